Source: an optimization exercise on an open RTL-to-GDS flow (aim: small area). Production flows keep margins and buffers that such runs may drop.
Only simulation tests tie the RTL to the original design; equivalence was not proved.
Order is by start time. A run may have started before the one above it ended, and the first run may already hold edits.
Not every run is shown, and edits may drop behaviour that the tests do not exercise.
Power is estimated from default activity; no workload was simulated.

===== design/flow/run.sh =====
#!/bin/bash
# synth_recipe.tcl (not shown) runs the flow's synth.tcl, then flattens the netlist and writes it again
# the make line also repeats each setting of config.mk as NAME=value (left out here)
make -C /OpenROAD-flow-scripts/flow DESIGN_CONFIG=/design/flow/config.mk WORK_HOME=/design/flow/orfs CLKGATE_MAP_FILE= SYNTH_SCRIPT=/design/flow/synth_recipe.tcl finish

===== design/flow/constraint.sdc =====
create_clock -name core_clock -period 6.0 [get_ports {clk}]
set_input_delay 1.2000 -clock core_clock [delete_from_list [all_inputs] [get_ports {clk}]]
set_output_delay 1.2000 -clock core_clock [all_outputs]
set_load 0.01 [all_outputs]

===== design/flow/design.v =====
`timescale 1ns / 1ps
module pipe_stage#(
    parameter DATA_WD = 32
)(
    input                   clk,
    input                   rst_n,
    input       [DATA_WD-1:0]   din,
    output reg  [DATA_WD-1:0]   dout,
    input                   pre_valid,
    output                  cur_ready,
    output reg              cur_valid,
    input                   nxt_ready
    );
    assign cur_ready = ~cur_valid | nxt_ready;   
always @(posedge clk) begin
    if(~rst_n)
        dout <= 0;
    else if (pre_valid && cur_ready)     
        dout <= din;
    else
        dout <= dout;
end
always @(posedge clk) begin
    if(~rst_n)
        cur_valid <= 0;
    else if(cur_ready)
        cur_valid <= pre_valid;
    else
        cur_valid <= cur_valid;
end
endmodule
`timescale 1ns / 1ps
module axi_stream_insert_header_pipe #(
    parameter   DATA_WD = 32,
    parameter   DATA_BYTE_WD = DATA_WD/8,
    parameter   BYTE_CNT_WD = $clog2(DATA_BYTE_WD)
)
(
        input                       clk,
        input                       rst_n,
        input                       valid_in,
        input   [DATA_WD-1:0]       data_in,
        input   [DATA_BYTE_WD-1:0]  keep_in,  
        input                       last_in,
        output reg                  ready_in,
        output                      valid_out,
        output  [DATA_WD-1:0]       data_out,
        output  [DATA_BYTE_WD-1:0]  keep_out,                      
        output                      last_out,
        input                       ready_out,
        input                       valid_insert,
        input   [DATA_WD-1:0]       data_insert,
        input   [DATA_BYTE_WD-1:0]  keep_insert,
        input   [BYTE_CNT_WD-1:0]   byte_insert_cnt,
        output reg                  ready_insert
    );
    wire [DATA_WD-1:0] data_s1_s2;
    wire [DATA_BYTE_WD-1:0] keep_s1_s2;
    wire last_s1_s2;
    wire valid_o_s1;
    wire rdy_s1_o;     
    wire [DATA_WD-1:0] data_s2_s3;
    wire [DATA_BYTE_WD-1:0] keep_s2_s3;
    wire last_s2_s3;
    wire valid_o_s2;
    wire rdy_s2_s1;     
    wire [DATA_WD-1:0] data_s3_o;
    wire [DATA_BYTE_WD-1:0] keep_s3_o;
    wire last_s3_o;
    wire valid_o_s3;
    wire rdy_s3_s2;     
    reg rdy_nxt;
pipe_stage #(
    .DATA_WD(DATA_WD + DATA_BYTE_WD + 1)
)data_st1(
    .clk                               (clk                       ),
    .rst_n                             (rst_n                     ),
    .din                               ({data_in, keep_in, last_in}),
    .dout                              ({data_s1_s2,keep_s1_s2,last_s1_s2}   ),
    .pre_valid                         (valid_in                  ),
    .cur_ready                         (rdy_s1_o                  ),
    .cur_valid                         (valid_o_s1                ),
    .nxt_ready                         (rdy_s2_s1                 ) 
);
pipe_stage #(
    .DATA_WD(DATA_WD + DATA_BYTE_WD+1)
)data_st2(
    .clk                               (clk                       ),
    .rst_n                             (rst_n                     ),
    .din                               ({data_s1_s2, keep_s1_s2,last_s1_s2}  ),
    .dout                              ({data_s2_s3, keep_s2_s3,last_s2_s3}  ),
    .pre_valid                         (valid_o_s1                ),
    .cur_ready                         (rdy_s2_s1                 ),
    .cur_valid                         (valid_o_s2                ),
    .nxt_ready                         (rdy_s3_s2                 )
);
pipe_stage #(
    .DATA_WD(DATA_WD + DATA_BYTE_WD+1)
)data_st3(
    .clk                               (clk                       ),
    .rst_n                             (rst_n                     ),
    .din                               ({data_s2_s3, keep_s2_s3,last_s2_s3}  ),
    .dout                              ({data_s3_o, keep_s3_o,last_s3_o}    ),
    .pre_valid                         (valid_o_s2                ),
    .cur_ready                         (rdy_s3_s2                 ),
    .cur_valid                         (valid_o_s3                ),
    .nxt_ready                         (rdy_nxt                 )
);
    wire [DATA_WD-1:0] head_s1_s2;
    wire [DATA_BYTE_WD-1:0] hkeep_s1_s2;
    wire hvalid_o_s1;
    wire hrdy_s1_o;     
    wire [DATA_WD-1:0] head_s2_s3;
    wire [DATA_BYTE_WD-1:0] hkeep_s2_s3;
    wire hvalid_o_s2;
    wire hrdy_s2_s1;     
    reg hrdy_nxt;
    reg [7:0] cnt_insert;
    reg [7:0] cnt_in;
    reg [7:0] cnt_out;
pipe_stage #(
    .DATA_WD(DATA_WD + DATA_BYTE_WD)
)head_st1(
    .clk                               (clk                       ),
    .rst_n                             (rst_n                     ),
    .din                               ({data_insert, keep_insert}),
    .dout                              ({head_s1_s2, hkeep_s1_s2} ),               
    .pre_valid                         (valid_insert              ),
    .cur_ready                         (hrdy_s1_o                 ),
    .cur_valid                         (hvalid_o_s1               ),
    .nxt_ready                         (hrdy_s2_s1                ) 
);
pipe_stage #(
    .DATA_WD(DATA_WD + DATA_BYTE_WD)
) head_st2(
    .clk                               (clk                       ),
    .rst_n                             (rst_n                     ),
    .din                               ({head_s1_s2, hkeep_s1_s2} ),
    .dout                              ({head_s2_s3, hkeep_s2_s3} ),
    .pre_valid                         (hvalid_o_s1               ),
    .cur_ready                         (hrdy_s2_s1                ),
    .cur_valid                         (hvalid_o_s2               ),
    .nxt_ready                         (hrdy_nxt                  )
);
always @(posedge clk) begin
    if(~rst_n)
        cnt_out <= 0;
    else if (valid_out & ready_out)
        cnt_out <= cnt_out + 1;
end
always @(posedge clk ) begin
    if(~rst_n)
        cnt_insert <= 0;
    else if (valid_insert & ready_insert)
        cnt_insert <= cnt_insert + 1;
end
always @(posedge clk ) begin
    if(~rst_n)
        cnt_in <= 0;
    else if (valid_in & ready_in)
        cnt_in <= cnt_in + 1;
end
always @(*) begin
    if (cnt_insert < 2-1)
        hrdy_nxt = 1;
    else if(cnt_out <= byte_insert_cnt)
        hrdy_nxt = ready_out;
    else
        hrdy_nxt = 0;
end
always @(*) begin
    if (cnt_in < 3-1)
        rdy_nxt = 1;
    else if(cnt_out <= byte_insert_cnt)
        rdy_nxt = 0;
    else
        rdy_nxt = ready_out;
end
always @(*) begin
    if(~rst_n) begin
        ready_insert = 0;
    end
    else if (cnt_insert < 2) begin
        ready_insert = 1;
    end
    else if (cnt_out < byte_insert_cnt) begin
        ready_insert = hrdy_s1_o;
    end
    else begin
        ready_insert = 0;
    end
end
always @(*) begin
    if(~rst_n) begin
        ready_in <= 0;
    end
    else if (cnt_in < 3) begin
        ready_in <= 1;
    end
    else if (cnt_out < byte_insert_cnt) begin
        ready_in <= 0;
    end
    else
        ready_in <= rdy_s1_o;
end
assign data_out = (cnt_out <= byte_insert_cnt) ? head_s2_s3 : data_s3_o;
assign keep_out = (cnt_out <= byte_insert_cnt) ? hkeep_s2_s3 : keep_s3_o;
assign last_out = (cnt_out <= byte_insert_cnt) ? 0 : last_s3_o & valid_o_s3;
assign valid_out = (cnt_out <= byte_insert_cnt) ? hvalid_o_s2 : valid_o_s3;
endmodule

===== design/flow/config.mk =====
export PLATFORM = sky130hd
export DESIGN_NAME = axi_stream_insert_header_pipe
export DESIGN_NICKNAME = axi_stream_insert_header_pipe
export VERILOG_FILES = /design/flow/design.v
export SDC_FILE = /design/flow/constraint.sdc
export NUM_CORES = 4
export LEC_CHECK = 0
export CAP_MARGIN = 20
export CORE_MARGIN = 2
export CORE_UTILIZATION = 40
export SLEW_MARGIN = 20

==> results of run 1 <==
==> cell families after synthesis <==
group                    synth area share [%]
buffers and inverters                    3.73
XOR/XNOR                                0.945
AND/OR/NAND/NOR                          20.8
flip-flops                               50.9
multiplexers                             9.78
AO/OA/AOI/OAI                            12.9
adder cells (fa/ha/maj)                 0.900
==> layer usage <==
metal  routed length, um  up-vias  global-route usage [%]
li1                    -     3515                       -
met3                 885       27                    2.61
met4                 352        0                    4.29
met1               10000     3121                    26.8
met5                   0        -                       0
met2                9010      152                    29.8
==> worst max-delay path: stages <==
cell and delay, ns:
clkdlybuf4s50_1 0.45, inv_1 0.05, ha_1 0.31, nand2b_1 0.11, a22o_1 0.28, nand2_2 0.13, buf_4 0.45, mux2_2 0.41
clkdlybuf4s50_1 0.48
==> through the flow <==
step / area, sq um / utilization [%]
3_5_place_dp: 9760 / 47.9
3_3_place_gp: 9710 / 47.7
2_1_floorplan: 8340 / -
6_report: 10500 / 51.8
4_1_cts: 10500 / 51.8
5_1_grt: 10500 / 51.8
==> report_power, final <==
group,switching [mW],internal [mW],total [mW],leakage (nW)
Sequential,0.0261,1.45,1.48,1.73
Clock,0.548,0.882,1.43,0.386
Combinational,0.138,0.117,0.254,1.91
==> area by class of cell <==
| cell class | count | area (sq um) | area share, % |
|---|---|---|---|
| flip-flops and latches | 212 | 4240 | 40.3 |
| well taps | 270 | 338 | 3.20 |
| multi-input cells | 705 | 3830 | 36.3 |
| clock inverters | 7 | 91.3 | 0.866 |
| repair buffers | 128 | 1300 | 12.3 |
| clock buffers | 32 | 689 | 6.54 |
| inverters | 13 | 53.8 | 0.510 |
==> sequential cells by signal, summed over array words and instances (netlist names) <==
register and cells:
head_st1.dout 36, data_st1.cur_valid 1, data_st2.cur_valid 1, head_st2.dout 36, data_st3.cur_valid 1, cnt_insert 8, data_st3.dout 37, cnt_in 8
data_st1.dout 37, cnt_out 8, head_st1.cur_valid 1, head_st2.cur_valid 1, data_st2.dout 37
==> worst max path at each step <==
stage                                   from            to  slack, ns  cells after the start
after floorplan           byte_insert_cnt[1]  data_out[10]       1.93                      7
after global placement    byte_insert_cnt[1]  data_out[24]       0.97                      9
after detailed placement  byte_insert_cnt[1]  data_out[23]       0.87                      9
after CTS                 byte_insert_cnt[1]  data_out[23]       0.85                      9
after global routing      byte_insert_cnt[1]  data_out[23]       0.71                      9
final                     byte_insert_cnt[1]  data_out[23]       0.91                      9
==> cell usage after synthesis, types with 3 or more instances <==
| master | number |
|---|---|
| mux2_2 | 36 |
| clkbuf_1 | 42 |
| ha_1 | 6 |
| or3_1 | 3 |
| mux2i_1 | 41 |
| and2_1 | 4 |
| buf_1 | 8 |
| o21a_1 | 5 |
| nand2_1 | 276 |
| nor4_1 | 5 |
| a21oi_1 | 121 |
| nand2b_1 | 7 |
| o21ai_0 | 40 |
| inv_1 | 11 |
| nand3_1 | 43 |
| a211oi_1 | 3 |
| o21ai_1 | 3 |
| or4_1 | 4 |
| o31ai_1 | 4 |
| o211ai_1 | 3 |
| nor2_1 | 60 |
| dfxtp_1 | 212 |
| and3_1 | 5 |
| buf_2 | 15 |
| nand4_1 | 6 |
| xnor2_1 | 9 |
==> cell usage in the layout, fill, tap and decap left out, types with 11 or more instances in the layout <==
cell and count:
o21ai_0 40, dfxtp_1 212, nand2_1 274, a21oi_1 121, clkdlybuf4s50_1 118, inv_1 11
clkbuf_16 23, mux2_2 36, nand3_1 43, mux2i_1 41, nor2_1 60
==> results.yml, run 1 <==
outcome:
  status: "no timing/DRC/antenna violations"
worst_setup_path:
  r2r_start: "cnt_out[2]"
  crit_path_max_fanout: 35
  r2r_cells: 7
  path_class: "in2out"
  regToRegSetupSlack_ns: 2.80
  worstPathArrival_ns: 3.89
  end_kind: "primary output"
  worstPathRequired_ns: 4.80
  r2r-end: "head_st2.dout[32]"
  startpoint_type: "primary input"
clock_tree:
  hold_buffers: 0
  cts_tree: "done"
  cts_buffers: 22
  htreeDepth: 1
  cts_resized: 0
  clkSinkCount: 212
  cts-root-buf: "clkbuf_16"
  clockBufferDepth: 3
  clk_pin_slew_ns: 0.06
  clkLatencyLatePin_ns: 0.50
  cts_setup_buffers: 0
floorplanning:
  die-area_sq_mm: 0.0220
  die_y_um: 148
  ios: 120
  die_w_um: 148
  placementRows: 52
  initial_utilization_pct: 41.0
  core_area_sq_mm: 0.0204
worst_hold_path:
  hold_class: "reg2reg"
  hold_end: "data_st3.dout[2]"
  min_from: "data_st2.dout[2]"
  hold_depth: 2
timing:
  post-route-period-util_pct: 84.9
  worstMarginPinSlew_ns: 1.02
  slew_viol_final: 0
  hold_violations: 0
  setup_viol: 0
  fin_ws_ns: 0.906
  worst_hold_slack_ns: 0.450
  tns_ns: 0
  fin_skew_ns: 0.0105
  slew_headroom_pct: 31.8
  min_period_ns: 5.09
  rsz0062_at_grt: "no"
  fmax_ghz: 0.196
place:
  place_ws_ns: 0.865
  place_congestion: 0.812
  portBuffers: 119
  placed_cells: 1328
  hpwl_um: 12800
grt:
  grt-ovfl-total: 0
  grt_antenna_before_repair: 0
  grt_pass1_vias: 6418
  grt_pass1_wl_um: 33500
  track_usage_pct: 18.6
  grt_max_degree: 92
synth:
  yosysWarnings: 3
  synth_cells: 995
  synth_top_cell_by_area: "dfxtp_1"
  seq_area_frac_synth_pct: 50.9
  ys_ff_latch: 212
  synth_nets: 1081
  async_flop_share_pct: 0
  ys.flop_type: "dfxtp_1"
  synthesis.area_sq_mm: 0.00834
  synth.avg_cell_area_sq_um: 8.38
  synth_area_leaders: "dfxtp_1 (51%), nand2_1 (12%), a21oi_1 (7.3%)"
  synth_edf_count: 0
  synth_cell_type_count: 46
  synth_top_area_share_pct: 50.9
route:
  ant_nets: 0
  vias_per_cell: 4.99
  drtIter0Drc: 389
  dr.pass1.iters: 5
  vias: 6815
  wl_per_cell_um: 14.8
  drcViolationCount: 0
  routed_wl_um: 20300
finish:
  nets: 1168
  fillers: 1941
  final_cells: 1367
  area_delta_synth_final_pct: 26.4
  drive_gt1_share_pct: 9.12
  antenna_cells: 0
power_and_ir_drop:
  leakage_nw: 4.02
  peakVddDrop_v: 0.000180
  p_per_area_mw_per_mm2: 300
  power_mw: 3.16
flow_run:
  drv_cap: 0
==> run 2: changes to the inputs <==
==> design/flow/design.v (replaced) <==
module pipe_stage #(
    parameter DATA_WD = 32
)(
    input                       clk,
    input                       rst_n,
    input       [DATA_WD-1:0]   din,
    output reg  [DATA_WD-1:0]   dout,
    input                       pre_valid,
    output                      cur_ready,
    output reg                  cur_valid,
    input                       nxt_ready
);
    assign cur_ready = ~cur_valid | nxt_ready;
    always @(posedge clk)
        if (cur_ready)
            dout <= din;
    always @(posedge clk)
        if (~rst_n)
            cur_valid <= 1'b0;
        else if (cur_ready)
            cur_valid <= pre_valid;
endmodule
`timescale 1ns / 1ps
module axi_stream_insert_header_pipe #(
    parameter   DATA_WD = 32,
    parameter   DATA_BYTE_WD = DATA_WD/8,
    parameter   BYTE_CNT_WD = $clog2(DATA_BYTE_WD)
)
(
        input                       clk,
        input                       rst_n,
        input                       valid_in,
        input   [DATA_WD-1:0]       data_in,
        input   [DATA_BYTE_WD-1:0]  keep_in,
        input                       last_in,
        output                      ready_in,
        output                      valid_out,
        output  [DATA_WD-1:0]       data_out,
        output  [DATA_BYTE_WD-1:0]  keep_out,
        output                      last_out,
        input                       ready_out,
        input                       valid_insert,
        input   [DATA_WD-1:0]       data_insert,
        input   [DATA_BYTE_WD-1:0]  keep_insert,
        input   [BYTE_CNT_WD-1:0]   byte_insert_cnt,
        output                      ready_insert
    );
    localparam DW = DATA_WD + DATA_BYTE_WD + 1;
    localparam HW = DATA_WD + DATA_BYTE_WD;
    reg [7:0] cnt_in, cnt_insert, cnt_out;
    wire out_hi  = |cnt_out[7:2];
    wire hdr_sel = ~out_hi & (cnt_out[1:0] <= byte_insert_cnt);
    wire hdr_lt  = ~out_hi & (cnt_out[1:0] <  byte_insert_cnt);
    wire in_hi   = |cnt_in[7:2];
    wire ins_hi  = |cnt_insert[7:2];
    wire in_lt2  = ~in_hi & ~cnt_in[1];
    wire in_lt3  = ~in_hi & ~(cnt_in[1] & cnt_in[0]);
    wire ins_lt1 = ~ins_hi & ~cnt_insert[1] & ~cnt_insert[0];
    wire ins_lt2 = ~ins_hi & ~cnt_insert[1];
    wire [DW-1:0] d1, d2, d3;
    wire v1, v2, v3, r1, r2, r3;
    wire rdy_nxt = in_lt2 | (~hdr_sel & ready_out);
    pipe_stage #(.DATA_WD(DW)) data_st1 (.clk(clk), .rst_n(rst_n),
        .din({data_in, keep_in, last_in}), .dout(d1),
        .pre_valid(valid_in), .cur_ready(r1), .cur_valid(v1), .nxt_ready(r2));
    pipe_stage #(.DATA_WD(DW)) data_st2 (.clk(clk), .rst_n(rst_n),
        .din(d1), .dout(d2),
        .pre_valid(v1), .cur_ready(r2), .cur_valid(v2), .nxt_ready(r3));
    pipe_stage #(.DATA_WD(DW)) data_st3 (.clk(clk), .rst_n(rst_n),
        .din(d2), .dout(d3),
        .pre_valid(v2), .cur_ready(r3), .cur_valid(v3), .nxt_ready(rdy_nxt));
    wire [HW-1:0] h1, h2;
    wire hv1, hv2, hr1, hr2;
    wire hrdy_nxt = ins_lt1 | (hdr_sel & ready_out);
    pipe_stage #(.DATA_WD(HW)) head_st1 (.clk(clk), .rst_n(rst_n),
        .din({data_insert, keep_insert}), .dout(h1),
        .pre_valid(valid_insert), .cur_ready(hr1), .cur_valid(hv1), .nxt_ready(hr2));
    pipe_stage #(.DATA_WD(HW)) head_st2 (.clk(clk), .rst_n(rst_n),
        .din(h1), .dout(h2),
        .pre_valid(hv1), .cur_ready(hr2), .cur_valid(hv2), .nxt_ready(hrdy_nxt));
    assign ready_insert = rst_n & (ins_lt2 | (hdr_lt & hr1));
    assign ready_in     = rst_n & (in_lt3 | (~hdr_lt & r1));
    assign data_out  = hdr_sel ? h2[HW-1:DATA_BYTE_WD] : d3[DW-1:DATA_BYTE_WD+1];
    assign keep_out  = hdr_sel ? h2[DATA_BYTE_WD-1:0]  : d3[DATA_BYTE_WD:1];
    assign last_out  = ~hdr_sel & d3[0] & v3;
    assign valid_out = hdr_sel ? hv2 : v3;
    always @(posedge clk)
        if (~rst_n)                  cnt_out <= 8'd0;
        else if (valid_out & ready_out) cnt_out <= cnt_out + 8'd1;
    always @(posedge clk)
        if (~rst_n)                  cnt_insert <= 8'd0;
        else if (valid_insert & ready_insert) cnt_insert <= cnt_insert + 8'd1;
    always @(posedge clk)
        if (~rst_n)                  cnt_in <= 8'd0;
        else if (valid_in & ready_in) cnt_in <= cnt_in + 8'd1;
endmodule
==> results.yml, run 2 <==
grt:
  grt_pass1_wl_um: 21300
  track_usage_pct: 13.6
  grt_max_degree: 39
  grt-ovfl-total: 0
  grt_antenna_before_repair: 0
  grt_pass1_vias: 4052
floorplanning:
  ios: 120
  die_w_um: 141
  core_area_sq_mm: 0.0186
  die_y_um: 141
  die-area_sq_mm: 0.0200
  initial_utilization_pct: 40.6
  placementRows: 50
clock_tree:
  cts_buffers: 22
  cts_resized: 0
  clockBufferDepth: 3
  cts_setup_buffers: 0
  clkLatencyLatePin_ns: 0.49
  htreeDepth: 1
  cts-root-buf: "clkbuf_16"
  hold_buffers: 0
  cts_tree: "done"
  clkSinkCount: 212
  clk_pin_slew_ns: 0.06
worst_setup_path:
  worstPathArrival_ns: 3.90
  worstPathRequired_ns: 4.80
  crit_path_max_fanout: 37
  startpoint_type: "primary input"
  path_class: "in2out"
  r2r_cells: 5
  end_kind: "primary output"
finish:
  top_regs: "data_st1.dout: 37 flops, data_st2.dout: 37 flops, data_st3.dout: 37 flops"
  area_delta_synth_final_pct: 28.5
  mostFrequentLayoutCells: "edfxtp_1 (183), clkdlybuf4s50_1 (119), mux2_2 (36)"
  drive_gt1_share_pct: 14.4
  antenna_cells: 0
  final_core_util_pct: 52.1
  multi_input_area_sq_mm: 0.00141
  fillers: 1504
  layout_commonest_cell: "edfxtp_1"
  ff_latch_area_sq_mm: 0.00608
  nets: 640
timing:
  tns_ns: 0
  worstMarginPinSlew_ns: 0.989
  rsz0062_at_grt: "no"
  slew_viol_final: 0
  hold_violations: 0
  fin_skew_ns: 0.0157
  setup_viol: 0
  slew_headroom_pct: 34.1
  min_period_ns: 5.10
  post-route-period-util_pct: 85.0
  fmax_ghz: 0.196
  fin_ws_ns: 0.901
route:
  wl_per_cell_um: 16.9
  ant_nets: 0
  vias_per_cell: 4.85
  vias: 3893
  routed_wl_um: 13500
  dr.pass1.iters: 4
  drcViolationCount: 0
  drtIter0Drc: 195
synth:
  async_flop_share_pct: 0
  synth_nets: 499
  synth_cells: 414
  synth_top_cell_by_area: "edfxtp_1"
  synth.avg_cell_area_sq_um: 18.2
  ys.flop_type: "edfxtp_1"
  yosysWarnings: 3
  synthesis.area_sq_mm: 0.00754
  synth_cell_type_count: 46
  synth_area_leaders: "edfxtp_1 (73%), dfxtp_1 (7.7%), mux2_2 (5.4%)"
  ys_ff_latch: 212
  synth_top_area_share_pct: 72.9
  seq_area_frac_synth_pct: 80.6
  synth_edf_count: 183
  yosys.cell_count.top_type: "edfxtp_1"
  synthTopCellsByCount: "edfxtp_1 (183), mux2_2 (36), dfxtp_1 (29)"
power_and_ir_drop:
  pwr-share-seq_pct: 54.6
  power_mw: 3.14
  p_comb_share_pct: 6.6
  peakVddDrop_v: 0.000170
  swShare_pct: 19.5
  p_sw_mw: 0.612
  p_int_mw: 2.53
  p_per_area_mw_per_mm2: 324
  clkPwrFrac_pct: 38.8
  leakage_nw: 3.49
worst_hold_path:
  hold_class: "reg2reg"
  hold_depth: 0
place:
  place_congestion: 0.857
  place_ws_ns: 0.898
  hpwl_um: 8730
  portBuffers: 119
outcome:
  status: "no timing/DRC/antenna violations"
flow_run:
  drv_cap: 0
## run 2: cell types whose count changed in the layout (fill, tap and decap cells not counted), sizes merged, moves of 32 or more
cell and change:
nand3 -38, a21oi -111, edfxtp +183, nor2 -43
dfxtp -183, o21ai -37, mux2i -32, nand2 -250
## run 2: layout make-up
| type | count | area share (%) |
|---|---|---|
| multi-input combinational | 185 | 14.5 |
| tap | 234 | 3.02 |
| clock inverter | 10 | 0.801 |
| inverter | 11 | 0.426 |
| sequential | 212 | 62.7 |
| timing repair buffer | 123 | 12.6 |
| clock buffer | 28 | 5.91 |
## run 2: stage by stage
stage,instance area [sq um],hold WS (ns),instances
floorplan,7540,0.400,414
global placement,9040,0.401,765
detailed placement,9040,0.405,765
CTS,9690,0.415,803
global route,9690,0.417,803
finish,9690,0.412,803
## run 2: path summary, 6_finish.rpt
kind	start	endpoint	slack, ns
setup / recovery	byte_insert_cnt[1]	data_out[31]	0.90
hold / removal	data_st1.dout[14]	data_st2.dout[14]	0.41
setup reg to reg	cnt_out[2]	data_st2.dout[7]	2.92
hold reg to reg	data_st1.dout[14]	data_st2.dout[14]	0.41
## run 2: cell families after synthesis
| group | Yosys count | share of synthesized area (%) |
|---|---|---|
| AOI/OAI and AO/OA | 35 | 3.53 |
| xor gates and xnor gates | 8 | 0.929 |
| adders and majority gates | 5 | 0.830 |
| buffers and inverters | 17 | 0.879 |
| DFF | 212 | 80.6 |
| muxes | 45 | 6.57 |
| and+or+nand+nor | 92 | 6.67 |
## run 2: critical path, stage by stage
cell and delay [ns]:
clkdlybuf4s50_1 0.45, inv_1 0.04, ha_1 0.27, nor2b_1 0.22, o21ai_1 0.22, nand2_2 0.12, buf_4 0.45, mux2_2 0.42
clkdlybuf4s50_1 0.49
## run 2: power by group through the flow
stage	clock [mW]	sequential, mW	combinational [mW]
2_1_floorplan	0	1.73	0.0867
3_3_place_gp	0	1.74	0.207
3_5_place_dp	0	1.75	0.209
4_1_cts	1.26	1.71	0.210
5_1_grt	1.32	1.72	0.225
6_report	1.22	1.71	0.208
## run 2: layer usage
metal  wire (um)  global-route usage [%]
met5           0                       0
met4         259                    4.74
met3         782                    3.14
met2        6650                    22.6
met1        5860                    17.8
==> run 3: changes to the inputs <==
==> design/flow/flow/run.sh (new file) <==
#!/bin/bash
# Standard ORFS layout, except that port buffers use the smallest buffer cell.
set -euo pipefail
export BUFFER_PORTS_ARGS="-buffer_cell sky130_fd_sc_hd__buf_1"
bash standard.sh > standard_flow.log 2>&1
==> design/flow/standard.sh (new file) <==
#!/bin/bash
# synth_recipe.tcl (not shown) runs the flow's synth.tcl, then flattens the netlist and writes it again
# the make line also repeats each setting of config.mk as NAME=value (left out here)
make -C /OpenROAD-flow-scripts/flow DESIGN_CONFIG=/design/flow/config.mk WORK_HOME=/design/flow/orfs CLKGATE_MAP_FILE= SYNTH_SCRIPT=/design/flow/synth_recipe.tcl "${@:-finish}"
removed: design/flow/run.sh
==> results.yml, run 3 <==
outcome:
  status: "no timing/DRC/antenna violations"
timing:
  min_period_ns: 4.78
  worst_hold_slack_ns: 0.405
  slew_viol_final: 0
  post-route-period-util_pct: 79.6
  worstMarginPinSlew_ns: 1.00
  tns_ns: 0
  slew_headroom_pct: 32.9
  setup_viol: 0
  fmax_ghz: 0.209
  rsz0062_at_grt: "no"
  fin_ws_ns: 1.22
  fin_skew_ns: 0.0145
  hold_violations: 0
route:
  vias: 3905
  routed_wl_um: 13800
  drtIter0Drc: 181
  vias_per_cell: 4.83
  ant_nets: 0
  wl_per_cell_um: 17.1
  dr.pass1.iters: 4
  drcViolationCount: 0
worst_setup_path:
  r2r_start: "cnt_out[2]"
  worstPathRequired_ns: 4.80
  r2r_cells: 5
  end_kind: "primary output"
  path_class: "in2out"
  crit_path_end: "data_out[3]"
  r2r-end: "data_st2.dout[0]"
  crit_path_max_fanout: 37
  regToRegSetupSlack_ns: 2.96
  worstPathArrival_ns: 3.58
  startpoint_type: "primary input"
  critPathLaunch: "byte_insert_cnt[1]"
synth:
  synth_cells: 414
  synth_cell_type_count: 46
  synthesis.area_sq_mm: 0.00754
  synth_top_cell_by_area: "edfxtp_1"
  synth_top_area_share_pct: 72.9
  yosysWarnings: 3
  synth_nets: 499
  yosys.cell_count.top_type: "edfxtp_1"
  synth_edf_count: 183
  synth_area_leaders: "edfxtp_1 (73%), dfxtp_1 (7.7%), mux2_2 (5.4%)"
  async_flop_share_pct: 0
  synth.avg_cell_area_sq_um: 18.2
  synthTopCellsByCount: "edfxtp_1 (183), mux2_2 (36), dfxtp_1 (29)"
  seq_area_frac_synth_pct: 80.6
  ys_ff_latch: 212
  ys.flop_type: "edfxtp_1"
clock_tree:
  clk_pin_slew_ns: 0.06
  cts-root-buf: "clkbuf_16"
  hold_buffers: 0
  clockBufferDepth: 3
  htreeDepth: 1
  clkSinkCount: 212
  cts_setup_buffers: 0
  clkLatencyLatePin_ns: 0.51
  cts_tree: "done"
  cts_resized: 0
  cts_buffers: 24
flow_run:
  drv_cap: 0
finish:
  design_area_sq_mm: 0.00917
  mostFrequentLayoutCells: "edfxtp_1 (183), buf_1 (119), mux2_2 (36)"
  layout_commonest_cell: "edfxtp_1"
  final_cells: 809
  area_delta_synth_final_pct: 21.7
  nets: 641
  drive_gt1_share_pct: 16.6
  top_regs: "data_st1.dout: 37 flops, data_st2.dout: 37 flops, data_st3.dout: 37 flops"
place:
  portBuffers: 119
  place_congestion: 0.786
  hpwl_um: 8700
  place_ws_ns: 1.18
  placed_area_sq_mm: 0.00829
  placed_cells: 764
floorplanning:
  die-area_sq_mm: 0.0200
  die_w_um: 141
  initial_utilization_pct: 40.6
  placementRows: 50
  ios: 120
  core_area_sq_mm: 0.0186
  die_y_um: 141
power_and_ir_drop:
  leakage_nw: 3.28
  peakVddDrop_v: 0.000310
  p_per_area_mw_per_mm2: 374
grt:
  grt_max_degree: 39
  grt_pass1_wl_um: 21300
  grt-ovfl-total: 0
  grt_antenna_before_repair: 1
  track_usage_pct: 13.6
  grt_pass1_vias: 4068
worst_hold_path:
  hold_class: "reg2reg"
run 3: metal layers:
metal	up-vias	share of wire [%]	global-route usage, %
li1	1875	-	-
met1	1882	42	17.1
met2	116	49	23.2
met3	32	6.4	3.31
met4	0	2.5	4.53
met5	-	0	0
run 3: critical path: stages:
cell and delay (ns):
buf_1 0.07, inv_1 0.04, ha_1 0.29, nor2b_1 0.16, o21ai_1 0.43, nand2_2 0.69
mux2_2 0.52, buf_1 0.15
run 3: metrics by stage:
stage | util (%) | total power, mW
2_1_floorplan | - | 1.82
3_3_place_gp | 44.6 | 1.88
3_5_place_dp | 44.6 | 1.89
4_1_cts | 49.4 | 3.47
5_1_grt | 49.4 | 3.55
6_report | 49.4 | 3.43
run 3: report_power, final:
part	switching [mW]	internal, mW	leakage (nW)
logic	0.0785	0.0617	0.678
registers	0.0292	1.68	2.17
clock network	0.557	1.02	0.432
total	0.664	2.76	3.28
run 3: cell type report:
class	count	area, sq um
clock buffer	30	678
fill	1558	9410
antenna	1	2.50
clock inverter	14	205
tap	234	293
sequential	212	6080
inverter	11	41.3
multi-input combinational	185	1410
timing repair buffer	122	469
run 3: cell families after synthesis:
| group | synth area share, % |
|---|---|
| AOI/OAI and AO/OA | 3.53 |
| xor gates and xnor gates | 0.929 |
| adders and majority gates | 0.830 |
| buffers and inverters | 0.879 |
| DFF | 80.6 |
| muxes | 6.57 |
| and+or+nand+nor | 6.67 |
run 3: how the worst min path moves through the flow:
stage	to	slack, ns	start	cells after the start
final	head_st2.dout[4]	0.40	head_st1.dout[4]	0
after global routing	data_st2.dout[6]	0.41	data_st1.dout[6]	0
after CTS	head_st2.dout[4]	0.40	head_st1.dout[4]	0
after detailed placement	data_st2.dout[18]	0.40	data_st1.dout[18]	0
after global placement	data_st3.dout[26]	0.40	data_st2.dout[26]	0
after floorplan	data_st2.dout[0]	0.40	data_st1.dout[0]	0
==> run 4: changes to the inputs <==
==> design/flow/flow/run.sh (replaced) <==
#!/bin/bash
# Standard ORFS layout with two changes: port buffers use the smallest buffer
# cell, and clock tree synthesis uses the arguments in flow/cts_args (no dummy
# loads, smaller clock buffers).
set -euo pipefail
export BUFFER_PORTS_ARGS="-buffer_cell sky130_fd_sc_hd__buf_1"
export CTS_ARGS="$(cat flow/cts_args)"
bash standard.sh > standard_flow.log 2>&1
==> design/flow/flow/cts_args (new file) <==
-sink_clustering_enable -repair_clock_nets -dont_use_dummy_load -buf_list sky130_fd_sc_hd__clkbuf_4 -sink_clustering_size 12 -sink_clustering_max_diameter 50
==> results.yml, run 4 <==
route:
  dr.pass1.iters: 4
  drcViolationCount: 0
  routed_wl_um: 13700
  wl_per_cell_um: 17.3
  vias_per_cell: 4.95
  drtIter0Drc: 182
  vias: 3912
  ant_nets: 0
timing:
  post-route-period-util_pct: 79.7
  slew_viol_final: 0
  slew_headroom_pct: 31.4
  min_period_ns: 4.78
  worstMarginPinSlew_ns: 1.03
  fmax_ghz: 0.209
  tns_ns: 0
  rsz0062_at_grt: "no"
  fin_skew_ns: 0.0421
  setup_viol: 0
  fin_ws_ns: 1.22
  hold_violations: 0
outcome:
  status: "no timing/DRC/antenna violations"
synth:
  synth_top_cell_by_area: "edfxtp_1"
  seq_area_frac_synth_pct: 80.6
  synth_edf_count: 183
  yosysWarnings: 3
  synth.avg_cell_area_sq_um: 18.2
  synthesis.area_sq_mm: 0.00754
  synth_nets: 499
  synth_cells: 414
  synthTopCellsByCount: "edfxtp_1 (183), mux2_2 (36), dfxtp_1 (29)"
  yosys.cell_count.top_type: "edfxtp_1"
  ys.flop_type: "edfxtp_1"
  synth_cell_type_count: 46
  synth_area_leaders: "edfxtp_1 (73%), dfxtp_1 (7.7%), mux2_2 (5.4%)"
  ys_ff_latch: 212
  synth_top_area_share_pct: 72.9
  async_flop_share_pct: 0
worst_hold_path:
  hold_class: "reg2reg"
finish:
  multi_input_area_sq_mm: 0.00141
  fillers: 1630
  area_delta_synth_final_pct: 12.4
  top_regs: "data_st1.dout: 37 flops, data_st2.dout: 37 flops, data_st3.dout: 37 flops"
  nets: 641
  final_cells: 790
  layout_commonest_cell: "edfxtp_1"
  drive_gt1_share_pct: 14.4
  mostFrequentLayoutCells: "edfxtp_1 (183), buf_1 (119), mux2_2 (36)"
  ff_latch_area_sq_mm: 0.00608
clock_tree:
  clkSinkCount: 212
  cts_resized: 0
  clkLatencyLatePin_ns: 0.62
  htreeDepth: 1
  clk_pin_slew_ns: 0.11
  clockBufferDepth: 3
  cts-root-buf: "clkbuf_4"
  cts_tree: "done"
  cts_buffers: 24
  cts_setup_buffers: 0
  hold_buffers: 0
floorplanning:
  die_y_um: 141
  die_w_um: 141
  core_area_sq_mm: 0.0186
  initial_utilization_pct: 40.6
  placementRows: 50
  die-area_sq_mm: 0.0200
  ios: 120
worst_setup_path:
  path_class: "in2out"
  worstPathArrival_ns: 3.58
  worstPathRequired_ns: 4.80
  end_kind: "primary output"
  crit_path_max_fanout: 37
  startpoint_type: "primary input"
grt:
  use_met1_pct: 17.2
  grt-ovfl-total: 0
  grt_antenna_before_repair: 2
  track_usage_pct: 13.6
  grt.met3_usage_pct: 3.48
  grt_max_degree: 39
  grt_pass1_wl_um: 21100
  grt_util_met2_pct: 22.5
  grt_pass1_vias: 4068
  grt_busiest_layer: "met2"
place:
  place_ws_ns: 1.18
  portBuffers: 119
  placed_cells: 764
  hpwl_um: 8700
  place_congestion: 0.786
power_and_ir_drop:
  peakVddDrop_v: 0.000148
  leakage_nw: 2.96
  p_per_area_mw_per_mm2: 289
  power_mw: 2.45
flow_run:
  drv_cap: 0
==> run 4: cell count changes in the layout (fill, tap and decap cells not counted), sizes merged <==
cell	previous run	this run
inv	11	10
clkbuf	30	24
diode	1	2
clkinv	8	1
clkinvlp	1	0
bufinv	5	0
==> run 4: worst paths after layout <==
| check | endpoint | startpoint | cells past startpoint | slack (ns) |
|---|---|---|---|---|
| worst max-delay path | data_out[3] | byte_insert_cnt[1] | 8 | 1.22 |
| worst max register to register | data_st2.dout[0] | cnt_out[2] | 5 | 2.90 |
| worst min register to register | data_st3.dout[0] | data_st2.dout[0] | 0 | 0.39 |
| worst min-delay path | data_st3.dout[0] | data_st2.dout[0] | 0 | 0.39 |
==> run 4: report_power, final <==
part           internal, mW  switching (mW)
registers              1.68          0.0291
logic                0.0617          0.0785
clock network         0.184           0.412
==> run 4: layer usage <==
layer	vias up	part of all wire, %
met2	117	48
met3	30	5.7
li1	1866	-
met5	-	0
met4	0	2.9
met1	1899	43
==> run 4: cells by family (layout without fill, tap and decap cells) <==
group	Yosys count	after routing	synth area share (%)
other	0	2	0
buffers and inverters	17	157	0.879
AO/OA/AOI/OAI	35	35	3.53
multiplexers	45	45	6.57
XOR/XNOR	8	8	0.929
flip-flops	212	212	80.6
AND/OR/NAND/NOR	92	92	6.67
adder cells (fa/ha/maj)	5	5	0.830
==> run 4: through the flow <==
stage / area [sq um] / utilization, % / hold slack (ns)
final: 8470 / 45.6 / 0.390
after global routing: 8470 / 45.6 / 0.393
after CTS: 8470 / 45.6 / 0.380
after detailed placement: 8290 / 44.6 / 0.405
after global placement: 8290 / 44.6 / 0.400
after floorplan: 7540 / - / 0.400
==> run 4: final cells by class <==
class,count,area share (%)
multi-input combinational,185,16.6
sequential,212,71.7
inverter,11,0.487
antenna,2,0.0591
tap,234,3.46
clock buffer,24,2.13
timing repair buffer,122,5.54
==> run 4: critical path: stages <==
cell and delay, ns:
buf_1 0.07, inv_1 0.04, ha_1 0.29, nor2b_1 0.16, o21ai_1 0.43, nand2_2 0.70
mux2_2 0.52, buf_1 0.15
==> run 5: changes to the inputs <==
==> design/flow/flow/cts_args (replaced) <==
-sink_clustering_enable -repair_clock_nets -dont_use_dummy_load -buf_list sky130_fd_sc_hd__clkbuf_8 -sink_clustering_size 20 -sink_clustering_max_diameter 60
==> results.yml, run 5 <==
clock_tree:
  hold_buffers: 0
  clkLatencyLatePin_ns: 0.52
  cts-root-buf: "clkbuf_8"
  cts_setup_buffers: 0
  clk_pin_slew_ns: 0.10
  cts_tree: "done"
  clockBufferDepth: 3
  clkSinkCount: 212
  cts_resized: 0
  htreeDepth: 1
  cts_buffers: 17
timing:
  slew_viol_final: 0
  hold_violations: 0
  worstMarginPinSlew_ns: 1.01
  setup_viol: 0
  fmax_ghz: 0.209
  slew_headroom_pct: 32.3
  rsz0062_at_grt: "no"
  fin_ws_ns: 1.21
  fin_skew_ns: 0.0577
  post-route-period-util_pct: 79.8
  min_period_ns: 4.79
  tns_ns: 0
worst_setup_path:
  worstPathArrival_ns: 3.59
  end_kind: "primary output"
  worstPathRequired_ns: 4.80
  path_class: "in2out"
  regToRegSetupSlack_ns: 2.89
  startpoint_type: "primary input"
  crit_path_max_fanout: 37
synth:
  yosys.cell_count.top_type: "edfxtp_1"
  async_flop_share_pct: 0
  seq_area_frac_synth_pct: 80.6
  ys.flop_type: "edfxtp_1"
  ys_ff_latch: 212
  synth_area_leaders: "edfxtp_1 (73%), dfxtp_1 (7.7%), mux2_2 (5.4%)"
  synth.avg_cell_area_sq_um: 18.2
  synth_cells: 414
  synth_top_cell_by_area: "edfxtp_1"
  synthTopCellsByCount: "edfxtp_1 (183), mux2_2 (36), dfxtp_1 (29)"
  synth_edf_count: 183
  yosysWarnings: 3
  synth_nets: 499
  synth_cell_type_count: 46
  synthesis.area_sq_mm: 0.00754
  synth_top_area_share_pct: 72.9
grt:
  grt_pass1_wl_um: 20900
  track_usage_pct: 13.4
  grt-ovfl-total: 0
  grt_pass1_vias: 3972
  grt_max_degree: 39
  grt_antenna_before_repair: 1
power_and_ir_drop:
  leakage_nw: 2.97
  p_int_mw: 2.00
  p_comb_share_pct: 5.6
  clkPwrFrac_pct: 26.6
  p_per_area_mw_per_mm2: 296
  power_mw: 2.52
  peakVddDrop_v: 0.000176
  pwr-share-seq_pct: 67.8
  swShare_pct: 20.8
  p_sw_mw: 0.524
outcome:
  status: "no timing/DRC/antenna violations"
finish:
  final_cells: 782
  fillers: 1612
  mostFrequentLayoutCells: "edfxtp_1 (183), buf_1 (119), mux2_2 (36)"
  nets: 634
  area_delta_synth_final_pct: 13.0
  layout_commonest_cell: "edfxtp_1"
  drive_gt1_share_pct: 13.3
  top_regs: "data_st1.dout: 37 flops, data_st2.dout: 37 flops, data_st3.dout: 37 flops"
  final_core_util_pct: 45.9
floorplanning:
  ios: 120
  initial_utilization_pct: 40.6
  core_area_sq_mm: 0.0186
  die-area_sq_mm: 0.0200
  die_y_um: 141
  die_w_um: 141
  placementRows: 50
place:
  portBuffers: 119
  place_congestion: 0.786
  hpwl_um: 8700
  placed_cells: 764
  place_ws_ns: 1.18
route:
  vias: 3815
  vias_per_cell: 4.88
  dr.pass1.iters: 4
  drtIter0Drc: 216
  routed_wl_um: 13600
  wl_per_cell_um: 17.4
  ant_nets: 0
  drcViolationCount: 0
flow_run:
  drv_cap: 0
worst_hold_path:
  hold_class: "reg2reg"
==> run 5: cell counts after synthesis <==
Identical to the previous run, type by type.
==> run 5: final timing paths <==
check | from | to | cells after the start
setup reg to reg | cnt_out[2] | data_st2.dout[30] | 5
hold / removal | data_st1.dout[0] | data_st2.dout[0] | 0
hold reg to reg | data_st1.dout[0] | data_st2.dout[0] | 0
setup / recovery | byte_insert_cnt[1] | data_out[3] | 8
==> run 5: worst max-delay path: stages <==
cell	delay, ns
buf_1	0.07
inv_1	0.04
ha_1	0.29
nor2b_1	0.16
o21ai_1	0.44
nand2_2	0.70
mux2_2	0.52
buf_1	0.15
==> run 5: cell families (layout without fill, tap and decap cells) <==
kind of cell             count (synthesis)  in the layout  synth area share [%]
flip-flops                             212            212                  80.6
AND/OR/NAND/NOR                         92             92                  6.67
multiplexers                            45             45                  6.57
AO/OA/AOI/OAI                           35             35                  3.53
buffers and inverters                   17            150                 0.879
XOR/XNOR                                 8              8                 0.929
adder cells (fa/ha/maj)                  5              5                 0.830
other                                    0              1                     0
==> run 5: final cells by class <==
type,instances,area (sq um),area share (%)
multi-input cells,185,1410,16.5
repair buffers,122,469,5.50
inverters,11,41.3,0.484
diodes,1,2.50,0.0294
well taps,234,293,3.44
clock buffers,17,234,2.75
flip-flops and latches,212,6080,71.3
==> run 5: per-layer routing <==
metal / track usage, % / up-vias / part of all wire (%)
met5: 0 / - / 0
met4: 4.42 / 0 / 2.7
met3: 2.94 / 25 / 4.9
met2: 22.8 / 106 / 49
met1: 17.2 / 1847 / 43
li1: - / 1837 / -
==> run 5: power by group through the flow <==
stage	Clock (mW)	Sequential [mW]	Combinational (mW)
after global placement	0	1.74	0.138
after CTS	0.712	1.71	0.143
after floorplan	0	1.73	0.0867
after detailed placement	0	1.75	0.142
after global routing	0.756	1.72	0.156
final	0.672	1.71	0.140
==> run 5: per-stage QoR <==
stage	instance area, sq um	hold WS [ns]
floorplan	7540	0.400
global placement	8290	0.400
detailed placement	8290	0.405
CTS	8520	0.378
global route	8520	0.379
finish	8520	0.382
==> run 6: changes to the inputs <==
--- a/design/flow/design.v
+++ b/design/flow/design.v
@@ -86,11 +86,20 @@
     assign valid_out = hdr_sel ? hv2 : v3;
-    always @(posedge clk)
-        if (~rst_n)                  cnt_out <= 8'd0;
-        else if (valid_out & ready_out) cnt_out <= cnt_out + 8'd1;
-    always @(posedge clk)
-        if (~rst_n)                  cnt_insert <= 8'd0;
-        else if (valid_insert & ready_insert) cnt_insert <= cnt_insert + 8'd1;
-    always @(posedge clk)
-        if (~rst_n)                  cnt_in <= 8'd0;
-        else if (valid_in & ready_in) cnt_in <= cnt_in + 8'd1;
+    wire fire_out = valid_out & ready_out;
+    wire fire_ins = valid_insert & ready_insert;
+    wire fire_in  = valid_in & ready_in;
+    wire [8:0] t_out, t_ins, t_in;
+    assign t_out[0] = fire_out;
+    assign t_ins[0] = fire_ins;
+    assign t_in[0]  = fire_in;
+    genvar i;
+    generate for (i = 0; i < 8; i = i + 1) begin : g_cnt
+        assign t_out[i+1] = t_out[i] & cnt_out[i];
+        assign t_ins[i+1] = t_ins[i] & cnt_insert[i];
+        assign t_in[i+1]  = t_in[i]  & cnt_in[i];
+        always @(posedge clk) begin
+            cnt_out[i]    <= rst_n & (cnt_out[i]    ^ t_out[i]);
+            cnt_insert[i] <= rst_n & (cnt_insert[i] ^ t_ins[i]);
+            cnt_in[i]     <= rst_n & (cnt_in[i]     ^ t_in[i]);
+        end
+    end endgenerate
 endmodule
==> design/flow/flow/cts_args (replaced) <==
-sink_clustering_enable -repair_clock_nets -dont_use_dummy_load -buf_list sky130_fd_sc_hd__clkbuf_4 -sink_clustering_size 12 -sink_clustering_max_diameter 50
==> results.yml, run 6 <==
timing:
  fmax_ghz: 0.213
  worst_hold_slack_ns: 0.378
  slew_viol_final: 0
  post-route-period-util_pct: 78.1
  hold_violations: 0
  fin_skew_ns: 0.0563
  slew_headroom_pct: 37.0
  rsz0062_at_grt: "no"
  min_period_ns: 4.69
  worstMarginPinSlew_ns: 0.944
  tns_ns: 0
  setup_viol: 0
clock_tree:
  htreeDepth: 1
  cts_buffers: 24
  clk_pin_slew_ns: 0.11
  clkSinkCount: 212
  clkLatencyLatePin_ns: 0.59
  cts-root-buf: "clkbuf_4"
  cts_setup_buffers: 0
  cts_tree: "done"
  clockBufferDepth: 3
  cts_resized: 0
  hold_buffers: 0
synth:
  synthXorXnorAreaFrac_pct: 0.361
  synth_top_area_share_pct: 75.5
  synth_nets: 459
  synth_top_cell_by_area: "edfxtp_1"
  synth_top_family_by_area: "multiplexers"
  synth_compound_area_share_pct: 1.53
  synthMuxAreaShare_pct: 5.72
  yosysWarnings: 3
  synthesis.area_sq_mm: 0.00728
  synth_edf_count: 183
  ys_ff_latch: 212
  synth.avg_cell_area_sq_um: 20.4
  synthAdderAreaFrac_pct: 3.95
  async_flop_share_pct: 0
  ys.flop_type: "edfxtp_1"
  yosys.cell_count.top_type: "edfxtp_1"
  synth_area_leaders: "edfxtp_1 (75%), dfxtp_1 (8.0%), mux2_2 (5.7%)"
  synth_cell_type_count: 30
  seq_area_frac_synth_pct: 83.5
  synthTopCellsByCount: "edfxtp_1 (183), mux2_2 (37), dfxtp_1 (29)"
  synthSimpleGateAreaFrac_pct: 3.88
  synth_cells: 356
worst_setup_path:
  r2r-end: "cnt_in[6]"
  crit_path_max_fanout: 18
  path_class: "in2out"
  worstPathArrival_ns: 3.49
  regToRegSetupSlack_ns: 2.10
  startpoint_type: "primary input"
  r2r_cells: 14
  end_kind: "primary output"
  worstPathRequired_ns: 4.80
  r2r_start: "cnt_out[1]"
finish:
  mostFrequentLayoutCells: "edfxtp_1 (183), buf_1 (119), mux2_2 (37)"
  layout_commonest_cell: "edfxtp_1"
  fillers: 1586
  drive_gt1_share_pct: 14.8
  final_cells: 724
  area_delta_synth_final_pct: 12.2
  top_regs: "data_st1.dout: 37 flops, data_st2.dout: 37 flops, data_st3.dout: 37 flops"
  nets: 599
floorplanning:
  ios: 120
  die_y_um: 139
  placementRows: 49
  core_area_sq_mm: 0.0179
  initial_utilization_pct: 40.7
  die-area_sq_mm: 0.0193
  die_w_um: 139
power_and_ir_drop:
  swShare_pct: 20.4
  power_mw: 2.39
  p_sw_mw: 0.488
  clkPwrFrac_pct: 24.9
  pwr-share-seq_pct: 70.6
  peakVddDrop_v: 0.000161
  p_int_mw: 1.90
  p_comb_share_pct: 4.5
  p_per_area_mw_per_mm2: 293
  leakage_nw: 3.03
route:
  routed_wl_um: 12000
  ant_nets: 0
  vias_per_cell: 4.63
  drcViolationCount: 0
  drtIter0Drc: 102
  dr.pass1.iters: 4
  vias: 3354
  wl_per_cell_um: 16.6
place:
  placed_cells: 699
  hpwl_um: 7500
  place_congestion: 0.722
  portBuffers: 119
grt:
  grt_util_met2_pct: 21.6
  grt_max_degree: 39
  track_usage_pct: 12.6
  grt_antenna_before_repair: 1
  grt.met3_usage_pct: 3.14
  grt-ovfl-total: 0
  grt_pass1_wl_um: 19000
  grt_pass1_vias: 3569
  grt_busiest_layer: "met2"
  use_met1_pct: 15.9
outcome:
  status: "no timing/DRC/antenna violations"
worst_hold_path:
  hold_class: "reg2reg"
  hold_end: "data_st3.dout[5]"
  min_from: "data_st2.dout[5]"
  hold_depth: 0
flow_run:
  drv_cap: 0
## run 6: cell count changes after synthesis, sizes merged, moves of 9 or more
cell,delta
mux2i,-9
and2,+21
nand2,-19
nor2,-13
ha,+18
## run 6: worst max-delay path: stages
cell and delay [ns]:
buf_1 0.07, inv_1 0.04, ha_1 0.29, nor2b_1 0.14, o21ai_0 0.33, nand2_2 0.40
a2111oi_2 0.65, o21ai_0 0.21, buf_1 0.16
## run 6: kinds of logic after synthesis
family	count (synthesis)
DFF	212
and+or+nand+nor	48
xor gates and xnor gates	3
adders and majority gates	23
buffers and inverters	17
muxes	37
AOI/OAI and AO/OA	16
## run 6: per-stage QoR
step,utilization [%],area (sq um),setup slack [ns]
finish,45.6,8170,1.31
global route,45.6,8170,1.05
CTS,45.6,8170,1.27
detailed placement,44.6,7990,1.06
global placement,44.6,7990,1.21
floorplan,-,7280,1.77
## run 6: metal layers
layer | vias up | routed length, um
met3 | 16 | 654
met2 | 94 | 6000
met5 | - | 0
met1 | 1616 | 5180
met4 | 0 | 189
li1 | 1628 | -
## run 6: worst max-delay path by stage
stage / from / end / slack (ns) / cells after the start
6_report: byte_insert_cnt[1] / ready_in / 1.31 / 9
5_1_grt: byte_insert_cnt[1] / ready_in / 1.05 / 9
4_1_cts: byte_insert_cnt[1] / ready_in / 1.27 / 9
3_5_place_dp: byte_insert_cnt[1] / cnt_in[7] / 1.06 / 17
3_3_place_gp: byte_insert_cnt[1] / cnt_in[6] / 1.21 / 16
2_1_floorplan: byte_insert_cnt[1] / cnt_in[6] / 1.77 / 15
## run 6: final cells by class
cell class / count / area (sq um) / area share (%)
tap: 229 / 287 / 3.51
multi-input combinational: 127 / 1130 / 13.8
inverter: 10 / 37.5 / 0.459
clock buffer: 24 / 180 / 2.21
sequential: 212 / 6080 / 74.4
antenna: 1 / 2.50 / 0.0306
timing repair buffer: 121 / 462 / 5.65
## run 6: power by group through the flow
stage                     sequential, mW  clock [mW]  combinational [mW]
final                               1.69       0.595               0.108
after global routing                1.70       0.691               0.120
after CTS                           1.69       0.638               0.111
after detailed placement            1.72           0               0.110
after global placement              1.72           0               0.108
after floorplan                     1.71           0              0.0623
==> run 7: changes to the inputs <==
==> design/flow/flow/run.sh (replaced) <==
#!/bin/bash
# Standard ORFS layout with three changes:
#  - after the standard synthesis, the combinational logic (everything but the
#    flip-flops, which keep their names and cells) is re-mapped by ABC for area
#    (flow/area.abc);
#  - port buffers use the smallest buffer cell;
#  - clock tree synthesis uses the arguments in flow/cts_args.
set -euo pipefail
export BUFFER_PORTS_ARGS="-buffer_cell sky130_fd_sc_hd__buf_1"
export CTS_ARGS="$(cat flow/cts_args)"
R=orfs/results/${FLOW_PLATFORM}/axi_stream_insert_header_pipe/base
LIB=${FLOW_HOME}/platforms/${FLOW_PLATFORM}/lib/sky130_fd_sc_hd__tt_025C_1v80.lib
YOSYS=${FLOW_HOME}/../tools/install/yosys/bin/yosys

bash standard.sh synth > standard_synth.log 2>&1
cp $R/1_2_yosys.v std_synth.v

DONT_USE=""
for c in $(sed -n '/^export DONT_USE_CELLS/,/^#/p' ${FLOW_HOME}/platforms/${FLOW_PLATFORM}/config.mk | grep -o 'sky130_fd_sc_hd__[a-z0-9_]*'); do
  DONT_USE="$DONT_USE -dont_use $c"
done
FLOPS=$(grep -oE '^ *sky130_fd_sc_hd__[a-z0-9_]+' std_synth.v | sort -u | grep -E '__(e|s|se)?df' | tr '\n' ' ')

cat > resyn.ys <<EOY
read_liberty -ignore_miss_func $LIB
blackbox $FLOPS
read_verilog std_synth.v
hierarchy -top ${FLOW_TOP}
flatten
opt_clean -purge
stat -liberty $LIB
abc -liberty $LIB -script flow/area.abc $DONT_USE
opt_clean -purge
setundef -zero
hilomap -singleton -hicell sky130_fd_sc_hd__conb_1 HI -locell sky130_fd_sc_hd__conb_1 LO
splitnets
opt_clean -purge
insbuf -buf sky130_fd_sc_hd__buf_1 A X
opt_clean -purge
rename -hide w:*.*
stat -liberty $LIB
write_verilog -noattr -noexpr -nohex -nodec resyn.v
EOY
$YOSYS -l resyn.log -q resyn.ys > /dev/null 2>&1

cp resyn.v $R/1_2_yosys.v
rm -f $R/1_synth.odb $R/1_synth.sdc
bash standard.sh > standard_flow.log 2>&1
==> design/flow/flow/area.abc (new file) <==
strash
dch -f
amap
topo
==> results.yml, run 7 <==
power_and_ir_drop:
  swShare_pct: 19.9
  p_per_area_mw_per_mm2: 295
  leakage_nw: 2.69
  pwr-share-seq_pct: 72.0
  p_int_mw: 1.88
  p_sw_mw: 0.466
  clkPwrFrac_pct: 24.6
  peakVddDrop_v: 0.000182
  p_comb_share_pct: 3.5
route:
  vias: 3532
  vias_per_cell: 4.81
  ant_nets: 0
  dr.pass1.iters: 4
  routed_wl_um: 12100
  drcViolationCount: 0
  drtIter0Drc: 186
  wl_per_cell_um: 16.4
worst_setup_path:
  startpoint_type: "primary input"
  worstPathArrival_ns: 3.61
  end_kind: "primary output"
  worstPathRequired_ns: 4.80
  crit_chain: "buf_1, nand2_1, a311oi_4, buf_4, o221ai_4, or2_2, nor2_1, o22a_1, nor2_1, buf_1"
  crit_family: "simple AND/OR/NAND/NOR gates"
  path_class: "in2out"
  critPathMaxStageDelay_ns: 0.65
  crit_path_max_fanout: 39
  crit_slowest_cell: "or2_2"
  cp.buffers_inverters: 3
floorplanning:
  ios: 120
  initial_utilization_pct: 40.5
  placementRows: 48
  die_w_um: 136
  die_y_um: 136
  core_area_sq_mm: 0.0172
  die-area_sq_mm: 0.0185
timing:
  rsz0062_at_grt: "no"
  worst_hold_slack_ns: 0.351
  post-route-period-util_pct: 80.2
  min_period_ns: 4.81
  hold_violations: 0
  slew_headroom_pct: 34.5
  fmax_ghz: 0.208
  setup_viol: 0
  tns_ns: 0
  worstMarginPinSlew_ns: 0.983
  fin_ws_ns: 1.19
  fin_skew_ns: 0.0575
  slew_viol_final: 0
clock_tree:
  clkSinkCount: 212
  clk_pin_slew_ns: 0.12
  cts_tree: "done"
  cts_resized: 0
  cts_buffers: 23
  clockBufferDepth: 3
  hold_buffers: 0
  clkLatencyLatePin_ns: 0.61
  cts-root-buf: "clkbuf_4"
  cts_setup_buffers: 0
  htreeDepth: 1
finish:
  final_cells: 735
  nets: 591
  mostFrequentLayoutCells: "edfxtp_1 (183), buf_1 (119), o22a_1 (37)"
  area_delta_synth_final_pct: 14.4
  fillers: 1544
  drive_gt1_share_pct: 6.88
  final_core_util_pct: 46.3
  top_regs: "data_st1.dout: 37 flops, data_st2.dout: 37 flops, data_st3.dout: 37 flops"
  layout_commonest_cell: "edfxtp_1"
place:
  place_ws_ns: 1.15
  place_congestion: 0.733
  hpwl_um: 7540
  portBuffers: 119
  placed_cells: 711
synth:
  synthesis.area_sq_mm: 0.00696
  yosysWarnings: 3
  synth_cells: 362
  synth.avg_cell_area_sq_um: 19.2
  synth_nets: 442
worst_hold_path:
  hold_class: "reg2reg"
grt:
  grt_antenna_before_repair: 1
  grt-ovfl-total: 0
  grt_max_degree: 40
  track_usage_pct: 13.0
  grt_pass1_wl_um: 18300
  grt_pass1_vias: 3513
outcome:
  status: "no timing/DRC/antenna violations"
flow_run:
  drv_cap: 0
-- run 7: routing by layer --
metal	vias up	wire [um]	track usage, %	part of all wire [%]
met1	1681	4770	16.0	40
met3	17	796	2.39	6.6
li1	1721	-	-	-
met2	113	6260	23.1	52
met5	-	0	0	0
met4	0	233	4.40	1.9
-- run 7: cell type report --
cell class | count | area [sq um] | share of cell area, %
Sequential cell | 212 | 6080 | 76.4
Timing Repair Buffer | 124 | 484 | 6.09
Tap cell | 225 | 282 | 3.54
Multi-Input combinational cell | 133 | 870 | 10.9
Inverter | 17 | 68.8 | 0.865
Antenna cell | 1 | 2.50 | 0.0315
Clock buffer | 23 | 173 | 2.17
-- run 7: worst paths after layout --
kind | start | end | slack (ns) | cells after the start
min reg2reg | data_st2.dout[1] | data_st3.dout[1] | 0.35 | 0
min | data_st2.dout[1] | data_st3.dout[1] | 0.35 | 0
max | byte_insert_cnt[1] | ready_in | 1.19 | 10
max reg2reg | cnt_out[1] | cnt_in[7] | 2.02 | 18
-- run 7: metrics by stage --
| stage | power, mW | area [sq um] |
|---|---|---|
| after floorplan | 1.76 | 7000 |
| after global placement | 1.80 | 7780 |
| after detailed placement | 1.81 | 7780 |
| after CTS | 2.38 | 7950 |
| after global routing | 2.45 | 7960 |
| final | 2.35 | 7960 |
-- run 7: power groups by stage --
stage | logic [mW] | clock network [mW] | registers [mW]
after global placement | 0.0823 | 0 | 1.72
after floorplan | 0.0398 | 0 | 1.72
after global routing | 0.0910 | 0.661 | 1.70
after CTS | 0.0840 | 0.608 | 1.69
final | 0.0819 | 0.576 | 1.69
after detailed placement | 0.0834 | 0 | 1.72
-- run 7: worst reg2reg max path: stages, from the launching register on --
cell and delay (ns):
dfxtp_1 0.33, clkinv_1 0.10, nor2_1 0.26, a311oi_4 0.09, buf_4 0.25, o221ai_4 0.20, or2_2 0.80, nor2_1 0.17
o22a_1 0.26, nor2_1 0.15, nand2_1 0.09, nor2_1 0.16, and2_0 0.23, nand2_1 0.09, nor2_1 0.19, nand2_1 0.11
nor2_1 0.18, nor2_1 0.06, a211oi_1 0.18
==> run 8: changes to the inputs <==
==> design/flow/flow/cts_args (replaced) <==
-sink_clustering_enable -repair_clock_nets -dont_use_dummy_load -buf_list sky130_fd_sc_hd__clkbuf_8 -sink_clustering_size 22 -sink_clustering_max_diameter 40
==> results.yml, run 8 <==
clock_tree:
  clk_pin_slew_ns: 0.08
  clockBufferDepth: 3
  cts-root-buf: "clkbuf_8"
  hold_buffers: 0
  clkSinkCount: 212
  clkLatencyLatePin_ns: 0.54
  htreeDepth: 1
  cts_setup_buffers: 0
  cts_tree: "done"
  cts_resized: 0
  cts_buffers: 25
worst_hold_path:
  hold_end: "data_st2.dout[36]"
  min_from: "data_st1.dout[36]"
  hold_depth: 0
  hold_class: "reg2reg"
timing:
  min_period_ns: 4.81
  worst_hold_slack_ns: 0.391
  tns_ns: 0
  setup_viol: 0
  hold_violations: 0
  rsz0062_at_grt: "no"
  post-route-period-util_pct: 80.2
  slew_headroom_pct: 34.8
  slew_viol_final: 0
  fin_skew_ns: 0.0752
  fin_ws_ns: 1.19
  worstMarginPinSlew_ns: 0.977
  fmax_ghz: 0.208
grt:
  grt_max_degree: 40
  grt-ovfl-total: 0
  track_usage_pct: 13.1
  grt_pass1_wl_um: 18400
  grt_pass1_vias: 3565
  grt_antenna_before_repair: 0
floorplanning:
  die_w_um: 136
  placementRows: 48
  initial_utilization_pct: 40.5
  ios: 120
  die-area_sq_mm: 0.0185
  core_area_sq_mm: 0.0172
  die_y_um: 136
place:
  portBuffers: 119
  place_ws_ns: 1.15
  place_congestion: 0.733
  placed_cells: 711
  hpwl_um: 7540
  placed_area_sq_mm: 0.00778
finish:
  area_delta_synth_final_pct: 16.8
  fillers: 1526
  final_core_util_pct: 47.3
  design_area_sq_mm: 0.00812
  nets: 593
  top_regs: "data_st1.dout: 37 flops, data_st2.dout: 37 flops, data_st3.dout: 37 flops"
  antenna_cells: 0
  drive_gt1_share_pct: 7.24
  final_cells: 736
  layout_commonest_cell: "edfxtp_1"
  mostFrequentLayoutCells: "edfxtp_1 (183), buf_1 (119), o22a_1 (37)"
worst_setup_path:
  r2r_start: "cnt_out[1]"
  crit_path_max_fanout: 39
  cp.buffers_inverters: 3
  crit_chain: "buf_1, nand2_1, a311oi_4, buf_4, o221ai_4, or2_2, nor2_1, o22a_1, nor2_1, buf_1"
  crit_family: "simple AND/OR/NAND/NOR gates"
  critPathMaxStageDelay_ns: 0.65
  startpoint_type: "primary input"
  end_kind: "primary output"
  r2r-end: "cnt_in[7]"
  path_class: "in2out"
  r2r_cells: 18
  worstPathRequired_ns: 4.80
  crit_slowest_cell: "or2_2"
  worstPathArrival_ns: 3.61
  regToRegSetupSlack_ns: 2.05
outcome:
  status: "no timing/DRC/antenna violations"
synth:
  synth.avg_cell_area_sq_um: 19.2
  synth_nets: 442
  yosysWarnings: 3
  synth_cells: 362
  synthesis.area_sq_mm: 0.00696
route:
  vias_per_cell: 4.79
  drtIter0Drc: 180
  dr.pass1.iters: 4
  ant_nets: 0
  vias: 3524
  wl_per_cell_um: 16.5
  drcViolationCount: 0
  routed_wl_um: 12200
power_and_ir_drop:
  peakVddDrop_v: 0.000197
  leakage_nw: 2.77
  power_mw: 2.57
  p_per_area_mw_per_mm2: 317
flow_run:
  drv_cap: 0
## run 8: changes by cell type in the layout (fill, tap and decap cells not counted)
cell      change
clkbuf_8     +25
clkbuf_4     -23
diode_2       -1
## run 8: how the worst max path moves through the flow
stage	endpoint	from	depth (start not counted)	slack (ns)
finish	ready_in	byte_insert_cnt[1]	10	1.19
global route	ready_in	byte_insert_cnt[0]	10	1.02
CTS	ready_in	byte_insert_cnt[1]	10	1.15
detailed placement	cnt_in[7]	byte_insert_cnt[1]	18	1.15
global placement	ready_in	byte_insert_cnt[0]	10	1.25
floorplan	cnt_insert[7]	byte_insert_cnt[0]	17	-0.06
## run 8: power by group
group          internal (mW)  switching [mW]  total [mW]
Combinational         0.0349          0.0471      0.0821
Clock                  0.368           0.431       0.799
Sequential              1.67          0.0200        1.69
Total                   2.07           0.498        2.57
## run 8: area by class of cell
| class | count | area [sq um] | area share (%) |
|---|---|---|---|
| well taps | 225 | 282 | 3.47 |
| inverters | 17 | 68.8 | 0.847 |
| multi-input cells | 133 | 870 | 10.7 |
| clock buffers | 25 | 344 | 4.24 |
| repair buffers | 124 | 484 | 5.96 |
| flip-flops and latches | 212 | 6080 | 74.8 |
## run 8: routing by layer
metal  track usage [%]  part of all wire, %  wire (um)
met2              23.0                   51       6250
met5                 0                    0          0
met4              4.57                  2.8        344
met3              2.72                  4.9        596
met1              16.2                   41       4980
## run 8: worst reg2reg max path, stage by stage (launching register included)
cell and delay (ns):
dfxtp_1 0.31, clkinv_1 0.10, nor2_1 0.26, a311oi_4 0.09, buf_4 0.25, o221ai_4 0.21, or2_2 0.80, nor2_1 0.17
o22a_1 0.26, nor2_1 0.15, nand2_1 0.09, nor2_1 0.16, and2_0 0.23, nand2_1 0.09, nor2_1 0.19, nand2_1 0.10
nor2_1 0.18, nor2_1 0.06, a211oi_1 0.16
==> run 9: changes to the inputs <==
==> design/flow/flow/cts_args (replaced) <==
-sink_clustering_enable -repair_clock_nets -dont_use_dummy_load -buf_list sky130_fd_sc_hd__clkbuf_4 -sink_clustering_size 12 -sink_clustering_max_diameter 50
--- a/design/flow/config.mk
+++ b/design/flow/config.mk
@@ -7,5 +7,5 @@
 export LEC_CHECK = 0
-export CAP_MARGIN = 20
+export CAP_MARGIN = 0
 export CORE_MARGIN = 2
-export CORE_UTILIZATION = 40
-export SLEW_MARGIN = 20
+export CORE_UTILIZATION = 65
+export SLEW_MARGIN = 0
==> results.yml, run 9 <==
floorplanning:
  placementRows: 37
  die-area_sq_mm: 0.0115
  die_y_um: 107
  initial_utilization_pct: 67.1
  ios: 120
  die_w_um: 107
  core_area_sq_mm: 0.0104
timing:
  worstMarginPinSlew_ns: 0.972
  fin_ws_ns: 1.51
  fin_skew_ns: 0.0434
  fmax_ghz: 0.223
  min_period_ns: 4.49
  worst_hold_slack_ns: 0.422
  setup_viol: 0
  tns_ns: 0
  rsz0062_at_grt: "no"
  slew_headroom_pct: 35.2
  slew_viol_final: 0
  hold_violations: 0
  post-route-period-util_pct: 74.8
route:
  vias: 3557
  wl_per_cell_um: 17.2
  drtIter0Drc: 187
  drcViolationCount: 0
  dr.pass1.iters: 4
  ant_nets: 0
  routed_wl_um: 11100
  vias_per_cell: 5.53
clock_tree:
  clockBufferDepth: 3
  hold_buffers: 0
  htreeDepth: 1
  cts_resized: 0
  cts_tree: "done"
  clk_pin_slew_ns: 0.11
  clkSinkCount: 212
  clkLatencyLatePin_ns: 0.59
  cts_buffers: 21
  cts-root-buf: "clkbuf_4"
  cts_setup_buffers: 0
worst_setup_path:
  worstPathRequired_ns: 4.80
  end_kind: "primary output"
  startpoint_type: "primary input"
  crit_chain: "buf_1, nand2_1, a311oi_4, o221ai_4, or2_2, nor2_1, o22a_1, nor2_1, buf_1"
  critPathMaxStageDelay_ns: 0.65
  crit_family: "simple AND/OR/NAND/NOR gates"
  worstPathArrival_ns: 3.29
  crit_path_max_fanout: 39
  cp.buffers_inverters: 2
  r2r_start: "cnt_out[4]"
  critPathLaunch: "byte_insert_cnt[1]"
  crit_slowest_cell: "or2_2"
  path_class: "in2out"
finish:
  top_regs: "data_st1.dout: 37 flops, data_st2.dout: 37 flops, data_st3.dout: 37 flops"
  nets: 589
  antenna_cells: 0
  drive_gt1_share_pct: 6.11
  area_delta_synth_final_pct: 12.5
  final_cells: 643
  layout_commonest_cell: "edfxtp_1"
  design_area_sq_mm: 0.00783
  mostFrequentLayoutCells: "edfxtp_1 (183), buf_1 (119), o22a_1 (37)"
place:
  placed_area_sq_mm: 0.00767
  hpwl_um: 6910
  place_congestion: 0.738
  portBuffers: 119
  place_ws_ns: 1.38
  placed_cells: 622
grt:
  use_met1_pct: 25.2
  grt.met3_usage_pct: 3.63
  grt_util_met2_pct: 34.7
  track_usage_pct: 19.6
  grt_pass1_wl_um: 17000
  grt_max_degree: 40
  grt_busiest_layer: "met2"
  grt-ovfl-total: 0
  grt_pass1_vias: 3479
  grt_antenna_before_repair: 0
synth:
  yosysWarnings: 3
  synth_nets: 442
  synthesis.area_sq_mm: 0.00696
  synth.avg_cell_area_sq_um: 19.2
  synth_cells: 362
worst_hold_path:
  min_from: "head_st1.dout[20]"
  hold_class: "reg2reg"
power_and_ir_drop:
  leakage_nw: 2.68
  peakVddDrop_v: 0.000281
  p_per_area_mw_per_mm2: 295
outcome:
  status: "no timing/DRC/antenna violations"
flow_run:
  drv_cap: 0
[run 9: cell type report]
class | count | area (sq um)
fillers | 637 | 2540
well taps | 136 | 170
clock buffers | 21 | 158
inverters | 17 | 68.8
multi-input cells | 133 | 870
flip-flops and latches | 212 | 6080
repair buffers | 124 | 484
[run 9: per-layer routing]
metal / share of wire [%] / up-vias
li1: - / 1709
met2: 51 / 110
met5: 0 / -
met3: 5.2 / 24
met4: 2.4 / 0
met1: 42 / 1714
[run 9: metrics by stage]
stage                     total power, mW  utilization [%]
after global placement               1.80             74.0
after detailed placement             1.81             74.0
final                                2.31             75.5
after CTS                            2.33             75.5
after floorplan                      1.76                -
after global routing                 2.40             75.5
[run 9: worst paths after layout]
kind,endpoint,slack (ns),cells after the start
worst max-delay path,ready_in,1.51,9
worst min register to register,head_st2.dout[20],0.42,0
worst max register to register,cnt_insert[7],2.27,18
worst min-delay path,head_st2.dout[20],0.42,0
[run 9: power by group]
group | internal, mW | total, mW | switching, mW
clock | 0.162 | 0.542 | 0.380
sequential | 1.67 | 1.69 | 0.0212
combinational | 0.0348 | 0.0799 | 0.0451
==> run 10: changes to the inputs <==
--- a/design/flow/config.mk
+++ b/design/flow/config.mk
@@ -7,5 +7,5 @@
 export LEC_CHECK = 0
-export CAP_MARGIN = 0
+export CAP_MARGIN = 20
 export CORE_MARGIN = 2
 export CORE_UTILIZATION = 65
-export SLEW_MARGIN = 0
+export SLEW_MARGIN = 20
==> results.yml, run 10 <==
finish:
  layout_commonest_cell: "edfxtp_1"
  top_regs: "data_st1.dout: 37 flops, data_st2.dout: 37 flops, data_st3.dout: 37 flops"
  design_area_sq_mm: 0.00783
  fillers: 637
  mostFrequentLayoutCells: "edfxtp_1 (183), buf_1 (119), o22a_1 (37)"
  antenna_cells: 0
  nets: 589
  final_core_util_pct: 75.5
  area_delta_synth_final_pct: 12.5
  drive_gt1_share_pct: 6.11
  final_cells: 643
worst_setup_path:
  startpoint_type: "primary input"
  crit_slowest_cell: "or2_2"
  cp.buffers_inverters: 2
  crit_chain: "buf_1, nand2_1, a311oi_4, o221ai_4, or2_2, nor2_1, o22a_1, nor2_1, buf_1"
  crit_path_max_fanout: 39
  end_kind: "primary output"
  worstPathArrival_ns: 3.29
  worstPathRequired_ns: 4.80
  path_class: "in2out"
  critPathMaxStageDelay_ns: 0.65
  crit_family: "simple AND/OR/NAND/NOR gates"
clock_tree:
  clockBufferDepth: 3
  htreeDepth: 1
  clkSinkCount: 212
  cts_buffers: 21
  clkLatencyLatePin_ns: 0.59
  cts-root-buf: "clkbuf_4"
  hold_buffers: 0
  cts_tree: "done"
  clk_pin_slew_ns: 0.11
  cts_setup_buffers: 0
  cts_resized: 0
floorplanning:
  die_y_um: 107
  core_area_sq_mm: 0.0104
  placementRows: 37
  ios: 120
  initial_utilization_pct: 67.1
  die-area_sq_mm: 0.0115
  die_w_um: 107
route:
  ant_nets: 0
  wl_per_cell_um: 17.2
  drtIter0Drc: 187
  routed_wl_um: 11100
  vias_per_cell: 5.53
  drcViolationCount: 0
  vias: 3557
  dr.pass1.iters: 4
synth:
  synth_cells: 362
  yosysWarnings: 3
  synth.avg_cell_area_sq_um: 19.2
  synthesis.area_sq_mm: 0.00696
  synth_nets: 442
timing:
  rsz0062_at_grt: "no"
  tns_ns: 0
  worstMarginPinSlew_ns: 0.972
  fin_skew_ns: 0.0434
  min_period_ns: 4.49
  slew_viol_final: 0
  slew_headroom_pct: 35.2
  fmax_ghz: 0.223
  hold_violations: 0
  post-route-period-util_pct: 74.8
  setup_viol: 0
grt:
  grt_pass1_vias: 3479
  grt-ovfl-total: 0
  grt_pass1_wl_um: 17000
  grt_antenna_before_repair: 0
  track_usage_pct: 19.6
  grt_max_degree: 40
power_and_ir_drop:
  peakVddDrop_v: 0.000281
  power_mw: 2.31
  leakage_nw: 2.68
  p_per_area_mw_per_mm2: 295
place:
  portBuffers: 119
  placed_cells: 622
  place_congestion: 0.738
  hpwl_um: 6910
  placed_area_sq_mm: 0.00767
worst_hold_path:
  hold_class: "reg2reg"
outcome:
  status: "no timing/DRC/antenna violations"
flow_run:
  drv_cap: 0
run 10: layout make-up:
type	instances	area (sq um)	share of cell area, %
repair buffers	124	484	6.19
clock buffers	21	158	2.01
multi-input cells	133	870	11.1
flip-flops and latches	212	6080	77.6
inverters	17	68.8	0.879
well taps	136	170	2.17
run 10: worst register-to-register path: stages, from the launching register on:
cell and delay, ns:
dfxtp_1 0.34, nor4_1 0.25, nand2_1 0.15, a311oi_4 0.37, clkinv_4 0.38, o221ai_4 0.28, nor2_1 0.09, clkinv_1 0.06
nand2_1 0.05, a21oi_1 0.23, and2_0 0.23, nand2_1 0.09, nor2_1 0.16, and2_0 0.23, and3_1 0.24, nand2_1 0.10
nor2_1 0.19, nor2_1 0.06, a211oi_1 0.16
run 10: final timing paths:
kind              cells after the start           endpoint               start  slack, ns
hold reg to reg                       0  head_st2.dout[20]   head_st1.dout[20]       0.42
setup reg to reg                     18      cnt_insert[7]          cnt_out[4]       2.27
hold / removal                        0  head_st2.dout[20]   head_st1.dout[20]       0.42
setup / recovery                      9           ready_in  byte_insert_cnt[1]       1.51
run 10: power by group:
part           leakage, nW  switching [mW]  internal (mW)
clock               0.0966           0.380          0.162
combinational        0.415          0.0451         0.0348
sequential            2.17          0.0212           1.67
run 10: metal layers:
layer,GRT usage [%],wire (um)
met1,25.2,4620
met2,34.7,5590
met3,3.63,579
met4,5.68,262
met5,0,0
run 10: per-stage QoR:
step	hold slack (ns)	setup WS [ns]
after floorplan	0.400	-0.0598
after global placement	0.400	1.55
after detailed placement	0.405	1.38
after CTS	0.424	1.48
after global routing	0.428	1.33
final	0.422	1.51
==> run 11: changes to the inputs <==
==> design/flow/flow/cts_args (replaced) <==
-sink_clustering_enable -repair_clock_nets -dont_use_dummy_load -buf_list sky130_fd_sc_hd__clkbuf_4 -sink_clustering_size 15 -sink_clustering_max_diameter 30
--- a/design/flow/config.mk
+++ b/design/flow/config.mk
@@ -10,2 +10,3 @@
 export CORE_UTILIZATION = 65
+export PLACE_DENSITY = 0.85
 export SLEW_MARGIN = 20
==> results.yml, run 11 <==
outcome:
  status: "no timing/DRC/antenna violations"
floorplanning:
  ios: 120
  core_area_sq_mm: 0.0104
  die-area_sq_mm: 0.0115
  die_w_um: 107
  placementRows: 37
  initial_utilization_pct: 67.1
  die_y_um: 107
route:
  dr_wl_met3_um: 825
  drcViolationCount: 0
  drtIter0Drc: 186
  routed_wl_um: 11200
  vias_per_cell: 5.43
  dr.pass1.iters: 6
  ant_nets: 0
  vias: 3543
  top_layer_used: "met4"
  wl_per_cell_um: 17.2
  dr_wl_met2_um: 5750
  met1Wirelength_um: 4520
flow_run:
  drv_cap: 0
power_and_ir_drop:
  clkPwrFrac_pct: 25.9
  p_sw_mw: 0.460
  p_comb_share_pct: 3.4
  power_mw: 2.39
  p_per_area_mw_per_mm2: 303
  peakVddDrop_v: 0.000240
  pwr-share-seq_pct: 70.7
  leakage_nw: 2.73
  p_int_mw: 1.93
  swShare_pct: 19.2
clock_tree:
  cts_resized: 0
  clk_pin_slew_ns: 0.08
  cts_buffers: 30
  cts_tree: "done"
  cts_setup_buffers: 0
  hold_buffers: 0
  clkSinkCount: 212
  clkLatencyLatePin_ns: 0.61
  htreeDepth: 1
  cts-root-buf: "clkbuf_4"
  clockBufferDepth: 3
timing:
  rsz0062_at_grt: "no"
  worstMarginPinSlew_ns: 0.939
  hold_violations: 0
  min_period_ns: 4.86
  post-route-period-util_pct: 81.0
  slew_viol_final: 0
  fin_skew_ns: 0.0549
  worst_hold_slack_ns: 0.402
  fmax_ghz: 0.206
  fin_ws_ns: 1.14
  slew_headroom_pct: 37.4
  setup_viol: 0
worst_setup_path:
  end_kind: "primary output"
  crit_chain: "buf_1, clkinv_1, a311oi_4, buf_4, o221ai_4, or2_2, nor2_1, o22a_1, nor2_1, buf_1"
  crit_family: "simple AND/OR/NAND/NOR gates"
  crit_path_max_fanout: 39
  cp.buffers_inverters: 4
  path_class: "in2out"
  worstPathRequired_ns: 4.80
  r2r_start: "cnt_out[3]"
  startpoint_type: "primary input"
  crit_slowest_cell: "or2_2"
  worstPathArrival_ns: 3.66
  critPathLaunch: "byte_insert_cnt[0]"
  critPathMaxStageDelay_ns: 0.64
grt:
  grt-ovfl-total: 0
  grt_max_degree: 40
  grt_antenna_before_repair: 0
  track_usage_pct: 20.0
  grt_pass1_vias: 3555
  grt_pass1_wl_um: 17500
finish:
  mostFrequentLayoutCells: "edfxtp_1 (183), buf_1 (119), o22a_1 (37)"
  area_delta_synth_final_pct: 13.5
  nets: 598
  design_area_sq_mm: 0.00789
  antenna_cells: 0
  layout_commonest_cell: "edfxtp_1"
  drive_gt1_share_pct: 7.75
  top_regs: "data_st1.dout: 37 flops, data_st2.dout: 37 flops, data_st3.dout: 37 flops"
  final_cells: 652
synth:
  synthesis.area_sq_mm: 0.00696
  yosysWarnings: 3
  synth.avg_cell_area_sq_um: 19.2
  synth_cells: 362
  synth_nets: 442
place:
  placed_cells: 622
  place_congestion: 0.800
  hpwl_um: 7190
  place_ws_ns: 1.12
  placed_area_sq_mm: 0.00767
  portBuffers: 119
worst_hold_path:
  min_from: "data_st2.dout[1]"
  hold_class: "reg2reg"
run 11: worst reg2reg max path, cell delays in order, from the launching register on:
cell and delay (ns):
dfxtp_1 0.33, nor4_1 0.31, nand2_1 0.17, a311oi_4 0.30
clkinv_4 0.33, o221ai_4 0.25, buf_4 0.48, nor2_1 0.12
clkinv_1 0.08, nand2_1 0.05, a21oi_1 0.20, and2_0 0.22
nand2_1 0.08, nor2_1 0.17, and2_0 0.24, and3_1 0.24
nand2_1 0.08, nor2_1 0.17, nor2_1 0.07, a211oi_1 0.18
run 11: area by class of cell:
type | count | area (sq um)
well taps | 136 | 170
repair buffers | 124 | 484
flip-flops and latches | 212 | 6080
clock buffers | 30 | 225
fillers | 605 | 2480
multi-input cells | 133 | 870
inverters | 17 | 68.8
run 11: path summary, 6_finish.rpt:
kind | to | slack (ns) | cells after the start
min reg2reg | data_st3.dout[1] | 0.40 | 0
max reg2reg | cnt_insert[7] | 1.85 | 19
min | data_st3.dout[1] | 0.40 | 0
max | ready_in | 1.14 | 10
run 11: per-layer routing:
layer | GRT usage (%) | vias up
met4 | 4.58 | 0
met3 | 4.90 | 6
li1 | - | 1727
met1 | 27.0 | 1684
met2 | 33.8 | 126
met5 | 0 | -
run 11: power by group through the flow:
| stage | clock network, mW | registers [mW] | logic (mW) |
|---|---|---|---|
| 6_report | 0.621 | 1.69 | 0.0810 |
| 5_1_grt | 0.703 | 1.70 | 0.0893 |
| 4_1_cts | 0.639 | 1.69 | 0.0821 |
| 3_5_place_dp | 0 | 1.73 | 0.0817 |
| 3_3_place_gp | 0 | 1.72 | 0.0796 |
| 2_1_floorplan | 0 | 1.72 | 0.0398 |
run 11: through the flow:
stage	TNS, ns	utilization, %
finish	0	76.1
global route	0	76.1
CTS	0	76.1
detailed placement	0	74.0
global placement	0	74.0
floorplan	-0.0598	-
==> run 12: changes to the inputs <==
==> design/flow/flow/cts_args (replaced) <==
-sink_clustering_enable -repair_clock_nets -dont_use_dummy_load -buf_list sky130_fd_sc_hd__clkbuf_4 -sink_clustering_size 12 -sink_clustering_max_diameter 50
--- a/design/flow/config.mk
+++ b/design/flow/config.mk
@@ -10,3 +10,3 @@
 export CORE_UTILIZATION = 65
-export PLACE_DENSITY = 0.85
+export GPL_TIMING_DRIVEN = 0
 export SLEW_MARGIN = 20
==> results.yml, run 12 <==
outcome:
  status: "no timing/DRC/antenna violations"
floorplanning:
  die_w_um: 107
  ios: 120
  placementRows: 37
  die_y_um: 107
  initial_utilization_pct: 67.1
  die-area_sq_mm: 0.0115
  core_area_sq_mm: 0.0104
synth:
  synth.avg_cell_area_sq_um: 19.2
  synthesis.area_sq_mm: 0.00696
  yosysWarnings: 3
  synth_cells: 362
  synth_nets: 442
worst_setup_path:
  r2r-end: "cnt_insert[7]"
  critPathLaunch: "byte_insert_cnt[0]"
  startpoint_type: "primary input"
  crit_slowest_cell: "o221ai_4"
  critPathMaxStageDelay_ns: 0.57
  worstPathArrival_ns: 4.34
  worstPathRequired_ns: 4.80
  path_class: "in2out"
  critPathMostFrequentCell: "buf_1"
  crit_path_max_fanout: 40
  r2r_cells: 20
  crit_chain: "buf_1, clkinv_1, a311oi_4, buf_6, clkinv_4, o221ai_4, buf_16, nor2_1, clkinv_2, nand2_1, a21oi_1, buf_1"
  regToRegSetupSlack_ns: 1.02
  crit_path_end: "ready_insert"
  r2r_start: "cnt_out[3]"
  end_kind: "primary output"
grt:
  grt_busiest_layer: "met2"
  use_met1_pct: 25.7
  grt_pass1_vias: 3447
  grt_max_degree: 40
  grt.met3_usage_pct: 3.57
  grt_pass1_wl_um: 16900
  grt_util_met2_pct: 34.1
  grt_antenna_before_repair: 0
  track_usage_pct: 19.6
  grt-ovfl-total: 0
clock_tree:
  cts_tree: "done"
  clkLatencyLatePin_ns: 0.59
  clockBufferDepth: 3
  cts-root-buf: "clkbuf_4"
  cts_buffers: 22
  htreeDepth: 1
  clk_pin_slew_ns: 0.12
  cts_resized: 0
  clkSinkCount: 212
  hold_buffers: 0
power_and_ir_drop:
  leakage_nw: 2.73
  peakVddDrop_v: 0.000217
  p_per_area_mw_per_mm2: 293
  power_mw: 2.33
finish:
  nets: 592
  final_core_util_pct: 76.5
  mostFrequentLayoutCells: "edfxtp_1 (183), buf_1 (119), o22a_1 (37)"
  drive_gt1_share_pct: 7.06
  final_cells: 646
  layout_commonest_cell: "edfxtp_1"
  antenna_cells: 0
  area_delta_synth_final_pct: 14.0
  top_regs: "data_st1.dout: 37 flops, data_st2.dout: 37 flops, data_st3.dout: 37 flops"
timing:
  worst_hold_slack_ns: 0.344
  fmax_ghz: 0.181
  post-route-period-util_pct: 92.3
  hold_violations: 0
  slew_headroom_pct: 43.5
  min_period_ns: 5.54
  slew_viol_final: 0
  setup_viol: 0
  fin_skew_ns: 0.0626
  rsz0062_at_grt: "no"
  worstMarginPinSlew_ns: 0.847
  fin_ws_ns: 0.463
worst_hold_path:
  hold_class: "reg2reg"
route:
  vias_per_cell: 5.54
  routed_wl_um: 11400
  dr.pass1.iters: 4
  ant_nets: 0
  drtIter0Drc: 236
  vias: 3580
  drcViolationCount: 0
  wl_per_cell_um: 17.7
place:
  placed_cells: 623
  portBuffers: 119
  place_ws_ns: 0.00925
  place_congestion: 0.774
  hpwl_um: 7260
flow_run:
  drv_cap: 0
-- run 12: worst min-delay path by stage --
stage	start	endpoint	slack, ns	cells past startpoint
2_1_floorplan	data_st1.dout[0]	data_st2.dout[0]	0.40	0
3_3_place_gp	data_st2.dout[33]	data_st3.dout[33]	0.40	0
3_5_place_dp	data_st1.dout[12]	data_st2.dout[12]	0.40	0
4_1_cts	data_st2.dout[13]	data_st3.dout[13]	0.34	0
5_1_grt	data_st2.dout[13]	data_st3.dout[13]	0.35	0
6_report	data_st2.dout[13]	data_st3.dout[13]	0.34	0
-- run 12: final cells by class --
class | count | area [sq um]
timing repair buffer | 125 | 567
fill | 635 | 2440
tap | 136 | 170
multi-input combinational | 134 | 885
inverter | 17 | 71.3
sequential | 212 | 6080
clock buffer | 22 | 165
-- run 12: where the power goes --
part	leakage [nW]	switching (mW)	total, mW	internal [mW]
Clock	0.101	0.384	0.554	0.170
Combinational	0.457	0.0457	0.0815	0.0358
Sequential	2.17	0.0215	1.69	1.67
-- run 12: layer usage --
metal | vias up | wire (um)
li1 | 1716 | -
met1 | 1717 | 4690
met2 | 128 | 5750
met3 | 19 | 795
met4 | 0 | 184
met5 | - | 0
-- run 12: worst max-delay path: cells and delay by family --
family | cells | cell delay (ns)
and+or+nand+nor | 2 | 0.20
AOI/OAI and AO/OA | 3 | 1.31
buffers and inverters | 7 | 1.60
-- run 12: stage by stage --
step	TNS, ns	cell area, sq um
floorplan	-0.0598	7000
global placement	-129.34	7620
detailed placement	0	7750
CTS	0	7920
global route	0	7930
finish	0	7930
-- run 12: timing repair --
action	in CTS	in global routing
setup buffers	0	0
endpoints found under the setup margin	0	1
hold endpoints to repair	0	0
==> run 13: changes to the inputs <==
--- a/design/flow/flow/run.sh
+++ b/design/flow/flow/run.sh
@@ -10,2 +10,3 @@
 export CTS_ARGS="$(cat flow/cts_args)"
+export RECOVER_POWER=100
 R=orfs/results/${FLOW_PLATFORM}/axi_stream_insert_header_pipe/base
--- a/design/flow/config.mk
+++ b/design/flow/config.mk
@@ -10,3 +10,2 @@
 export CORE_UTILIZATION = 65
-export GPL_TIMING_DRIVEN = 0
 export SLEW_MARGIN = 20
==> results.yml, run 13 <==
outcome:
  status: "complete, but fails checks"
  violatedChecks: "max-capacitance violations, max-slew violations"
clock_tree:
  clk_pin_slew_ns: 0.11
  clkSinkCount: 212
  cts-root-buf: "clkbuf_4"
  cts_setup_buffers: 0
  cts_buffers: 21
  cts_resized: 0
  htreeDepth: 1
  clockBufferDepth: 3
  clkLatencyLatePin_ns: 0.59
  cts_tree: "done"
  hold_buffers: 0
power_and_ir_drop:
  swShare_pct: 19.2
  leakage_nw: 2.66
  peakVddDrop_v: 0.000280
  pwr-share-seq_pct: 73.2
  p_per_area_mw_per_mm2: 297
  p_comb_share_pct: 3.4
  p_sw_mw: 0.443
  clkPwrFrac_pct: 23.4
  p_int_mw: 1.87
grt:
  track_usage_pct: 19.6
  grt_antenna_before_repair: 0
  grt_pass1_vias: 3479
  grt_max_degree: 40
  grt_pass1_wl_um: 17000
  grt-ovfl-total: 0
finish:
  design_area_sq_mm: 0.00778
  area_delta_synth_final_pct: 11.8
  layout_commonest_cell: "edfxtp_1"
  top_regs: "data_st1.dout: 37 flops, data_st2.dout: 37 flops, data_st3.dout: 37 flops"
  final_core_util_pct: 75.0
  antenna_cells: 0
  mostFrequentLayoutCells: "edfxtp_1 (183), buf_1 (119), o22a_1 (37)"
  drive_gt1_share_pct: 4.93
  nets: 589
synth:
  synthesis.area_sq_mm: 0.00696
  synth_cells: 362
  yosysWarnings: 3
  synth_nets: 442
  synth.avg_cell_area_sq_um: 19.2
worst_hold_path:
  hold_depth: 0
  hold_class: "reg2reg"
timing:
  setup_viol: 0
  tns_ns: 0
  hold_violations: 0
  slew_viol_final: 114
  fmax_ghz: 0.205
  rsz0062_at_grt: "no"
  worstMarginPinSlew_ns: 2.26
  worst_hold_slack_ns: 0.422
  slew_headroom_pct: -50.6
  fin_ws_ns: 1.12
  post-route-period-util_pct: 81.3
  min_period_ns: 4.88
  fin_skew_ns: 0.0458
floorplanning:
  initial_utilization_pct: 67.1
  core_area_sq_mm: 0.0104
  ios: 120
  die-area_sq_mm: 0.0115
  die_w_um: 107
  die_y_um: 107
  placementRows: 37
place:
  hpwl_um: 6910
  place_ws_ns: 1.38
  placed_area_sq_mm: 0.00767
  place_congestion: 0.738
  portBuffers: 119
route:
  dr.pass1.iters: 5
  routed_wl_um: 11100
  drcViolationCount: 0
  wl_per_cell_um: 17.2
  ant_nets: 0
  vias: 3553
  vias_per_cell: 5.53
  drtIter0Drc: 194
worst_setup_path:
  worstPathRequired_ns: 4.80
  worstPathArrival_ns: 3.68
  startpoint_type: "primary input"
  end_kind: "primary output"
  r2r_cells: 8
  crit_path_max_fanout: 39
  path_class: "in2out"
  regToRegSetupSlack_ns: 1.57
flow_run:
  drv_cap: 3
[run 13: cell count changes in the layout (fill, tap and decap cells not counted), moves of 2 or more]
| cell | previous run | this run |
|---|---|---|
| buf_6 | 2 | 0 |
| clkinv_1 | 14 | 16 |
| clkinv_2 | 2 | 0 |
| clkbuf_1 | 0 | 4 |
| buf_16 | 3 | 0 |
[run 13: cell type report]
type | instances | area [sq um]
multi-input cells | 133 | 835
clock buffers | 21 | 158
well taps | 136 | 170
repair buffers | 124 | 469
inverters | 17 | 68.8
fillers | 649 | 2590
flip-flops and latches | 212 | 6080
[run 13: metal layers]
metal / GRT usage, % / vias up / wire [um]
li1: - / 1709 / -
met1: 25.2 / 1693 / 4510
met2: 34.7 / 127 / 5570
met3: 3.63 / 24 / 724
met4: 5.68 / 0 / 259
met5: 0 / - / 0
[run 13: power by group through the flow]
stage / Combinational (mW) / Sequential, mW / Clock (mW)
after floorplan: 0.0398 / 1.72 / 0
after global placement: 0.0793 / 1.72 / 0
after detailed placement: 0.0803 / 1.72 / 0
after CTS: 0.0810 / 1.69 / 0.563
after global routing: 0.0871 / 1.70 / 0.610
final: 0.0787 / 1.69 / 0.540
[run 13: worst paths after layout]
path | startpoint | endpoint
worst max-delay path | byte_insert_cnt[1] | ready_insert
worst min-delay path | head_st1.dout[30] | head_st2.dout[30]
worst max register to register | cnt_out[4] | head_st1.dout[2]
worst min register to register | head_st1.dout[30] | head_st2.dout[30]
[run 13: critical path: stages]
cell and delay [ns]:
buf_1 0.10, nand2_1 0.08, a311oi_1 0.79, clkinv_4 0.50, o221ai_1 0.37, nor2_1 0.10
clkinv_1 0.06, nand2_1 0.05, a21oi_1 0.23, buf_1 0.19
[run 13: through the flow]
| stage | total power, mW | instances |
|---|---|---|
| floorplan | 1.76 | 362 |
| global placement | 1.80 | 622 |
| detailed placement | 1.81 | 622 |
| CTS | 2.33 | 643 |
| global route | 2.39 | 643 |
| finish | 2.31 | 643 |
==> run 14: changes to the inputs <==
--- a/design/flow/flow/run.sh
+++ b/design/flow/flow/run.sh
@@ -1,3 +1,3 @@
 #!/bin/bash
-# Standard ORFS layout with three changes:
+# Standard ORFS layout with these changes:
 #  - after the standard synthesis, the combinational logic (everything but the
@@ -5,2 +5,4 @@
 #    (flow/area.abc);
+#  - each net that drives 30 or more cell inputs gets one buf_4
+#    (flow/fanout_buf.py) instead of leaving the repair to upsize its driver;
 #  - port buffers use the smallest buffer cell;
@@ -10,3 +12,3 @@
 export CTS_ARGS="$(cat flow/cts_args)"
-export RECOVER_POWER=100
+export PRE_GLOBAL_PLACE_TCL="$PWD/flow/pre_gpl.tcl"
 R=orfs/results/${FLOW_PLATFORM}/axi_stream_insert_header_pipe/base
@@ -46,3 +48,4 @@
 
-cp resyn.v $R/1_2_yosys.v
+python3 flow/fanout_buf.py resyn.v resyn_fb.v 30 sky130_fd_sc_hd__buf_4 > fanout_buf.log 2>&1
+cp resyn_fb.v $R/1_2_yosys.v
 rm -f $R/1_synth.odb $R/1_synth.sdc
==> design/flow/flow/fanout_buf.py (new file) <==
#!/usr/bin/env python3
"""Give each high-fanout net of a Yosys cell netlist one buffer.

usage: fanout_buf.py IN.v OUT.v MIN_FANOUT BUF_CELL

Every net (except the clock) driven by a cell output and read by at least
MIN_FANOUT cell inputs gets a BUF_CELL that drives all of those inputs; the
original net keeps its driver and any module port it is connected to."""
import re
import sys

src, dst, min_fo, buf = sys.argv[1], sys.argv[2], int(sys.argv[3]), sys.argv[4]
text = open(src).read()
OUT_PINS = {"X", "Y", "Q", "Q_N", "HI", "LO"}
inst_re = re.compile(r"^(\s*)(sky130_fd_sc_hd__\w+)\s+(\S+)\s*\((.*?)\);", re.S | re.M)
pin_re = re.compile(r"\.(\w+)\(\s*([^()]*?)\s*\)")

driven, loads = set(), {}
for m in inst_re.finditer(text):
    for pin, net in pin_re.findall(m.group(4)):
        if pin in OUT_PINS:
            driven.add(net)
        else:
            loads[net] = loads.get(net, 0) + 1

targets = sorted(n for n, c in loads.items() if c >= min_fo and n in driven and n != "clk")
newname = {n: f"_fanout_{i}_" for i, n in enumerate(targets)}


def fix(m):
    body = pin_re.sub(
        lambda p: f".{p.group(1)}({newname[p.group(2)]})"
        if p.group(1) not in OUT_PINS and p.group(2) in newname else p.group(0),
        m.group(4))
    return f"{m.group(1)}{m.group(2)} {m.group(3)} ({body});"


text = inst_re.sub(fix, text)
decl = "".join(f"  wire {w};\n" for w in newname.values())
cells = "".join(
    f"  {buf} _fanout_buf_{i}_ (\n    .A({n}),\n    .X({newname[n]})\n  );\n"
    for i, n in enumerate(targets))
text = text.replace("endmodule", decl + cells + "endmodule", 1)
open(dst, "w").write(text)
print(f"buffered {len(targets)} nets: " + " ".join(f"{n}({loads[n]})" for n in targets))
==> design/flow/flow/pre_gpl.tcl (new file) <==
# Keep the fanout buffers that flow/fanout_buf.py added to the netlist:
# timing-driven global placement would otherwise remove them as synthesis
# buffers before its own repair.
foreach inst [get_cells _fanout_buf_*] {
  set_dont_touch $inst
}
==> results.yml, run 14 <==
clock_tree:
  cts_setup_buffers: 0
  cts_resized: 0
  htreeDepth: 1
  cts_buffers: 21
  clockBufferDepth: 3
  cts_tree: "done"
  clkLatencyLatePin_ns: 0.58
  clkSinkCount: 212
  clk_pin_slew_ns: 0.12
  hold_buffers: 0
  cts-root-buf: "clkbuf_4"
grt:
  track_usage_pct: 20.2
  grt_max_degree: 40
  grt_pass1_wl_um: 17600
  grt-ovfl-total: 0
  grt_antenna_before_repair: 0
  grt_pass1_vias: 3562
timing:
  setup_viol: 0
  post-route-period-util_pct: 91.6
  hold_violations: 0
  slew_headroom_pct: 55.1
  fin_skew_ns: 0.0235
  rsz0062_at_grt: "no"
  slew_viol_final: 0
  fmax_ghz: 0.182
  worstMarginPinSlew_ns: 0.669
  min_period_ns: 5.49
  tns_ns: 0
route:
  vias_per_cell: 5.54
  routed_wl_um: 11400
  drtIter0Drc: 190
  ant_nets: 0
  dr.pass1.iters: 4
  drcViolationCount: 0
  vias: 3574
  wl_per_cell_um: 17.7
synth:
  synth.avg_cell_area_sq_um: 19.0
  synthesis.area_sq_mm: 0.00701
  synth_cells: 369
  synth_nets: 449
  yosysWarnings: 3
finish:
  final_core_util_pct: 74.7
  nets: 591
  area_delta_synth_final_pct: 11.0
  mostFrequentLayoutCells: "edfxtp_1 (183), buf_1 (119), o22a_1 (37)"
  top_regs: "data_st1.dout: 37 flops, data_st2.dout: 37 flops, data_st3.dout: 37 flops"
  antenna_cells: 0
  drive_gt1_share_pct: 5.50
  layout_commonest_cell: "edfxtp_1"
  final_cells: 645
worst_setup_path:
  crit_family: "buffers and inverters"
  crit_slowest_cell: "buf_4"
  crit_path_max_fanout: 39
  end_kind: "primary output"
  critPathMostFrequentCell: "buf_4"
  cp.buffers_inverters: 8
  path_class: "in2out"
  critPathMaxStageDelay_ns: 0.45
  crit_chain: "buf_1, nand2_1, a311oi_1, buf_4, clkinv_1, buf_4, o221ai_1, buf_4, nor2_1, clkinv_1, buf_4, nand2_1, a21oi_1, buf_1"
  worstPathArrival_ns: 4.29
  worstPathRequired_ns: 4.80
  startpoint_type: "primary input"
floorplanning:
  ios: 120
  die_y_um: 108
  placementRows: 37
  core_area_sq_mm: 0.0104
  die_w_um: 108
  initial_utilization_pct: 67.3
  die-area_sq_mm: 0.0116
place:
  placed_cells: 624
  hpwl_um: 7220
  portBuffers: 119
  place_congestion: 0.732
power_and_ir_drop:
  power_mw: 2.31
  leakage_nw: 2.68
  peakVddDrop_v: 0.000223
  p_per_area_mw_per_mm2: 297
outcome:
  status: "no timing/DRC/antenna violations"
flow_run:
  drv_cap: 0
worst_hold_path:
  hold_class: "reg2reg"
## run 14: worst register-to-register path: stages, from the launching register on
cell      delay (ns)
dfxtp_1         0.34
nor4_1          0.28
nand2_1         0.14
a311oi_1        0.22
buf_4           0.44
clkinv_1        0.14
buf_4           0.29
o221ai_1        0.20
buf_4           0.46
nor2_1          0.13
clkinv_1        0.06
buf_4           0.42
nand2_1         0.13
a21oi_1         0.19
and2_0          0.21
nand2_1         0.08
nor2_1          0.15
and2_0          0.23
and3_1          0.23
nand2_1         0.09
nor2_1          0.17
nor2_1          0.06
a211oi_1        0.18
## run 14: per-layer routing
| layer | wire, um | global-route usage (%) |
|---|---|---|
| met1 | 4840 | 27.1 |
| met2 | 5600 | 34.0 |
| met3 | 727 | 4.12 |
| met4 | 250 | 6.04 |
| met5 | 0 | 0 |
## run 14: cell type report
cell class                      instances  area (sq um)
Inverter                               17          63.8
Multi-Input combinational cell        133           817
Tap cell                              136           170
Clock buffer                           21           158
Sequential cell                       212          6080
Buffer                                  7          52.6
Timing Repair Buffer                  119           447
Fill cell                             651          2630
## run 14: worst paths after layout
kind | endpoint | cells past startpoint | from | slack, ns
max | ready_insert | 14 | byte_insert_cnt[1] | 0.51
min | data_st3.dout[27] | 0 | data_st2.dout[27] | 0.42
max reg2reg | cnt_insert[7] | 22 | cnt_out[3] | 1.06
min reg2reg | data_st3.dout[27] | 0 | data_st2.dout[27] | 0.42
## run 14: stage by stage
step / area [sq um] / setup slack, ns / hold WS [ns]
5_1_grt: 7780 / 0.122 / 0.434
2_1_floorplan: 7010 / 1.17 / 0.400
6_report: 7780 / 0.506 / 0.423
3_5_place_dp: 7630 / 0.354 / 0.405
4_1_cts: 7780 / 0.452 / 0.413
3_3_place_gp: 7630 / 0.615 / 0.401
## run 14: power by group
part | switching (mW) | leakage, nW | internal (mW)
combinational | 0.0464 | 0.410 | 0.0346
sequential | 0.0208 | 2.17 | 1.67
clock | 0.381 | 0.0966 | 0.162
total | 0.448 | 2.68 | 1.87
==> run 15: changes to the inputs <==
--- a/design/flow/flow/run.sh
+++ b/design/flow/flow/run.sh
@@ -48,3 +48,3 @@
 
-python3 flow/fanout_buf.py resyn.v resyn_fb.v 30 sky130_fd_sc_hd__buf_4 > fanout_buf.log 2>&1
+python3 flow/fanout_buf.py resyn.v resyn_fb.v 30 sky130_fd_sc_hd__buf_2 > fanout_buf.log 2>&1
 cp resyn_fb.v $R/1_2_yosys.v
==> results.yml, run 15 <==
grt:
  grt.met3_usage_pct: 3.45
  grt_max_degree: 40
  grt-ovfl-total: 0
  grt_pass1_vias: 3578
  use_met1_pct: 28.4
  grt_antenna_before_repair: 0
  grt_busiest_layer: "met2"
  grt_pass1_wl_um: 18300
  grt_util_met2_pct: 37.6
  track_usage_pct: 21.5
clock_tree:
  cts-root-buf: "clkbuf_4"
  clk_pin_slew_ns: 0.12
  clkLatencyLatePin_ns: 0.58
  clockBufferDepth: 3
  cts_buffers: 21
  cts_tree: "done"
  htreeDepth: 1
  clkSinkCount: 212
route:
  wl_per_cell_um: 18.6
  routed_wl_um: 12200
  ant_nets: 0
  vias_per_cell: 5.51
  vias: 3604
  drtIter0Drc: 158
  drcViolationCount: 0
  dr.pass1.iters: 4
timing:
  setup_viol: 0
  fmax_ghz: 0.181
  fin_skew_ns: 0.0166
  hold_violations: 0
  post-route-period-util_pct: 92.2
  min_period_ns: 5.53
  tns_ns: 0
  rsz0062_at_grt: "no"
  slew_viol_final: 0
  worstMarginPinSlew_ns: 0.991
  worst_hold_slack_ns: 0.419
  slew_headroom_pct: 33.7
  fin_ws_ns: 0.465
worst_setup_path:
  crit_path_max_fanout: 39
  end_kind: "primary output"
  path_class: "in2out"
  startpoint_type: "primary input"
  worstPathRequired_ns: 4.80
  worstPathArrival_ns: 4.33
place:
  place_congestion: 0.697
  portBuffers: 119
  placed_cells: 627
  hpwl_um: 7540
  place_ws_ns: -0.569
outcome:
  status: "no timing/DRC/antenna violations"
finish:
  mostFrequentLayoutCells: "edfxtp_1 (183), buf_1 (119), o22a_1 (37)"
  drive_gt1_share_pct: 6.56
  final_cells: 654
  area_delta_synth_final_pct: 12.3
  nets: 600
  antenna_cells: 0
  top_regs: "data_st1.dout: 37 flops, data_st2.dout: 37 flops, data_st3.dout: 37 flops"
  layout_commonest_cell: "edfxtp_1"
floorplanning:
  die-area_sq_mm: 0.0116
  core_area_sq_mm: 0.0104
  initial_utilization_pct: 67.4
  placementRows: 37
  die_w_um: 108
  die_y_um: 108
  ios: 120
power_and_ir_drop:
  p_per_area_mw_per_mm2: 295
  peakVddDrop_v: 0.000219
  leakage_nw: 2.71
synth:
  synthesis.area_sq_mm: 0.00699
  yosysWarnings: 3
  synth_nets: 449
  synth.avg_cell_area_sq_um: 18.9
  synth_cells: 369
flow_run:
  drv_cap: 0
worst_hold_path:
  hold_class: "reg2reg"
-- run 15: layer usage --
metal	vias to the layer above	part of all wire (%)	routed length (um)
li1	1735	-	-
met1	1724	41	4980
met2	123	51	6220
met3	22	5.9	723
met4	0	2.1	257
met5	-	0	0
-- run 15: critical path: stages --
cell and delay (ns):
buf_1 0.09, nand2_1 0.09, a311oi_2 0.48, buf_2 0.33, clkinv_1 0.08, buf_2 0.37
o221ai_1 0.39, buf_2 0.20, nor2_1 0.05, clkinv_1 0.09, buf_2 0.44, nand2_1 0.11
a21oi_1 0.20, buf_1 0.19
-- run 15: final cells by class --
type / count / area, sq um
tap: 136 / 170
fill: 654 / 2520
inverter: 17 / 63.8
clock buffer: 21 / 158
multi-input combinational: 133 / 823
sequential: 212 / 6080
buffer: 7 / 35.0
timing repair buffer: 128 / 524
-- run 15: stage by stage --
step	util [%]	power, mW	area (sq um)
global route	75.7	2.41	7850
detailed placement	73.6	1.81	7630
floorplan	-	1.75	6990
finish	75.7	2.32	7850
CTS	75.6	2.34	7840
global placement	73.6	1.80	7630
-- run 15: worst paths after layout --
check                 endpoint  cells past startpoint  slack (ns)                from
max               ready_insert                     14        0.47  byte_insert_cnt[1]
max reg2reg          cnt_in[7]                     20        1.14          cnt_out[1]
min          head_st2.dout[24]                      0        0.42   head_st1.dout[24]
min reg2reg  head_st2.dout[24]                      0        0.42   head_st1.dout[24]
-- run 15: what timing repair did --
action | CTS | global route
pin swaps | 0 | 0
buffers inserted | 0 | 2
cloned | 4 | 0
endpoints found under the setup margin | 1 | 1
resized for setup | 1 | 0
hold buffers | 0 | 0
-- run 15: power breakdown --
group,total (mW),internal (mW),switching (mW)
registers,1.69,1.67,0.0211
logic,0.0824,0.0352,0.0472
clock network,0.545,0.163,0.382
total,2.32,1.87,0.451
==> run 16: changes to the inputs <==
--- a/design/flow/flow/run.sh
+++ b/design/flow/flow/run.sh
@@ -48,3 +48,3 @@
 
-python3 flow/fanout_buf.py resyn.v resyn_fb.v 30 sky130_fd_sc_hd__buf_2 > fanout_buf.log 2>&1
+python3 flow/fanout_buf.py resyn.v resyn_fb.v 30 sky130_fd_sc_hd__buf_4 > fanout_buf.log 2>&1
 cp resyn_fb.v $R/1_2_yosys.v
==> design/flow/flow/cts_args (replaced) <==
-sink_clustering_enable -repair_clock_nets -dont_use_dummy_load -buf_list sky130_fd_sc_hd__clkbuf_4 -sink_clustering_size 11 -sink_clustering_max_diameter 50
==> results.yml, run 16 <==
clock_tree:
  htreeDepth: 1
  clkSinkCount: 212
  cts_buffers: 23
  clk_pin_slew_ns: 0.11
  clockBufferDepth: 3
  cts_tree: "done"
  cts_setup_buffers: 0
  cts_resized: 0
  hold_buffers: 0
  cts-root-buf: "clkbuf_4"
  clkLatencyLatePin_ns: 0.57
floorplanning:
  core_area_sq_mm: 0.0104
  die_y_um: 108
  initial_utilization_pct: 67.3
  ios: 120
  die-area_sq_mm: 0.0116
  placementRows: 37
  die_w_um: 108
route:
  ant_nets: 0
  routed_wl_um: 11400
  wl_per_cell_um: 17.6
  drcViolationCount: 0
  vias_per_cell: 5.49
  drtIter0Drc: 218
  vias: 3554
  dr.pass1.iters: 6
power_and_ir_drop:
  power_mw: 2.33
  p_per_area_mw_per_mm2: 299
  leakage_nw: 2.69
  peakVddDrop_v: 0.000234
finish:
  final_cells: 647
  area_delta_synth_final_pct: 11.3
  final_core_util_pct: 74.9
  ff_latch_area_sq_mm: 0.00608
  layout_commonest_cell: "edfxtp_1"
  multi_input_area_sq_um: 817
  top_regs: "data_st1.dout: 37 flops, data_st2.dout: 37 flops, data_st3.dout: 37 flops"
  drive_gt1_share_pct: 5.87
  mostFrequentLayoutCells: "edfxtp_1 (183), buf_1 (119), o22a_1 (37)"
  nets: 593
  fillers: 653
  antenna_cells: 0
timing:
  worstMarginPinSlew_ns: 0.671
  rsz0062_at_grt: "no"
  slew_viol_final: 0
  slew_headroom_pct: 55.0
  fin_skew_ns: 0.0490
  post-route-period-util_pct: 91.5
  tns_ns: 0
  setup_viol: 0
  hold_violations: 0
  min_period_ns: 5.49
  fmax_ghz: 0.182
worst_setup_path:
  r2r_start: "cnt_out[3]"
  path_class: "in2out"
  worstPathArrival_ns: 4.29
  critPathLaunch: "byte_insert_cnt[1]"
  startpoint_type: "primary input"
  crit_path_max_fanout: 39
  end_kind: "primary output"
  worstPathRequired_ns: 4.80
grt:
  grt_pass1_vias: 3551
  grt_pass1_wl_um: 17700
  track_usage_pct: 20.3
  grt_max_degree: 40
  grt-ovfl-total: 0
  grt_antenna_before_repair: 0
outcome:
  status: "no timing/DRC/antenna violations"
worst_hold_path:
  min_from: "data_st1.cur_valid"
  hold_class: "reg2reg"
synth:
  synth.avg_cell_area_sq_um: 19.0
  synthesis.area_sq_mm: 0.00701
  yosysWarnings: 3
  synth_nets: 449
  synth_cells: 369
place:
  place_congestion: 0.732
  hpwl_um: 7220
  placed_cells: 624
  portBuffers: 119
flow_run:
  drv_cap: 0
==> run 16: metal layers <==
metal	track usage, %	vias to the layer above	wire, um
met5	0	-	0
met4	6.59	0	233
met3	4.06	22	650
met2	33.5	115	5550
met1	27.7	1696	4920
li1	-	1721	-
==> run 16: worst paths after layout <==
check                                           to  slack, ns  depth (start not counted)
worst max-delay path                  ready_insert       0.51                         14
worst min-delay path            data_st2.cur_valid       0.38                          2
worst max register to register       cnt_insert[7]       1.12                         22
worst min register to register  data_st2.cur_valid       0.38                          2
==> run 16: power by group <==
part / leakage [nW] / switching [mW] / internal (mW) / total, mW
combinational: 0.410 / 0.0464 / 0.0346 / 0.0809
sequential: 2.17 / 0.0208 / 1.67 / 1.69
clock: 0.106 / 0.383 / 0.177 / 0.560
==> run 16: area by class of cell <==
type / count / share of cell area, %
tap: 136 / 2.18
clock buffer: 23 / 2.21
timing repair buffer: 119 / 5.73
buffer: 7 / 0.674
sequential: 212 / 77.9
multi-input combinational: 133 / 10.5
inverter: 17 / 0.818
==> run 16: worst max-delay path, cell delays in order <==
cell and delay (ns):
buf_1 0.10, nand2_1 0.08, a311oi_1 0.26, buf_4 0.45, clkinv_1 0.12, buf_4 0.29
o221ai_1 0.20, buf_4 0.46, nor2_1 0.11, clkinv_1 0.06, buf_4 0.42, nand2_1 0.12
a21oi_1 0.19, buf_1 0.19
==> run 16: metrics by stage <==
| step | cell area [sq um] | worst slack (ns) | hold WS, ns |
|---|---|---|---|
| after global placement | 7630 | 0.615 | 0.401 |
| after CTS | 7800 | 0.458 | 0.376 |
| after floorplan | 7010 | 1.17 | 0.400 |
| after global routing | 7800 | 0.0973 | 0.387 |
| after detailed placement | 7630 | 0.354 | 0.405 |
| final | 7800 | 0.510 | 0.376 |

-- re-timing with driven ports --
The flow's constraints put no driver on any port. The routed layouts listed below were extracted and timed again, unchanged, in two steps.
Step 1 assumes that a clkbuf_16 drives the clock port and a buf_2 every other input.
Step 2 also shifts input and output timing later by t, the mid clock arrival at the registers, as if the neighbouring blocks saw the same clock.
Three values: no drivers, after step 1, after step 2; two values: the first two.
run | shift t [ns] | setup WS [ns] | worst register clock-pin slew, ns | pins driven straight from the clock port
run 1 | 0.537 | 0.906 / 0.884 / 0.884 | 0.06 / 0.06 | 1
run 2 | 0.528 | 0.901 / 0.875 / 0.875 | 0.06 / 0.06 | 1
run 3 | 0.538 | 1.221 / 1.200 / 1.200 | 0.06 / 0.06 | 1
run 4 | 0.641 | 1.218 / 1.196 / 1.196 | 0.12 / 0.12 | 1
run 5 | 0.527 | 1.210 / 1.188 / 1.188 | 0.11 / 0.11 | 1
run 6 | 0.617 | 1.315 / 1.290 / 1.113 | 0.12 / 0.12 | 1
run 7 | 0.614 | 1.186 / 1.141 / 1.136 | 0.12 / 0.12 | 1
run 8 | 0.533 | 1.186 / 1.142 / 1.142 | 0.09 / 0.09 | 1
run 9 | 0.601 | 1.515 / 1.487 / 1.421 | 0.12 / 0.12 | 1
run 10 | 0.601 | 1.515 / 1.487 / 1.421 | 0.12 / 0.12 | 1
run 11 | 0.617 | 1.140 / 1.117 / 1.110 | 0.10 / 0.10 | 1
run 12 | 0.588 | 0.463 / 0.437 / 0.327 | 0.12 / 0.12 | 1
run 13 | 0.598 | 1.120 / 1.095 / 0.794 | 0.12 / 0.12 | 1
run 14 | 0.595 | 0.506 / 0.483 / 0.381 | 0.12 / 0.12 | 1
run 15 | 0.605 | 0.465 / 0.438 / 0.313 | 0.12 / 0.12 | 1
run 16 | 0.580 | 0.510 / 0.487 / 0.437 | 0.11 / 0.11 | 1
The setup slack of run 13, which loses most, moves by -0.025 ns with the drivers and by -0.326 ns with both steps.
